Source: an optimization exercise on an open RTL-to-GDS flow (aim: small area). Production flows keep margins and buffers that such runs may drop. RTL that was checked went through simulation tests only; none was proved equivalent to the original. Runs are listed by start time; runs that overlapped did not see each other's results, and the first one shown may already differ from the original design. The series may have gaps, and a smaller design here may also do less where the tests do not look. The RTL of runs 2 to 6 was laid out without a check of its function. In runs 5 to 8 and 10 to 15 the design's own scripts or RTL, not TritonCTS, make the clock network. No driver is modelled on the clock port, so clock power and skew are understated where the tree is cut down; a real chip needs a root buffer or a tree.

[design/flow/config.mk]
export PLATFORM = sky130hd
export DESIGN_NAME = top_digital_clock
export DESIGN_NICKNAME = top_digital_clock
export VERILOG_FILES = /design/flow/design.v
export SDC_FILE = /design/flow/constraint.sdc
export NUM_CORES = 4
export LEC_CHECK = 0
export CAP_MARGIN = 20
export CORE_MARGIN = 2
export CORE_UTILIZATION = 40
export SLEW_MARGIN = 20
[design/flow/constraint.sdc]
create_clock -name core_clock -period 10.0 [get_ports {clk_50mhz}]
set_input_delay 2.0000 -clock core_clock [delete_from_list [all_inputs] [get_ports {clk_50mhz}]]
set_output_delay 2.0000 -clock core_clock [all_outputs]
set_load 0.01 [all_outputs]
[design/flow/design.v]
module bcd_to_7seg (
    input  logic [3:0] bcd_in,
    output logic [6:0] seg_out  
);
    always_comb begin
        case (bcd_in)
            4'h0:    seg_out = 7'b1000000;  
            4'h1:    seg_out = 7'b1111001;  
            4'h2:    seg_out = 7'b0100100;  
            4'h3:    seg_out = 7'b0110000;  
            4'h4:    seg_out = 7'b0011001;  
            4'h5:    seg_out = 7'b0010010;  
            4'h6:    seg_out = 7'b0000010;  
            4'h7:    seg_out = 7'b1111000;  
            4'h8:    seg_out = 7'b0000000;  
            4'h9:    seg_out = 7'b0010000;  
            default: seg_out = 7'b1111111;  
        endcase
    end
endmodule
module clock_counter (
    input  logic clk,
    input  logic rst_n,
    input  logic clk_1hz_tick,  
    input  logic set_en,        
    input  logic set_load,      
    input  logic [7:0] set_hh,  
    input  logic [7:0] set_mm,
    input  logic [7:0] set_ss,
    output logic [7:0] hh,
    output logic [7:0] mm,
    output logic [7:0] ss
);
    logic [7:0] r_hh, r_mm, r_ss;
    assign hh = r_hh;
    assign mm = r_mm;
    assign ss = r_ss;
    always_ff @(posedge clk or negedge rst_n) begin
        if (!rst_n) begin
            r_hh <= 8'h12;
            r_mm <= 8'h00;
            r_ss <= 8'h00;
        end 
        else if (set_load) begin
            r_hh <= set_hh;
            r_mm <= set_mm;
            r_ss <= set_ss;
        end 
        else if (clk_1hz_tick && !set_en) begin
            if (r_ss == 8'h59) begin
                r_ss <= 8'h00;
                if (r_mm == 8'h59) begin
                    r_mm <= 8'h00;
                    if (r_hh == 8'h23) begin
                        r_hh <= 8'h00;
                    end else if (r_hh[3:0] == 9) begin
                        r_hh <= {r_hh[7:4] + 1, 4'h0};  
                    end else begin
                        r_hh <= r_hh + 1;  
                    end
                end else if (r_mm[3:0] == 9) begin
                    r_mm <= {r_mm[7:4] + 1, 4'h0};  
                end else begin
                    r_mm <= r_mm + 1;  
                end
            end else if (r_ss[3:0] == 9) begin
                r_ss <= {r_ss[7:4] + 1, 4'h0};  
            end else begin
                r_ss <= r_ss + 1;  
            end
        end
    end
endmodule
module clk_divider #(
    parameter CLK_FREQ = 50_000_000  
) (
    input  logic clk,
    input  logic rst_n,
    output logic clk_1hz_tick,  
    output logic blink_toggle   
);
    localparam CNT_1HZ_MAX = CLK_FREQ - 1;
    localparam CNT_2HZ_MAX = (CLK_FREQ / 2) - 1;
    logic [$clog2(CLK_FREQ):0] cnt_1hz;
    logic [$clog2(CLK_FREQ):0] cnt_2hz;
    logic r_blink_toggle;
    assign clk_1hz_tick = (cnt_1hz == CNT_1HZ_MAX);
    assign blink_toggle = r_blink_toggle;
    always_ff @(posedge clk or negedge rst_n) begin
        if (!rst_n) begin
            cnt_1hz <= 0;
            cnt_2hz <= 0;
            r_blink_toggle <= 1'b0;
        end else begin
            if (cnt_1hz == CNT_1HZ_MAX) begin
                cnt_1hz <= 0;
            end else begin
                cnt_1hz <= cnt_1hz + 1;
            end
            if (cnt_2hz == CNT_2HZ_MAX) begin
                cnt_2hz <= 0;
                r_blink_toggle <= ~r_blink_toggle;
            end else begin
                cnt_2hz <= cnt_2hz + 1;
            end
        end
    end
endmodule
module debouncer (
    input       clk,
    input       rst_n,
    input       btn_in,
    output reg  btn_out,
    output      btn_pulse
);
    parameter N = 10 ;            
    parameter FREQ = 32768;       
    parameter MAX_TIME = 20;      
    localparam TIMER_MAX_VAL =   MAX_TIME * FREQ / 1000;  
    wire button_diff;
    reg Q1, Q2;
    always @(posedge clk or negedge rst_n) begin
        if (!rst_n) begin
            Q1 <= 1'b1;
            Q2 <= 1'b1;
        end else begin
            Q1 <= btn_in;
            Q2 <= Q1;
        end
    end
    assign button_diff = Q1 ^ Q2;
    reg [N-1:0] cnt;
    always @(posedge clk or negedge rst_n) begin
        if (!rst_n) begin
            cnt <= 0;
        end else if (button_diff == 1) begin
            cnt <= 0;
        end else if (cnt == TIMER_MAX_VAL) begin
            cnt <= cnt;
        end else begin
            cnt <= cnt + 1;
        end
    end
    reg btn_out_temp1, btn_out_temp2;
    always @(posedge clk or negedge rst_n) begin
        if (!rst_n) begin
            btn_out <= 1'b1;
            btn_out_temp1 <= 1'b1;
            btn_out_temp2 <= 1'b1;
        end else if (cnt == TIMER_MAX_VAL) begin
            btn_out <= Q2;
            btn_out_temp1 <= Q2;
            btn_out_temp2 <= btn_out_temp1;
        end
    end
    assign btn_pulse = (btn_out_temp1 == 1'b1) && (btn_out_temp2 == 1'b0);
endmodule
module display_mux (
    input  logic clk,
    input  logic rst_n,
    input  logic [7:0] hh,         
    input  logic [7:0] mm,         
    input  logic [7:0] ss,         
    input  logic       blink_en,   
    input  logic [1:0] blink_sel,  
    output logic [7:0] seg_out,    
    output logic [7:0] an_out      
);
    logic [8:0]  mux_cnt;  
    logic [2:0]  sel;  
    always_ff @(posedge clk or negedge rst_n) begin
        if (!rst_n) mux_cnt <= '0;
        else        mux_cnt <= mux_cnt + 1;
    end
    assign sel = mux_cnt[8:6];  
    logic [3:0] digit_data;
    logic       dp;
    logic [6:0] seg_data;
    logic       digit_off;
    always_comb begin
        dp = 1'b1;  
        case (sel)
            3'h0:    begin 
                digit_data = ss[3:0];   
                an_out = 8'b00000001;
            end
            3'h1:    begin
                digit_data = ss[7:4];   
                an_out = 8'b00000010;
            end
            3'h2:    begin
                {dp, digit_data} = {1'b0, mm[3:0]};  
                an_out = 8'b00000100;
            end
            3'h3:    begin
                digit_data = mm[7:4];   
                an_out = 8'b00001000;
            end
            3'h4:    begin
                {dp, digit_data} = {1'b0, hh[3:0]};  
                an_out = 8'b00010000;
            end
            3'h5:    begin
                digit_data = hh[7:4];   
                an_out = 8'b00100000;
            end
            default: begin
                digit_data = 4'h0;      
                an_out = 8'b00000000;       
            end
        endcase
    end
    bcd_to_7seg u_decoder (
        .bcd_in (digit_data),
        .seg_out(seg_data)
    );
    always_comb begin
        digit_off = 1'b0;
        if (blink_en) begin  
            case (blink_sel)
                2'b00: if (sel == 3'h4 || sel == 3'h5) digit_off = 1'b1;  
                2'b01: if (sel == 3'h2 || sel == 3'h3) digit_off = 1'b1;  
                2'b10: if (sel == 3'h0 || sel == 3'h1) digit_off = 1'b1;  
                default: digit_off = 1'b0;
            endcase
        end
    end
    assign seg_out =  digit_off ? 8'b11111111 : {dp, seg_data};
endmodule
module time_setter (
    input  logic clk,
    input  logic rst_n,
    input  logic set_p,      
    input  logic sel_p,      
    input  logic inc_p,      
    input  logic [7:0] cur_hh,   
    input  logic [7:0] cur_mm,
    input  logic [7:0] cur_ss,
    output logic       set_en,      
    output logic       set_load,    
    output logic [7:0] set_hh,      
    output logic [7:0] set_mm,
    output logic [7:0] set_ss,
    output logic [1:0] blink_sel    
);
    typedef enum logic [1:0] {
        STATE_RUN,
        STATE_SET_HH,
        STATE_SET_MM,
        STATE_SET_SS
    } state_t;
    state_t state, next_state;
    logic [7:0] r_set_hh, r_set_mm, r_set_ss;
    function automatic [7:0] bcd_inc_59(input [7:0] val);
        if (val == 8'h59) bcd_inc_59 = 8'h00;
        else if (val[3:0] == 9) bcd_inc_59 = {val[7:4] + 1, 4'h0};
        else bcd_inc_59 = val + 1;
    endfunction
    function automatic [7:0] bcd_inc_23(input [7:0] val);
        if (val == 8'h23) bcd_inc_23 = 8'h00;
        else if (val[3:0] == 9) bcd_inc_23 = {val[7:4] + 1, 4'h0};
        else bcd_inc_23 = val + 1;
    endfunction
    always_ff @(posedge clk or negedge rst_n) begin
        if (!rst_n) begin
            state <= STATE_RUN;
        end else begin
            state <= next_state;
        end
    end
    always_comb begin
        next_state = state;
        set_load   = 1'b0;
        case (state)
            STATE_RUN:
                if (set_p) next_state = STATE_SET_HH;
            STATE_SET_HH:
                if (set_p)begin
                    next_state = STATE_RUN; 
                    set_load = 1'b1; 
                end 
                else if (sel_p) next_state = STATE_SET_MM;
            STATE_SET_MM:
                if (set_p) begin
                    next_state = STATE_RUN; 
                    set_load = 1'b1; 
                end
                else if (sel_p) next_state = STATE_SET_SS;
            STATE_SET_SS:
                if (set_p) begin
                    next_state = STATE_RUN; 
                    set_load = 1'b1; 
                end
                else if (sel_p) next_state = STATE_SET_HH;
            default:
                next_state = STATE_RUN;
        endcase
    end
    always_ff @(posedge clk or negedge rst_n) begin
        if (!rst_n) begin
            r_set_hh <= 8'h12;
            r_set_mm <= 8'h00;
            r_set_ss <= 8'h00;
        end else begin
            if (state == STATE_RUN && next_state == STATE_SET_HH) begin
                r_set_hh <= cur_hh;
                r_set_mm <= cur_mm;
                r_set_ss <= cur_ss;
            end 
            else if (state == STATE_SET_HH && inc_p) begin
                r_set_hh <= bcd_inc_23(r_set_hh);
            end
            else if (state == STATE_SET_MM && inc_p) begin
                r_set_mm <= bcd_inc_59(r_set_mm);
            end
            else if (state == STATE_SET_SS && inc_p) begin
                r_set_ss <= bcd_inc_59(r_set_ss);
            end
        end
    end
    assign set_hh = r_set_hh;
    assign set_mm = r_set_mm;
    assign set_ss = r_set_ss;
    assign set_en = (state != STATE_RUN);
    always_comb begin
        case(state)
            STATE_SET_HH: blink_sel = 2'b00;  
            STATE_SET_MM: blink_sel = 2'b01;  
            STATE_SET_SS: blink_sel = 2'b10;  
            default:      blink_sel = 2'b11;  
        endcase
    end
endmodule
module top_digital_clock (
    input  logic clk_50mhz,
    input  logic rst_n,
    input  logic btn_set_n,
    input  logic btn_sel_n,
    input  logic btn_inc_n,
    output logic [7:0] seg_out,  
    output logic [7:0] an_out    
);
    localparam CLK_FREQ = 32768;  
    logic clk_1hz_tick;
    logic blink_toggle;
    logic set_p, sel_p, inc_p;  
    logic [7:0] cur_hh, cur_mm, cur_ss;  
    logic [7:0] set_hh, set_mm, set_ss;  
    logic       set_en;      
    logic       set_load;    
    logic [1:0] blink_sel;   
    clk_divider #(
        .CLK_FREQ(CLK_FREQ)
    ) u_clk_div (
        .clk          (clk_50mhz),
        .rst_n        (rst_n),
        .clk_1hz_tick (clk_1hz_tick),
        .blink_toggle (blink_toggle)
    );
    debouncer u_db_set (
        .clk      (clk_50mhz),
        .rst_n    (rst_n),
        .btn_in   (~btn_set_n),  
        .btn_out  (),
        .btn_pulse(set_p)
    );
    debouncer u_db_sel (
        .clk      (clk_50mhz),
        .rst_n    (rst_n),
        .btn_in   (~btn_sel_n),
        .btn_out  (),
        .btn_pulse(sel_p)
    );
    debouncer u_db_inc (
        .clk      (clk_50mhz),
        .rst_n    (rst_n),
        .btn_in   (~btn_inc_n),
        .btn_out  (),
        .btn_pulse(inc_p)
    );
    clock_counter u_counter (
        .clk          (clk_50mhz),
        .rst_n        (rst_n),
        .clk_1hz_tick (clk_1hz_tick),
        .set_en       (set_en),
        .set_load     (set_load),
        .set_hh       (set_hh),
        .set_mm       (set_mm),
        .set_ss       (set_ss),
        .hh           (cur_hh),
        .mm           (cur_mm),
        .ss           (cur_ss)
    );
    time_setter u_setter (
        .clk      (clk_50mhz),
        .rst_n    (rst_n),
        .set_p    (set_p),
        .sel_p    (sel_p),
        .inc_p    (inc_p),
        .cur_hh   (cur_hh),
        .cur_mm   (cur_mm),
        .cur_ss   (cur_ss),
        .set_en   (set_en),
        .set_load (set_load),
        .set_hh   (set_hh),
        .set_mm   (set_mm),
        .set_ss   (set_ss),
        .blink_sel(blink_sel)
    );
    display_mux u_disp (
        .clk       (clk_50mhz),
        .rst_n     (rst_n),
        .hh        (set_en ? set_hh : cur_hh),
        .mm        (set_en ? set_mm : cur_mm),
        .ss        (set_en ? set_ss : cur_ss),
        .blink_en  (blink_toggle),
        .blink_sel (blink_sel),
        .seg_out   (seg_out),
        .an_out    (an_out)
    );
endmodule
[design/flow/run.sh]
#!/bin/bash
# synth_recipe.tcl (not shown) runs the flow's synth.tcl, then flattens the netlist and writes it again
# the make line also repeats each setting of config.mk as NAME=value (left out here)
make -C /OpenROAD-flow-scripts/flow DESIGN_CONFIG=/design/flow/config.mk WORK_HOME=/design/flow/orfs CLKGATE_MAP_FILE= SYNTH_SCRIPT=/design/flow/synth_recipe.tcl finish
==> run summary, run 1 <==
run status = finished clean
number of I/O pins = 21
n_diodes = 0
Post-DP HPWL = 11.9 mm
unique cell type count in the Yosys netlist = 75
CP required = 8.00 ns
WP buf/inv = 3
max incr delay on CP = 0.58 ns
Worst Setup SP = u_setter.state[1]
worst reg2reg path endpoint = u_setter.r_set_ss[6]
clk sinks = 134
Crit-path slowest cell = nor2_4
CTS H-tree lvls = 4
TNS Setup = 0 ns
FILL cells = 1918
Hold Path Depth = 0
hold_buf cts = 0
WP data arrival = 3.69 ns
unrepaired setup endpoints after global routing = no
share of cells above drive strength 1 = 9.69%
Fmax = 176 MHz
Seq/Total Area, Yosys = 42.8%
initial antenna violation count = 0
post-route ant nets = 0
clk root buf = clkbuf_16
Fin. Hold Viols = 0
gr usage total = 17.9%
Startpoint Class = register
drt drc = 0
gr ovfl total = 0
EDFF count, synth = 0
commonest register cell after synthesis = dfrtp_1
most used cell, CP = inv_1
period utilisation layout = 56.9%
DR vias/cell = 5.41
post-CTS setup buffers = 0
P&R area growth vs syn = 12.2%
Critical Path End Type = primary output
post-layout util = 45.5%
Crit path max-delay family = buffers and inverters
gpl congestion = 0.843
CP Cell Sequence = nor2_4 -> mux4_2 -> a211o_1 -> inv_1 -> ha_1 -> inv_1 -> o21ba_2 -> o21ai_0 -> clkdlybuf4s50_1
port bufs = 18
Post-Place Setup Slack = 4.74 ns
Final #Nets = 894
setup ws final = 4.31 ns
leading cell types in the layout, fill and taps excluded = dfrtp_1 (118), nor2_1 (89), nand2_1 (63)
commonest non-fill, non-tap cell in the layout = dfrtp_1
DR pass1 iterations = 5
Final Instance Area = 8830 sq um
die height = 144 microns
CTS Buf Count = 17
die area = 20800 sq um
Final Critical Period = 5.69 ns
Via Count = 6119
Die X = 144 microns
R2R setup slack = 7.28 ns
WHS Endpoint = u_db_set.Q2
vias in the first global route = 5813
first-pass GRT wire length = 29.6 mm
worst r2r path cells = 6
Cell Area, Placed = 8270 sq um
Avg WL per Cell = 15.2 microns
Initial Util = 40.6%
total of max-cap violations = 0
cell count after synthesis = 843
Mapped Area = 7870 sq um
reg2reg start = u_setter.state[1]
crit path max fanout = 19
Final setup viols = 0
Slew Limit Headroom = 34.3%
min-delay worst type = reg -> reg
CTS tree = built
Worst-path clk slew = 0.06 ns
Synth async-reset ratio = 100%
worst skew pair latency = 0.42 ns
max-slew violations = 0
Avg Inst Size Synth = 9.34 sq um
Seq cells post-synth = 134
Hold Crit Start = u_db_set.Q1
cell row count = 51
final wirelength = 17.3 mm
Core Area = 19400 sq um
Worst Tran Pin Value = 0.983 ns
largest net degree at the start of global routing = 76
worst setup path class = reg -> out
post-cts resize count = 0
Layout Skew = 0.00740 ns
Bufs on Longest Clock Path = 2
warnings from Yosys = 6
DR iter-0 viols = 478
==> worst max-delay path by stage <==
stage,slack [ns],endpoint,depth (start not counted)
finish,4.31,seg_out[2],9
global route,4.09,seg_out[1],9
CTS,4.28,seg_out[2],9
detailed placement,4.74,seg_out[2],9
global placement,4.79,seg_out[2],9
floorplan,5.64,seg_out[2],11
==> routing by layer <==
layer | part of all wire [%] | global-route usage, %
met1 | 49 | 25.4
met2 | 46 | 28.0
met3 | 4.2 | 4.14
met4 | 0.97 | 3.99
met5 | 0 | 0
==> sequential cells by signal, indices dropped and copies added (netlist names), 2 cells and up <==
signal and flops:
u_clk_div.cnt_2hz 16, u_db_inc.cnt 10, u_db_sel.cnt 10, u_clk_div.cnt_1hz 16, u_counter.r_mm 8, u_disp.mux_cnt 9, u_setter.r_set_hh 8, u_setter.state 2
u_setter.r_set_mm 8, u_setter.r_set_ss 8, u_db_set.cnt 10, u_counter.r_ss 8, u_counter.r_hh 8
==> logic make-up (layout without fill, tap and decap cells) <==
kind of cell / after synthesis / count (layout) / synth area share, %
simple gates: 332 / 332 / 21.9
fa+ha+maj: 35 / 35 / 5.56
xor+xnor: 59 / 59 / 6.56
other cells: 1 / 2 / 0.0476
mux: 45 / 45 / 6.28
buf+inv: 63 / 86 / 3.48
compound gates: 174 / 174 / 13.3
flops: 134 / 134 / 42.8
==> stage by stage <==
stage / instances / hold WS, ns
global route: 1132 / 0.368
global placement: 1100 / 0.363
detailed placement: 1100 / 0.366
CTS: 1132 / 0.364
finish: 1132 / 0.367
floorplan: 844 / 0.360
==> area by class of cell <==
| cell class | instances | area [sq um] | area share, % |
|---|---|---|---|
| clock buffers | 18 | 439 | 4.97 |
| clock inverters | 14 | 126 | 1.43 |
| repair buffers | 21 | 204 | 2.31 |
| flip-flops and latches | 134 | 3370 | 38.2 |
| multi-input cells | 647 | 4240 | 47.9 |
| inverters | 33 | 124 | 1.40 |
| well taps | 265 | 332 | 3.75 |
==> synth_stat cells, types with 5 or more instances <==
library cell	instances	area (sq um)
a21oi_1	49	245
a31oi_1	9	56.3
and3_1	20	125
and4_1	6	52.6
buf_2	6	30.0
clkbuf_1	16	60.1
dfrtp_1	118	2950
dfstp_2	16	420
ha_1	35	438
inv_1	33	124
mux2_2	11	124
mux2i_1	31	310
nand2_1	63	236
nand2b_1	7	43.8
nand3_1	50	250
nand3b_1	7	52.6
nand4_1	9	56.3
nor2_1	91	342
nor2b_1	15	93.8
nor3_1	19	95.1
nor3b_1	6	45.0
o21ai_0	54	270
o22ai_1	14	87.6
or2_2	5	31.3
or3_1	8	50.1
xnor2_1	21	184
xor2_1	38	333
==> worst reg2reg max path: stages, from the launching register on <==
cell and delay, ns:
dfrtp_1 0.50, nor2_4 0.58, nand2_1 0.71, o31ai_1 0.40, a21oi_1 0.07, o21ai_0 0.17, a31oi_1 0.12
Power of run 1 is not shown: the default activity estimate is doubtful for this run.
==> run 2: changes to the inputs <==
==> design/flow/design.v (replaced) <==
module bcd_to_7seg (
    input  logic [3:0] bcd_in,
    output logic [6:0] seg_out
);
    always_comb begin
        case (bcd_in)
            4'h0:    seg_out = 7'b1000000;
            4'h1:    seg_out = 7'b1111001;
            4'h2:    seg_out = 7'b0100100;
            4'h3:    seg_out = 7'b0110000;
            4'h4:    seg_out = 7'b0011001;
            4'h5:    seg_out = 7'b0010010;
            4'h6:    seg_out = 7'b0000010;
            4'h7:    seg_out = 7'b1111000;
            4'h8:    seg_out = 7'b0000000;
            4'h9:    seg_out = 7'b0010000;
            default: seg_out = 7'b1111111;
        endcase
    end
endmodule
module time_regs (
    input  logic clk,
    input  logic rst_n,
    input  logic adv,
    input  logic inc_en,
    input  logic [1:0] st,
    output logic [1:0] h1, output logic [3:0] h0,
    output logic [2:0] m1, output logic [3:0] m0,
    output logic [2:0] s1, output logic [3:0] s0
);
    wire s0_9 = (s0 == 4'd9);
    wire m0_9 = (m0 == 4'd9);
    wire h0_9 = (h0 == 4'd9);
    wire s59 = (s1 == 3'd5) && s0_9;
    wire m59 = (m1 == 3'd5) && m0_9;
    wire h23 = (h1 == 2'd2) && (h0 == 4'd3);
    wire inc_s = adv | (inc_en && st == 2'd3);
    wire inc_m = (adv & s59) | (inc_en && st == 2'd2);
    wire inc_h = (adv & s59 & m59) | (inc_en && st == 2'd1);
    always_ff @(posedge clk or negedge rst_n) begin
        if (!rst_n) begin
            h1 <= 2'd1; h0 <= 4'd2;
            m1 <= 3'd0; m0 <= 4'd0;
            s1 <= 3'd0; s0 <= 4'd0;
        end else begin
            if (inc_s) begin
                s0 <= s0_9 ? 4'd0 : s0 + 4'd1;
                if (s0_9) s1 <= (s1 == 3'd5) ? 3'd0 : s1 + 3'd1;
            end
            if (inc_m) begin
                m0 <= m0_9 ? 4'd0 : m0 + 4'd1;
                if (m0_9) m1 <= (m1 == 3'd5) ? 3'd0 : m1 + 3'd1;
            end
            if (inc_h) begin
                if (h23) begin
                    h1 <= 2'd0; h0 <= 4'd0;
                end else begin
                    h0 <= h0_9 ? 4'd0 : h0 + 4'd1;
                    if (h0_9) h1 <= h1 + 2'd1;
                end
            end
        end
    end
endmodule
module debouncer (
    input  logic clk,
    input  logic rst_n,
    input  logic btn_n,
    output logic pulse
);
    localparam logic [9:0] START = 10'h268;
    logic q1, q2, t1, t2;
    logic [9:0] x;
    wire [9:0] c = x ^ START;
    wire diff = q1 ^ q2;
    wire z9   = (c[8:0] == 9'd0);
    wire done = z9 & ~c[9];
    wire fb   = (c[9] ^ c[2]) & ~z9;
    wire [9:0] c_next = {c[8:0], fb};
    always_ff @(posedge clk or negedge rst_n) begin
        if (!rst_n) begin
            q1 <= 1'b0; q2 <= 1'b0; t1 <= 1'b0; t2 <= 1'b0;
            x <= '0;
        end else begin
            q1 <= btn_n;
            q2 <= q1;
            x  <= diff ? 10'd0 : (c_next ^ START);
            if (done) begin
                t1 <= q2;
                t2 <= t1;
            end
        end
    end
    assign pulse = ~t1 & t2;
endmodule
module display_mux (
    input  logic [2:0] sel,
    input  logic       blink,
    input  logic [1:0] st,
    input  logic [1:0] h1, input logic [3:0] h0,
    input  logic [2:0] m1, input logic [3:0] m0,
    input  logic [2:0] s1, input logic [3:0] s0,
    output logic [7:0] seg_out,
    output logic [7:0] an_out
);
    logic [3:0] d;
    always_comb begin
        case (sel)
            3'd0: d = s0;
            3'd1: d = {1'b0, s1};
            3'd2: d = m0;
            3'd3: d = {1'b0, m1};
            3'd4: d = h0;
            3'd5: d = {2'b00, h1};
            default: d = 4'd0;
        endcase
    end
    always_comb begin
        an_out = 8'd0;
        if (sel < 3'd6) an_out[sel] = 1'b1;
    end
    wire dp = ~(sel == 3'd2 || sel == 3'd4);
    wire blank = blink && (
        (st == 2'd1 && (sel == 3'd4 || sel == 3'd5)) ||
        (st == 2'd2 && (sel == 3'd2 || sel == 3'd3)) ||
        (st == 2'd3 && (sel == 3'd0 || sel == 3'd1)));
    logic [6:0] seg;
    bcd_to_7seg u_dec (.bcd_in(d), .seg_out(seg));
    assign seg_out = blank ? 8'hFF : {dp, seg};
endmodule
module top_digital_clock (
    input  logic clk_50mhz,
    input  logic rst_n,
    input  logic btn_set_n,
    input  logic btn_sel_n,
    input  logic btn_inc_n,
    output logic [7:0] seg_out,
    output logic [7:0] an_out
);
    logic [5:0] lo;
    logic [2:0] mid;
    logic [5:0] hi;
    wire z5 = (lo[4:0] == 5'd0);
    wire c6 = lo[5] & z5;
    wire c9 = c6 & (&mid);
    always_ff @(posedge clk_50mhz or negedge rst_n)
        if (!rst_n) begin
            lo <= '0; mid <= '0; hi <= '0;
        end else begin
            lo <= {lo[4:0], lo[5] ^ lo[4] ^ z5};
            if (c6) mid <= mid + 3'd1;
            if (c9) hi  <= hi + 6'd1;
        end
    wire tick  = c9 & (&hi);
    wire blink = hi[5];
    wire [2:0] sel = mid;
    wire set_p, sel_p, inc_p;
    debouncer u_db_set (.clk(clk_50mhz), .rst_n(rst_n), .btn_n(btn_set_n), .pulse(set_p));
    debouncer u_db_sel (.clk(clk_50mhz), .rst_n(rst_n), .btn_n(btn_sel_n), .pulse(sel_p));
    debouncer u_db_inc (.clk(clk_50mhz), .rst_n(rst_n), .btn_n(btn_inc_n), .pulse(inc_p));
    logic [1:0] st;
    wire run = (st == 2'd0);
    always_ff @(posedge clk_50mhz or negedge rst_n)
        if (!rst_n)       st <= 2'd0;
        else if (set_p)   st <= run ? 2'd1 : 2'd0;
        else if (sel_p && !run) st <= (st == 2'd3) ? 2'd1 : st + 2'd1;
    logic [1:0] h1; logic [3:0] h0;
    logic [2:0] m1; logic [3:0] m0;
    logic [2:0] s1; logic [3:0] s0;
    time_regs u_time (
        .clk(clk_50mhz), .rst_n(rst_n),
        .adv(run & tick & ~set_p),
        .inc_en(~run & inc_p & ~set_p),
        .st(st),
        .h1(h1), .h0(h0), .m1(m1), .m0(m0), .s1(s1), .s0(s0)
    );
    display_mux u_disp (
        .sel(sel), .blink(blink), .st(st),
        .h1(h1), .h0(h0), .m1(m1), .m0(m0), .s1(s1), .s0(s0),
        .seg_out(seg_out), .an_out(an_out)
    );
endmodule
--- a/design/flow/config.mk
+++ b/design/flow/config.mk
@@ -6,4 +6,5 @@
 export NUM_CORES = 4
 export LEC_CHECK = 0
+export ABC_AREA = 1
 export CAP_MARGIN = 20
 export CORE_MARGIN = 2
==> run summary, run 2 <==
run status = finished clean
post-cts resize count = 0
total of max-cap violations = 0
worst reg2reg path endpoint = u_time.h1[1]
unique cell type count in the Yosys netlist = 28
Bufs on Longest Clock Path = 2
Layout Skew = 0.00921 ns
TNS Setup = 0 ns
Crit path max-delay family = simple AND/OR/NAND/NOR gates
top cells by area, synth = dfrtp_1 (50%), nand2_1 (10%), inv_1 (6.2%)
post-CTS setup buffers = 0
CTS Buf Count = 9
Core Area = 9330 sq um
Final Instance Area = 4440 sq um
Avg Inst Size Synth = 8.67 sq um
FILL cells = 919
Slew Limit Headroom = 53.0%
Cell Area, Placed = 4200 sq um
Largest regs = u_db_inc.x (10), u_db_sel.x (10), u_db_set.x (10)
final wirelength = 7.03 mm
Mapped Area = 3870 sq um
initial antenna violation count = 0
reg2reg start = mid[1]
min-delay worst type = reg -> reg
drt drc = 0
WP buf/inv = 3
gr ovfl total = 0
commonest non-fill, non-tap cell in the layout = nand2_1
Cells after DPL = 593
Non-Filler Instances = 609
vias in the first global route = 2718
cell count after synthesis = 446
Worst Tran Pin Value = 0.705 ns
first-pass GRT wire length = 12.5 mm
synth cell count leaders = nand2_1 (108), dfrtp_1 (77), inv_1 (64)
DR vias/cell = 4.63
Synth async-reset ratio = 100%
area leader, netlist = dfrtp_1
R2R setup slack = 8.21 ns
Yosys top cell area share = 49.8%
most used cell, CP = nand2_1
Seq cells post-synth = 79
DR iter-0 viols = 115
Seq/Total Area, Yosys = 51.2%
worst r2r path cells = 9
Final Critical Period = 5.12 ns
register area = 1980 sq um
EDFF count, synth = 0
worst skew pair latency = 0.35 ns
DR pass1 iterations = 5
port bufs = 20
Fin. Hold Viols = 0
worst setup path class = reg -> out
commonest register cell after synthesis = dfrtp_1
Final setup viols = 0
max-slew violations = 0
Avg WL per Cell = 11.6 microns
Final #Nets = 498
Hold Crit Start = u_db_set.q1
CP Cell Sequence = inv_1 -> ha_1 -> ha_1 -> nand2_1 -> nand2_1 -> a21oi_1 -> nand2_1 -> nand2_1 -> inv_1 -> ha_1 -> or2_2 -> nand3_1 -> nand2_1 -> clkdlybuf4s50_1
WHS Endpoint = u_db_set.q2
most common cell in the netlist = nand2_1
clk sinks = 79
CP required = 8.00 ns
warnings from Yosys = 5
unrepaired setup endpoints after global routing = no
Die X = 102 microns
crit path max fanout = 6
clk root buf = clkbuf_8
die area = 10500 sq um
period utilisation layout = 51.2%
WP data arrival = 3.12 ns
share of cells above drive strength 1 = 7.50%
leading cell types in the layout, fill and taps excluded = nand2_1 (108), dfrtp_1 (77), inv_1 (64)
post-route ant nets = 0
cell row count = 35
Hold Path Depth = 0
n_diodes = 0
largest net degree at the start of global routing = 80
max incr delay on CP = 0.48 ns
Initial Util = 41.4%
CTS H-tree lvls = 3
gpl congestion = 0.890
hold_buf cts = 0
Post-DP HPWL = 5.17 mm
Worst-path clk slew = 0.09 ns
gr usage total = 15.5%
Fmax = 195 MHz
Startpoint Class = register
die height = 102 microns
Crit-path slowest cell = clkdlybuf4s50_1
P&R area growth vs syn = 14.8%
Worst path depth = 14
area of the multi-input gates = 1620 sq um
Critical Path End Type = primary output
number of I/O pins = 21
CTS tree = built
Via Count = 2817
==> run 2: cell types whose count changed after synthesis, sizes merged, moves of 22 or more <==
cell and delta:
dfrtp -41, a21oi -40, o21ai -32, nor2 -40
nand2 +51, xor2 -22, mux2i -31, inv +32
==> run 2: layout make-up <==
cell class,count,share of cell area (%)
Clock buffer,9,2.79
Clock inverter,7,2.45
Inverter,65,5.61
Multi-Input combinational cell,300,36.4
Sequential cell,79,44.6
Tap cell,129,3.64
Timing Repair Buffer,20,4.54
==> run 2: kinds of logic (layout without fill, tap and decap cells) <==
family          count (synthesis)  after routing  synth area share [%]
compound gates                 41             41                  5.92
xor+xnor                       19             19                  4.30
fa+ha+maj                      18             18                  5.83
buf+inv                        67            101                  7.02
flops                          79             79                  51.2
simple gates                  222            222                  25.7
==> run 2: worst max-delay path by stage <==
stage	from	end	slack, ns
CTS	mid[0]	seg_out[3]	4.84
global route	mid[0]	seg_out[3]	4.60
global placement	mid[0]	seg_out[3]	5.30
finish	mid[0]	seg_out[3]	4.88
floorplan	mid[0]	seg_out[3]	5.88
detailed placement	mid[0]	seg_out[3]	5.24
==> run 2: per-layer routing <==
metal  global-route usage, %  share of wire [%]  vias to the layer above
met5                       0                  0                        -
met4                    4.92               0.80                        0
met3                    3.90                2.9                        6
met2                    25.1                 47                       43
met1                    20.6                 49                     1299
li1                        -                  -                     1469
==> run 2: through the flow <==
stage / hold slack [ns] / util, % / setup WS, ns
after CTS: 0.391 / 47.6 / 4.84
after global placement: 0.366 / 45.1 / 5.30
after detailed placement: 0.370 / 45.1 / 5.24
final: 0.389 / 47.6 / 4.88
after floorplan: 0.354 / - / 5.88
after global routing: 0.408 / 47.6 / 4.60
Power of run 2 is not shown: the default activity estimate is doubtful for this run.
==> run 3: changes to the inputs <==
==> design/flow/flow/run.sh (new file) <==
#!/bin/bash
# Standard layout, with plain buf_1 port buffers and a small clock tree.
set -euo pipefail
export BUFFER_PORTS_ARGS="-buffer_cell sky130_fd_sc_hd__buf_1"
export CTS_ARGS="-sink_clustering_enable -sink_clustering_size 100 -sink_clustering_max_diameter 500 -buf_list sky130_fd_sc_hd__clkbuf_8 -dont_use_dummy_load -repair_clock_nets"
bash standard.sh > standard.log 2>&1
==> design/flow/standard.sh (new file) <==
#!/bin/bash
# synth_recipe.tcl (not shown) runs the flow's synth.tcl, then flattens the netlist and writes it again
# the make line also repeats each setting of config.mk as NAME=value (left out here)
make -C /OpenROAD-flow-scripts/flow DESIGN_CONFIG=/design/flow/config.mk WORK_HOME=/design/flow/orfs CLKGATE_MAP_FILE= SYNTH_SCRIPT=/design/flow/synth_recipe.tcl "${@:-finish}"
removed: design/flow/run.sh
==> run summary, run 3 <==
unrepaired setup endpoints after global routing = no
drt drc = 0
DR iter-0 viols = 152
total of max-cap violations = 0
gr ovfl total = 0
P&R area growth vs syn = 9.13%
unique cell type count in the Yosys netlist = 28
Worst Tran Pin Value = 0.710 ns
max-slew violations = 0
number of I/O pins = 21
Fin. Hold Viols = 0
Final #Nets = 499
clk root buf = clkbuf_8
die area = 10500 sq um
port bufs = 20
Seq cells post-synth = 79
Post-DP HPWL = 4.99 mm
Initial Util = 41.4%
Die X = 102 microns
worst skew pair latency = 0.34 ns
register area = 1980 sq um
Slew Limit Headroom = 52.7%
die height = 102 microns
Final Critical Period = 4.84 ns
WP data arrival = 2.84 ns
Startpoint Class = register
max incr delay on CP = 0.44 ns
area leader, netlist = dfrtp_1
first-pass GRT wire length = 12.4 mm
Yosys top cell area share = 49.8%
Mapped Area = 3870 sq um
most used cell, CP = nand2_1
CP Cell Sequence = inv_1 -> ha_1 -> ha_1 -> nand2_1 -> nand2_1 -> a21oi_1 -> nand2_1 -> nand2_1 -> inv_1 -> ha_1 -> or2_2 -> nand3_1 -> nand2_1 -> buf_1
clk sinks = 79
top cells by area, synth = dfrtp_1 (50%), nand2_1 (10%), inv_1 (6.2%)
cell count after synthesis = 446
run status = finished clean
FILL cells = 920
commonest register cell after synthesis = dfrtp_1
most common cell in the netlist = nand2_1
largest net degree at the start of global routing = 80
initial antenna violation count = 0
cell row count = 35
vias in the first global route = 2746
Critical Path End Type = primary output
Seq/Total Area, Yosys = 51.2%
Avg WL per Cell = 11.3 microns
n_diodes = 0
worst setup path class = reg -> out
hold_buf cts = 0
post-CTS setup buffers = 0
post-route ant nets = 0
Largest regs = u_db_inc.x (10), u_db_sel.x (10), u_db_set.x (10)
Worst-path clk slew = 0.07 ns
Avg Inst Size Synth = 8.67 sq um
warnings from Yosys = 5
CTS Buf Count = 9
area of the multi-input gates = 1620 sq um
Synth async-reset ratio = 100%
share of cells above drive strength 1 = 6.33%
DR vias/cell = 4.64
post-cts resize count = 0
CP required = 8.00 ns
synth cell count leaders = nand2_1 (108), dfrtp_1 (77), inv_1 (64)
Layout Skew = 0.0260 ns
Crit-path slowest cell = dfrtp_1
crit path max fanout = 6
Fmax = 207 MHz
commonest non-fill, non-tap cell in the layout = nand2_1
final wirelength = 6.80 mm
Core Area = 9330 sq um
Bufs on Longest Clock Path = 2
TNS Setup = 0 ns
CTS tree = built
min-delay worst type = reg -> reg
Via Count = 2799
DR pass1 iterations = 5
CTS H-tree lvls = 3
gpl congestion = 0.982
leading cell types in the layout, fill and taps excluded = nand2_1 (108), dfrtp_1 (77), inv_1 (64)
gr usage total = 15.0%
EDFF count, synth = 0
period utilisation layout = 48.4%
Final setup viols = 0
-- run 3: changes by cell type in the layout (fill, tap and decap cells not counted) --
| cell | previous run | this run |
|---|---|---|
| buf_1 | 0 | 19 |
| clkdlybuf4s50_1 | 19 | 0 |
| bufinv_16 | 2 | 0 |
| inv_6 | 3 | 1 |
| inv_8 | 2 | 0 |
| clkbuf_4 | 0 | 1 |
| clkinv_4 | 1 | 0 |
-- run 3: layout make-up --
| type | count | area share, % |
|---|---|---|
| clock buffer | 9 | 2.94 |
| inverter | 65 | 5.90 |
| multi-input combinational | 300 | 38.3 |
| sequential | 79 | 46.9 |
| tap | 129 | 3.83 |
| timing repair buffer | 21 | 2.14 |
-- run 3: worst max-delay path, delay by kind of cell (launching register included) --
family	cells	cell delay (ns)
fa+ha+maj	3	0.78
compound gates	1	0.12
simple gates	7	0.80
buf+inv	3	0.36
flops	1	0.44
-- run 3: cell families (layout without fill, tap and decap cells) --
logic type	after synthesis	after routing	synth area share [%]
adders and majority gates	18	18	5.83
DFF	79	79	51.2
xor gates and xnor gates	19	19	4.30
AOI/OAI and AO/OA	41	41	5.92
buffers and inverters	67	95	7.02
and+or+nand+nor	222	222	25.7
-- run 3: final timing paths --
path / from / slack (ns) / end / cells after the start
max in group asynchronous: rst_n / 7.68 / u_time.m0[2] / 2
max: mid[0] / 5.16 / seg_out[3] / 14
max reg2reg: mid[0] / 8.24 / u_time.h1[1] / 9
min in group asynchronous: rst_n / 1.80 / u_time.h0[2] / 2
min: u_db_set.q1 / 0.40 / u_db_set.q2 / 0
min reg2reg: u_db_set.q1 / 0.40 / u_db_set.q2 / 0
-- run 3: per-stage QoR --
stage	cells	setup WS (ns)	area, sq um	hold slack, ns	utilization, %
after global placement	594	5.66	4090	0.376	43.9
after floorplan	446	5.88	3870	0.354	-
final	603	5.16	4220	0.397	45.2
after global routing	603	4.92	4220	0.411	45.2
after CTS	603	5.17	4220	0.402	45.2
after detailed placement	594	5.55	4090	0.376	43.9
-- run 3: metal layers --
| layer | track usage, % | routed length, microns |
|---|---|---|
| met1 | 19.9 | 3400 |
| met2 | 24.5 | 3080 |
| met3 | 3.76 | 220 |
| met4 | 4.41 | 102 |
| met5 | 0 | 0 |
Power of run 3 is not shown: the default activity estimate is doubtful for this run.
==> run 4: changes to the inputs <==
==> design/flow/flow/run.sh (replaced) <==
#!/bin/bash
# Standard layout, with plain buf_1 port buffers and a small clock tree.
set -euo pipefail
export BUFFER_PORTS_ARGS="-buffer_cell sky130_fd_sc_hd__buf_1"
export CTS_ARGS="-sink_clustering_enable -sink_clustering_size 100 -sink_clustering_max_diameter 500 -buf_list sky130_fd_sc_hd__clkbuf_16 -dont_use_dummy_load -repair_clock_nets"
bash standard.sh > standard.log 2>&1
==> run summary, run 4 <==
Final Instance Area = 4320 sq um
Final setup viols = 0
cell count after synthesis = 446
drt drc = 0
DR iter-0 viols = 151
most common cell in the netlist = nand2_1
commonest non-fill, non-tap cell in the layout = nand2_1
Final Critical Period = 4.82 ns
Worst Tran Pin Value = 0.729 ns
gpl congestion = 0.982
largest net degree at the start of global routing = 80
gr ovfl total = 0
n_diodes = 0
Final #Nets = 499
DR pass1 iterations = 5
worst setup path class = reg -> out
EDFF count, synth = 0
die area = 10500 sq um
initial antenna violation count = 0
Yosys top cell area share = 49.8%
CTS tree = built
Avg WL per Cell = 11.5 microns
FILL cells = 904
post-cts resize count = 0
Seq cells post-synth = 79
busiest grt layer = met2
grt met2 use = 25.4%
crit path max fanout = 6
Initial Util = 41.4%
Core Area = 9330 sq um
leading cell types in the layout, fill and taps excluded = nand2_1 (108), dfrtp_1 (77), inv_1 (64)
first-pass GRT wire length = 12.5 mm
Startpoint Class = register
area leader, netlist = dfrtp_1
worst skew pair latency = 0.33 ns
vias in the first global route = 2798
Avg Inst Size Synth = 8.67 sq um
die height = 102 microns
TNS Setup = 0 ns
number of I/O pins = 21
met3 Use GR = 3.97%
period utilisation layout = 48.2%
P&R area growth vs syn = 11.7%
Largest regs = u_db_inc.x (10), u_db_sel.x (10), u_db_set.x (10)
CTS H-tree lvls = 3
GR Layer Usage met1 = 19.5%
Die X = 102 microns
CTS Buf Count = 9
Slew Limit Headroom = 51.4%
DR vias/cell = 4.65
cell row count = 35
WP data arrival = 2.82 ns
Synth async-reset ratio = 100%
run status = finished clean
Hold Slack = 0.394 ns
Via Count = 2806
Layout Skew = 0.0177 ns
max-slew violations = 0
Bufs on Longest Clock Path = 2
clk sinks = 79
post-route ant nets = 0
total of max-cap violations = 0
Fin. Hold Viols = 0
clk root buf = clkbuf_16
Cell Area, Placed = 4090 sq um
Post-DP HPWL = 4.99 mm
Worst-path clk slew = 0.06 ns
hold_buf cts = 0
warnings from Yosys = 5
Non-Filler Instances = 603
unrepaired setup endpoints after global routing = no
Seq/Total Area, Yosys = 51.2%
commonest register cell after synthesis = dfrtp_1
Mapped Area = 3870 sq um
post-CTS setup buffers = 0
top cells by area, synth = dfrtp_1 (50%), nand2_1 (10%), inv_1 (6.2%)
port bufs = 20
Cells after DPL = 594
synth cell count leaders = nand2_1 (108), dfrtp_1 (77), inv_1 (64)
min-delay worst type = reg -> reg
gr usage total = 15.2%
unique cell type count in the Yosys netlist = 28
share of cells above drive strength 1 = 6.33%
final wirelength = 6.95 mm
CP required = 8.00 ns
Fmax = 207 MHz
Critical Path End Type = primary output
-- run 4: cells by family after synthesis --
| logic type | after synthesis | synth area share [%] |
|---|---|---|
| AOI/OAI and AO/OA | 41 | 5.92 |
| DFF | 79 | 51.2 |
| adders and majority gates | 18 | 5.83 |
| and+or+nand+nor | 222 | 25.7 |
| buffers and inverters | 67 | 7.02 |
| xor gates and xnor gates | 19 | 4.30 |
-- run 4: area by class of cell --
cell class                 instances  area (sq um)  share of cell area [%]
tap                              129           161                    3.74
timing repair buffer              21          90.1                    2.09
clock buffer                       9           225                    5.21
multi-input combinational        300          1620                    37.4
inverter                          65           249                    5.76
sequential                        79          1980                    45.8
-- run 4: per-layer routing --
metal | wire [microns] | share of wire [%]
met1 | 3420 | 49
met2 | 3220 | 46
met3 | 209 | 3.0
met4 | 101 | 1.5
met5 | 0 | 0
-- run 4: worst max-delay path, cell delays in order (launching register included) --
cell	delay (ns)
dfrtp_1	0.43
inv_1	0.13
ha_1	0.25
ha_1	0.23
nand2_1	0.08
nand2_1	0.06
a21oi_1	0.12
nand2_1	0.07
nand2_1	0.17
inv_1	0.10
ha_1	0.30
or2_2	0.30
nand3_1	0.07
nand2_1	0.05
buf_1	0.13
-- run 4: final timing paths --
kind / start / slack [ns] / cells past startpoint / end
max: mid[0] / 5.18 / 14 / seg_out[3]
min: u_db_set.q1 / 0.39 / 0 / u_db_set.q2
max reg2reg: mid[0] / 8.24 / 9 / u_time.h1[1]
min reg2reg: u_db_set.q1 / 0.39 / 0 / u_db_set.q2
max in group asynchronous: rst_n / 7.68 / 2 / u_time.s0[2]
min in group asynchronous: rst_n / 1.79 / 2 / u_time.h0[2]
-- run 4: stage by stage --
stage / util [%] / setup slack (ns)
after floorplan: - / 5.88
after global placement: 43.9 / 5.66
after detailed placement: 43.9 / 5.55
after CTS: 46.3 / 5.19
after global routing: 46.3 / 4.94
final: 46.3 / 5.18
Power of run 4 is not shown: the default activity estimate is doubtful for this run.
==> run 5: changes to the inputs <==
==> design/flow/flow/run.sh (replaced) <==
#!/bin/bash
# The standard layout (standard.sh), with two changes:
#  - ports are buffered with buf_1 cells;
#  - the clock tree is a few hand-placed clock buffers (flow/clock_buffers.tcl,
#    run as the CTS step's PRE hook) in place of CTS's H-tree and dummy loads.
set -euo pipefail
W=$(pwd)
export BUFFER_PORTS_ARGS="-buffer_cell sky130_fd_sc_hd__buf_1"
export PRE_CTS_TCL=$W/flow/clock_buffers.tcl
export CLK_NBUF=${CLK_NBUF:-4}
export CLK_BUF_CELL=${CLK_BUF_CELL:-sky130_fd_sc_hd__clkbuf_16}
bash standard.sh > standard.log 2>&1
==> design/flow/flow/clock_buffers.tcl (new file) <==
# Replaces CTS's tree: the flip-flops' clock pins are grouped by position
# (k-means, CLK_NBUF groups) and each group is driven by one clock buffer
# placed at its centre. The clock port then drives only those buffers.
set nbuf [expr {[info exists ::env(CLK_NBUF)] ? $::env(CLK_NBUF) : 2}]
set bufcell [expr {[info exists ::env(CLK_BUF_CELL)] ? $::env(CLK_BUF_CELL) : "sky130_fd_sc_hd__clkbuf_8"}]
set block [ord::get_db_block]
set master [[ord::get_db] findMaster $bufcell]
set clknet [$block findNet clk_50mhz]
set items {}
foreach it [$clknet getITerms] {
  set loc [[$it getInst] getLocation]
  lappend items [list [lindex $loc 0] [lindex $loc 1] $it]
}
set n [llength $items]
puts "clock_buffers: $n clock pins, $nbuf x $bufcell"
# k-means, seeded with points spread along the sorted x order
set items [lsort -integer -index 0 $items]
set cent {}
for {set b 0} {$b < $nbuf} {incr b} {
  set e [lindex $items [expr {(2 * $b + 1) * $n / (2 * $nbuf)}]]
  lappend cent [list [lindex $e 0] [lindex $e 1]]
}
for {set iter 0} {$iter < 50} {incr iter} {
  for {set b 0} {$b < $nbuf} {incr b} { set grp($b) {} }
  foreach e $items {
    set best 0; set bd -1
    for {set b 0} {$b < $nbuf} {incr b} {
      set c [lindex $cent $b]
      set d [expr {abs([lindex $e 0] - [lindex $c 0]) + abs([lindex $e 1] - [lindex $c 1])}]
      if {$bd < 0 || $d < $bd} { set bd $d; set best $b }
    }
    lappend grp($best) $e
  }
  set newc {}
  for {set b 0} {$b < $nbuf} {incr b} {
    set sx 0; set sy 0; set k [llength $grp($b)]
    if {$k == 0} { lappend newc [lindex $cent $b]; continue }
    foreach e $grp($b) { incr sx [lindex $e 0]; incr sy [lindex $e 1] }
    lappend newc [list [expr {$sx / $k}] [expr {$sy / $k}]]
  }
  if {$newc eq $cent} break
  set cent $newc
}
for {set b 0} {$b < $nbuf} {incr b} {
  if {[llength $grp($b)] == 0} continue
  set c [lindex $cent $b]
  set inst [odb::dbInst_create $block $master "clkbuf_hand_$b"]
  set net [odb::dbNet_create $block "clknet_hand_$b"]
  $net setSigType CLOCK
  foreach e $grp($b) {
    set it [lindex $e 2]
    $it disconnect
    $it connect $net
  }
  [$inst findITerm A] connect $clknet
  [$inst findITerm X] connect $net
  $inst setLocation [lindex $c 0] [lindex $c 1]
  $inst setPlacementStatus PLACED
  puts "clock_buffers: clkbuf_hand_$b drives [llength $grp($b)] pins at $c"
}
proc clock_tree_synthesis { args } {
  puts "clock_tree_synthesis skipped: clock buffers placed by clock_buffers.tcl"
}
==> run summary, run 5 <==
run status = finished clean
commonest register cell after synthesis = dfrtp_1
Initial Util = 41.4%
n_diodes = 0
WP data arrival = 2.63 ns
crit path max fanout = 6
Fmax = 216 MHz
WP buf/inv = 3
max incr delay on CP = 0.43 ns
unique cell type count in the Yosys netlist = 28
Worst-path clk slew = 0.08 ns
Post-DP HPWL = 4.99 mm
Largest regs = u_db_inc.x (10), u_db_sel.x (10), u_db_set.x (10)
total of max-cap violations = 0
Final #Nets = 494
synth cell count leaders = nand2_1 (108), dfrtp_1 (77), inv_1 (64)
drt drc = 0
Final Instance Area = 4200 sq um
Avg Inst Size Synth = 8.67 sq um
Non-Filler Instances = 598
gr usage total = 13.9%
unrepaired setup endpoints after global routing = no
worst skew pair latency = 0.15 ns
most used cell, CP = nand2_1
cell count after synthesis = 446
final wirelength = 6.72 mm
Synth async-reset ratio = 100%
die height = 102 microns
initial antenna violation count = 0
FILL cells = 926
gr ovfl total = 0
Final Critical Period = 4.63 ns
DR iter-0 viols = 198
Seq cells post-synth = 79
Mapped Area = 3870 sq um
EDFF count, synth = 0
post-CTS setup buffers = 0
gpl congestion = 0.982
cell row count = 35
Via Count = 2760
largest net degree at the start of global routing = 80
area leader, netlist = dfrtp_1
post-route ant nets = 0
share of cells above drive strength 1 = 5.33%
P&R area growth vs syn = 8.51%
vias in the first global route = 2712
commonest non-fill, non-tap cell in the layout = nand2_1
DR pass1 iterations = 4
min-delay worst type = reg -> reg
CP required = 8.00 ns
post-cts resize count = 0
Worst Tran Pin Value = 0.725 ns
first-pass GRT wire length = 12.2 mm
DR vias/cell = 4.62
Avg WL per Cell = 11.2 microns
Final setup viols = 0
Slew Limit Headroom = 51.7%
top cells by area, synth = dfrtp_1 (50%), nand2_1 (10%), inv_1 (6.2%)
Seq/Total Area, Yosys = 51.2%
period utilisation layout = 46.3%
leading cell types in the layout, fill and taps excluded = nand2_1 (108), dfrtp_1 (77), inv_1 (64)
number of I/O pins = 21
hold_buf cts = 0
Critical Path End Type = primary output
worst setup path class = reg -> out
Crit-path slowest cell = dfrtp_1
Cell Area, Placed = 4090 sq um
Yosys top cell area share = 49.8%
Crit path max-delay family = simple AND/OR/NAND/NOR gates
warnings from Yosys = 5
Die X = 102 microns
most common cell in the netlist = nand2_1
Startpoint Class = register
port bufs = 20
Fin. Hold Viols = 0
TNS Setup = 0 ns
Layout Skew = 0.0245 ns
max-slew violations = 0
die area = 10500 sq um
CP Cell Sequence = inv_1 -> ha_1 -> ha_1 -> nand2_1 -> nand2_1 -> a21oi_1 -> nand2_1 -> nand2_1 -> inv_1 -> ha_1 -> or2_2 -> nand3_1 -> nand2_1 -> buf_1
Cells after DPL = 594
Core Area = 9330 sq um
==> run 5: cell families after synthesis <==
family / after synthesis / synth area share (%)
AND/OR/NAND/NOR: 222 / 25.7
XOR/XNOR: 19 / 4.30
AO/OA/AOI/OAI: 41 / 5.92
adder cells (fa/ha/maj): 18 / 5.83
flip-flops: 79 / 51.2
buffers and inverters: 67 / 7.02
==> run 5: worst paths after layout <==
kind / slack, ns / endpoint / start / depth (start not counted)
min in group asynchronous: 1.97 / u_time.h0[2] / rst_n / 2
max in group asynchronous: 7.51 / u_time.h0[3] / rst_n / 2
worst max register to register: 8.25 / u_time.h1[1] / mid[1] / 9
worst max-delay path: 5.37 / seg_out[3] / mid[0] / 14
worst min register to register: 0.40 / u_db_set.q2 / u_db_set.q1 / 0
worst min-delay path: 0.40 / u_db_set.q2 / u_db_set.q1 / 0
==> run 5: per-stage QoR <==
stage          hold slack (ns)  util (%)  setup WS (ns)
2_1_floorplan            0.354         -           5.88
3_3_place_gp             0.376      43.9           5.66
3_5_place_dp             0.376      43.9           5.55
4_1_cts                  0.382      44.9           5.55
5_1_grt                  0.414      45.0           5.14
6_report                 0.397      45.0           5.37
==> run 5: routing by layer <==
layer,track usage (%),routed length (microns),up-vias
met2,24.7,3050,42
met4,1.44,78,0
met1,19.4,3360,1263
li1,-,-,1450
met3,0.821,227,5
met5,0,0,-
==> run 5: area by class of cell <==
class	count	area, sq um	area share (%)
Timing Repair Buffer	21	90.1	2.15
Buffer	4	100	2.39
Tap cell	129	161	3.85
Sequential cell	79	1980	47.2
Inverter	65	249	5.93
Multi-Input combinational cell	300	1620	38.5
Power of run 5 is not shown: the default activity estimate is doubtful for this run.
==> run 6: changes to the inputs <==
--- a/design/flow/design.v
+++ b/design/flow/design.v
@@ -70,5 +70,5 @@
 );
     localparam logic [9:0] START = 10'h268;
-    logic q1, q2, t1, t2;
+    logic q1, q2, t1, p;
     logic [9:0] x;
     wire [9:0] c = x ^ START;
@@ -80,5 +80,5 @@
     always_ff @(posedge clk or negedge rst_n) begin
         if (!rst_n) begin
-            q1 <= 1'b0; q2 <= 1'b0; t1 <= 1'b0; t2 <= 1'b0;
+            q1 <= 1'b0; q2 <= 1'b0; t1 <= 1'b0; p <= 1'b0;
             x <= '0;
         end else begin
@@ -88,9 +88,9 @@
             if (done) begin
                 t1 <= q2;
-                t2 <= t1;
+                p  <= t1 & ~q2;
             end
         end
     end
-    assign pulse = ~t1 & t2;
+    assign pulse = p;
 endmodule
 module display_mux (
==> design/flow/flow/run.sh (replaced) <==
#!/bin/bash
# Own layout flow: the standard layout (standard.sh) with three changes.
#  1. After the standard synthesis, the combinational logic is re-mapped by
#     ABC for area (flow/resynth.sh); every flip-flop stays as synthesised.
#  2. Ports are buffered with buf_1 cells.
#  3. The clock tree is a few hand-placed clock buffers (flow/clock_buffers.tcl,
#     run as the CTS step's PRE hook) in place of CTS's H-tree.
# Each tool's output goes to a log file of its own in this folder.
set -euo pipefail
W=$(pwd)
R=$W/orfs/results/sky130hd/top_digital_clock/base
export BUFFER_PORTS_ARGS="-buffer_cell sky130_fd_sc_hd__buf_1"
export PRE_CTS_TCL=$W/flow/clock_buffers.tcl
export CLK_NBUF=${CLK_NBUF:-3}
export CLK_BUF_CELL=${CLK_BUF_CELL:-sky130_fd_sc_hd__clkbuf_16}
bash standard.sh synth > synth.log 2>&1
cp $R/1_2_yosys.v $W/standard_synth.v
bash flow/resynth.sh $W/standard_synth.v $W/resynth.v $W > resynth.log 2>&1
cp $W/resynth.v $R/1_2_yosys.v
touch $R/1_2_yosys.v
bash standard.sh > layout.log 2>&1
==> design/flow/flow/abc/a1.abc (new file) <==
strash
dc2
dc2
dch -f
amap
==> design/flow/flow/abc/a2.abc (new file) <==
strash
dch -f
amap
==> design/flow/flow/abc/a3.abc (new file) <==
strash
&get -n
&deepsyn -T 30
&put
dch -f
amap
==> design/flow/flow/abc/a4.abc (new file) <==
strash
ifraig
dc2
dch -f
amap
--- a/design/flow/flow/clock_buffers.tcl
+++ b/design/flow/flow/clock_buffers.tcl
@@ -22,13 +22,23 @@
 }
 for {set iter 0} {$iter < 50} {incr iter} {
-  for {set b 0} {$b < $nbuf} {incr b} { set grp($b) {} }
+  # balanced assignment: nearest centre first, at most cap pins per buffer
+  set cap [expr {($n + $nbuf - 1) / $nbuf}]
+  set pairs {}
+  set i 0
   foreach e $items {
-    set best 0; set bd -1
     for {set b 0} {$b < $nbuf} {incr b} {
       set c [lindex $cent $b]
-      set d [expr {abs([lindex $e 0] - [lindex $c 0]) + abs([lindex $e 1] - [lindex $c 1])}]
-      if {$bd < 0 || $d < $bd} { set bd $d; set best $b }
+      lappend pairs [list [expr {abs([lindex $e 0] - [lindex $c 0]) + abs([lindex $e 1] - [lindex $c 1])}] $i $b]
     }
-    lappend grp($best) $e
+    incr i
+  }
+  for {set b 0} {$b < $nbuf} {incr b} { set grp($b) {}; set cnt($b) 0 }
+  array unset done
+  foreach pr [lsort -integer -index 0 $pairs] {
+    lassign $pr d i b
+    if {[info exists done($i)] || $cnt($b) >= $cap} continue
+    set done($i) 1
+    incr cnt($b)
+    lappend grp($b) [lindex $items $i]
   }
   set newc {}
==> design/flow/flow/gen_map.py (new file) <==
#!/usr/bin/env python3
"""Writes a Yosys techmap file that turns each combinational cell of a
Liberty library into plain logic (from its pins' function attributes).
usage: gen_map.py LIB > comb_map.v"""
import re, sys

text = open(sys.argv[1]).read()

def cells(t):
    for m in re.finditer(r'\n\s*cell\s*\(\s*"?([\w]+)"?\s*\)\s*\{', t):
        name, start = m.group(1), m.end()
        depth, i = 1, start
        while depth:
            c = t[i]
            if c == '{': depth += 1
            elif c == '}': depth -= 1
            i += 1
        yield name, t[start:i - 1]

def pins(body):
    for m in re.finditer(r'\n\s*pin\s*\(\s*"?([\w]+)"?\s*\)\s*\{', body):
        name, start = m.group(1), m.end()
        depth, i = 1, start
        while depth:
            c = body[i]
            if c == '{': depth += 1
            elif c == '}': depth -= 1
            i += 1
        yield name, body[start:i - 1]

def expr(f):
    f = f.replace('!', '~').replace('*', '&').replace('+', '|')
    return f

out = []
for name, body in cells(text):
    if re.search(r'\b(ff|latch|statetable)\s*\(', body) or 'lpflow' in name or 'probe' in name:
        continue
    ins, outs = [], []
    for p, pb in pins(body):
        d = re.search(r'direction\s*:\s*"?(\w+)"?', pb)
        if not d:
            continue
        if d.group(1) == 'input':
            ins.append(p)
        elif d.group(1) == 'output':
            f = re.search(r'function\s*:\s*"([^"]*)"', pb)
            if not f:
                outs = None
                break
            outs.append((p, f.group(1)))
    if not outs:
        continue
    if any(re.search(r'VPWR|VGND|KAPWR|SLEEP', f) for _, f in outs):
        continue
    ports = ins + [p for p, _ in outs]
    out.append(f'module {name} ({", ".join(ports)});')
    for p in ins:
        out.append(f'  input {p};')
    for p, f in outs:
        out.append(f'  output {p};')
        out.append(f'  assign {p} = {expr(f)};')
    out.append('endmodule')
print('\n'.join(out))
==> design/flow/flow/resynth.sh (new file) <==
#!/bin/bash
# usage: resynth.sh IN.v OUT.v LOGDIR
# Re-maps the combinational logic of the standard synthesis netlist with ABC,
# area-oriented, keeping every flip-flop instance (name, cell type and
# connections) as it is. Tries the ABC scripts in flow/abc/*.abc and keeps
# the smallest result.
set -euo pipefail
IN=$1; OUT=$2; LOGDIR=$3
HERE=$(cd "$(dirname "$0")" && pwd)
YOSYS=$(command -v yosys || echo $FLOW_HOME/../tools/install/yosys/bin/yosys)
LIB=$FLOW_HOME/platforms/sky130hd/lib/sky130_fd_sc_hd__tt_025C_1v80.lib
TMP=$LOGDIR/resynth_tmp
mkdir -p $TMP
python3 $HERE/gen_map.py $LIB > $TMP/comb_map.v
DU=""
for c in $(sed -n '/DONT_USE_CELLS +=/,/^$/p' $FLOW_HOME/platforms/sky130hd/config.mk | tr -d '\\' | grep -o 'sky130_fd_sc_hd__[a-z0-9_]*'); do DU="$DU -dont_use $c"; done
best=""; besta=""
for s in $HERE/abc/*.abc; do
  n=$(basename $s .abc)
  $YOSYS -p "
read_liberty -lib $LIB
read_verilog $IN
hierarchy -top top_digital_clock
techmap -map $TMP/comb_map.v
techmap
opt -purge
abc -liberty $LIB $DU -script $s
opt_clean -purge
hilomap -singleton -hicell sky130_fd_sc_hd__conb_1 HI -locell sky130_fd_sc_hd__conb_1 LO
insbuf -buf sky130_fd_sc_hd__buf_4 A X
splitnets
opt_clean -purge
tee -o $TMP/$n.stat stat -liberty $LIB
write_verilog -noattr -noexpr -nohex -nodec $TMP/$n.v
" > $LOGDIR/resynth_$n.log 2>&1 || { echo "resynth: $n failed"; continue; }
  a=$(grep "Chip area" $TMP/$n.stat | awk '{print $NF}')
  echo "resynth: $n area $a"
  if [[ -z "$besta" ]] || python3 -c "import sys; sys.exit(0 if $a < $besta else 1)"; then best=$n; besta=$a; fi
done
[[ -n "$best" ]] || { echo "resynth: no result"; exit 1; }
echo "resynth: using $best ($besta)"
cp $TMP/$best.v $OUT
==> run summary, run 6 <==
DR iter-0 viols = 132
port bufs = 18
worst setup path class = reg -> out
WP buf/inv = 4
run status = finished clean
TNS Setup = 0 ns
Worst-path clk slew = 0.10 ns
commonest non-fill, non-tap cell in the layout = dfrtp_1
leading cell types in the layout, fill and taps excluded = dfrtp_1 (77), nor2_1 (61), clkinv_1 (38)
FILL cells = 754
DR pass1 iterations = 6
register area = 1980 sq um
WP data arrival = 2.99 ns
Avg WL per Cell = 12.1 microns
Mapped Area = 3180 sq um
Final #Nets = 345
drt drc = 0
vias in the first global route = 2149
largest net degree at the start of global routing = 80
hold_buf cts = 0
gpl congestion = 0.775
cell count after synthesis = 317
Hold Path Depth = 0
gr ovfl total = 0
period utilisation layout = 49.9%
Die X = 93.1 microns
Avg Inst Size Synth = 10.0 sq um
crit path max fanout = 7
Slew Limit Headroom = 35.4%
Largest regs = u_db_inc.x (10), u_db_sel.x (10), u_db_set.x (10)
warnings from Yosys = 5
initial antenna violation count = 0
Fmax = 201 MHz
min-delay worst type = reg -> reg
post-route ant nets = 0
area of the multi-input gates = 1040 sq um
Critical Path End Type = primary output
most used cell, CP = clkinv_1
cell row count = 32
post-CTS setup buffers = 0
P&R area growth vs syn = 8.51%
first-pass GRT wire length = 9.74 mm
Layout Skew = 0.0116 ns
Core Area = 7730 sq um
DR vias/cell = 4.94
total of max-cap violations = 0
CP required = 8.00 ns
worst r2r path cells = 23
Startpoint Class = register
Final setup viols = 0
final wirelength = 5.34 mm
Crit-path slowest cell = dfrtp_1
Worst Tran Pin Value = 0.970 ns
CP Cell Sequence = clkinv_1 -> nor3_1 -> a222oi_1 -> nand3_1 -> nor2b_1 -> clkinv_1 -> nor2_1 -> a21oi_1 -> clkinv_1 -> o31ai_1 -> nor3_1 -> nor2_1 -> or3_1 -> buf_1
share of cells above drive strength 1 = 2.07%
n_diodes = 0
R2R setup slack = 5.19 ns
Initial Util = 41.1%
Final Critical Period = 4.99 ns
worst reg2reg path endpoint = u_time.h1[1]
Fin. Hold Viols = 0
worst skew pair latency = 0.16 ns
reg2reg start = lo[3]
Crit path max-delay family = simple AND/OR/NAND/NOR gates
Post-DP HPWL = 3.88 mm
unrepaired setup endpoints after global routing = no
max incr delay on CP = 0.46 ns
number of I/O pins = 21
post-cts resize count = 0
WHS Endpoint = lo[4]
die area = 8670 sq um
die height = 93.1 microns
gr usage total = 13.2%
max-slew violations = 0
Hold Crit Start = lo[3]
Via Count = 2174
[run 6: worst max-delay path by stage]
| stage | startpoint | end | slack (ns) | cells past startpoint |
|---|---|---|---|---|
| global placement | mid[2] | seg_out[3] | 5.25 | 14 |
| detailed placement | lo[3] | u_time.h1[1] | 5.20 | 23 |
| finish | mid[2] | seg_out[3] | 5.01 | 14 |
| global route | lo[3] | u_time.h1[1] | 4.51 | 23 |
| CTS | lo[3] | u_time.h1[1] | 5.19 | 23 |
| floorplan | mid[2] | seg_out[3] | 5.57 | 13 |
[run 6: layout make-up]
class / instances / area share, %
plain buffers: 3 / 2.18
flip-flops and latches: 79 / 57.4
inverters: 38 / 4.14
repair buffers: 19 / 2.29
well taps: 102 / 3.70
multi-input cells: 199 / 30.3
[run 6: metal layers]
layer	vias up	track usage, %	share of wire, %
li1	1119	-	-
met1	1015	19.3	50
met2	33	22.0	45
met3	7	1.05	3.7
met4	0	2.21	1.5
met5	-	0	0
[run 6: through the flow]
| stage | utilization (%) | cells | area [sq um] | hold WS, ns | worst slack [ns] |
|---|---|---|---|---|---|
| final | 44.6 | 440 | 3450 | 0.384 | 5.01 |
| after global routing | 44.6 | 440 | 3450 | 0.412 | 4.51 |
| after CTS | 44.6 | 440 | 3450 | 0.364 | 5.19 |
| after detailed placement | 43.6 | 437 | 3370 | 0.364 | 5.20 |
| after global placement | 43.6 | 437 | 3370 | 0.358 | 5.25 |
| after floorplan | - | 318 | 3180 | 0.354 | 5.57 |
Power of run 6 is not shown: the default activity estimate is doubtful for this run.
==> run 7: changes to the inputs <==
--- a/design/flow/design.v
+++ b/design/flow/design.v
@@ -1,22 +1,2 @@
-module bcd_to_7seg (
-    input  logic [3:0] bcd_in,
-    output logic [6:0] seg_out
-);
-    always_comb begin
-        case (bcd_in)
-            4'h0:    seg_out = 7'b1000000;
-            4'h1:    seg_out = 7'b1111001;
-            4'h2:    seg_out = 7'b0100100;
-            4'h3:    seg_out = 7'b0110000;
-            4'h4:    seg_out = 7'b0011001;
-            4'h5:    seg_out = 7'b0010010;
-            4'h6:    seg_out = 7'b0000010;
-            4'h7:    seg_out = 7'b1111000;
-            4'h8:    seg_out = 7'b0000000;
-            4'h9:    seg_out = 7'b0010000;
-            default: seg_out = 7'b1111111;
-        endcase
-    end
-endmodule
 module time_regs (
     input  logic clk,
@@ -29,34 +9,36 @@
     output logic [2:0] s1, output logic [3:0] s0
 );
-    wire s0_9 = (s0 == 4'd9);
-    wire m0_9 = (m0 == 4'd9);
-    wire h0_9 = (h0 == 4'd9);
-    wire s59 = (s1 == 3'd5) && s0_9;
-    wire m59 = (m1 == 3'd5) && m0_9;
-    wire h23 = (h1 == 2'd2) && (h0 == 4'd3);
-    wire inc_s = adv | (inc_en && st == 2'd3);
-    wire inc_m = (adv & s59) | (inc_en && st == 2'd2);
-    wire inc_h = (adv & s59 & m59) | (inc_en && st == 2'd1);
+    function automatic [3:0] t10(input [3:0] d, input e);
+        t10 = {e & d[0] & (d[3] | (d[1] & d[2])), e & d[0] & d[1], e & d[0] & ~d[3], e};
+    endfunction
+    function automatic [2:0] t6(input [2:0] d, input e);
+        t6 = {e & d[0] & (d[1] | d[2]), e & d[0] & ~d[2], e};
+    endfunction
+    wire s0_9 = s0[0] & s0[3];
+    wire m0_9 = m0[0] & m0[3];
+    wire s59 = s0_9 & s1[0] & s1[2];
+    wire m59 = m0_9 & m1[0] & m1[2];
+    wire h23 = h1[1] & h0[0] & h0[1];
+    wire e_s = adv | (inc_en & st == 2'd3);
+    wire e_m = (adv & s59) | (inc_en & st == 2'd2);
+    wire e_h = (adv & s59 & m59) | (inc_en & st == 2'd1);
+    logic [1:0] h1x; logic [3:0] h0x;
+    assign h1 = h1x ^ 2'd1;
+    assign h0 = h0x ^ 4'd2;
     always_ff @(posedge clk or negedge rst_n) begin
         if (!rst_n) begin
-            h1 <= 2'd1; h0 <= 4'd2;
+            h1x <= 2'd0; h0x <= 4'd0;
             m1 <= 3'd0; m0 <= 4'd0;
             s1 <= 3'd0; s0 <= 4'd0;
         end else begin
-            if (inc_s) begin
-                s0 <= s0_9 ? 4'd0 : s0 + 4'd1;
-                if (s0_9) s1 <= (s1 == 3'd5) ? 3'd0 : s1 + 3'd1;
-            end
-            if (inc_m) begin
-                m0 <= m0_9 ? 4'd0 : m0 + 4'd1;
-                if (m0_9) m1 <= (m1 == 3'd5) ? 3'd0 : m1 + 3'd1;
-            end
-            if (inc_h) begin
-                if (h23) begin
-                    h1 <= 2'd0; h0 <= 4'd0;
-                end else begin
-                    h0 <= h0_9 ? 4'd0 : h0 + 4'd1;
-                    if (h0_9) h1 <= h1 + 2'd1;
-                end
+            s0 <= s0 ^ t10(s0, e_s);
+            s1 <= s1 ^ t6(s1, e_s & s0_9);
+            m0 <= m0 ^ t10(m0, e_m);
+            m1 <= m1 ^ t6(m1, e_m & m0_9);
+            if (e_h & h23) begin
+                h1x <= 2'd1; h0x <= 4'd2;
+            end else begin
+                h0x <= h0x ^ t10(h0, e_h);
+                h1x <= h1x ^ {e_h & h0[0] & h0[3] & h1[0], e_h & h0[0] & h0[3]};
             end
         end
@@ -104,28 +86,24 @@
     output logic [7:0] an_out
 );
-    logic [3:0] d;
-    always_comb begin
-        case (sel)
-            3'd0: d = s0;
-            3'd1: d = {1'b0, s1};
-            3'd2: d = m0;
-            3'd3: d = {1'b0, m1};
-            3'd4: d = h0;
-            3'd5: d = {2'b00, h1};
-            default: d = 4'd0;
-        endcase
-    end
-    always_comb begin
-        an_out = 8'd0;
-        if (sel < 3'd6) an_out[sel] = 1'b1;
-    end
-    wire dp = ~(sel == 3'd2 || sel == 3'd4);
-    wire blank = blink && (
-        (st == 2'd1 && (sel == 3'd4 || sel == 3'd5)) ||
-        (st == 2'd2 && (sel == 3'd2 || sel == 3'd3)) ||
-        (st == 2'd3 && (sel == 3'd0 || sel == 3'd1)));
-    logic [6:0] seg;
-    bcd_to_7seg u_dec (.bcd_in(d), .seg_out(seg));
-    assign seg_out = blank ? 8'hFF : {dp, seg};
+    logic [5:0] a;
+    always_comb for (int i = 0; i < 6; i++) a[i] = (sel == i);
+    assign an_out = {2'b00, a};
+    wire [3:0] d = ({4{a[0]}} & s0) | ({4{a[1]}} & {1'b0, s1}) |
+                   ({4{a[2]}} & m0) | ({4{a[3]}} & {1'b0, m1}) |
+                   ({4{a[4]}} & h0) | ({4{a[5]}} & {2'b00, h1});
+    wire dp = ~(a[2] | a[4]);
+    wire blank = blink & ((st == 2'd1 & (a[4] | a[5])) |
+                          (st == 2'd2 & (a[2] | a[3])) |
+                          (st == 2'd3 & (a[0] | a[1])));
+    wire A = d[3], B = d[2], C = d[1], D = d[0];
+    wire [6:0] on;
+    assign on[0] = A | C | (B & D) | (~B & ~D);
+    assign on[1] = ~B | (~C & ~D) | (C & D);
+    assign on[2] = B | ~C | D;
+    assign on[3] = A | (~B & ~D) | (~B & C) | (C & ~D) | (B & ~C & D);
+    assign on[4] = (~B & ~D) | (C & ~D);
+    assign on[5] = A | (~C & ~D) | (B & ~C) | (B & ~D);
+    assign on[6] = A | (~B & C) | (B & ~C) | (C & ~D);
+    assign seg_out = {dp | blank, ~on | {7{blank}}};
 endmodule
 module top_digital_clock (
==> run summary, run 7 <==
Final setup viols = 0
initial antenna violation count = 0
Fin. Hold Viols = 0
vias in the first global route = 2042
cell count after synthesis = 317
number of I/O pins = 21
P&R area growth vs syn = 8.41%
reg2reg start = lo[4]
Worst-path clk slew = 0.10 ns
TNS Setup = 0 ns
Cells after DPL = 436
gpl congestion = 0.885
commonest non-fill, non-tap cell in the layout = dfrtp_1
cell row count = 32
Mapped Area = 3130 sq um
Largest regs = u_db_inc.x (10), u_db_sel.x (10), u_db_set.x (10)
Avg WL per Cell = 12.4 microns
Hold Crit Start = lo[3]
share of cells above drive strength 1 = 1.19%
area of the multi-input gates = 1000 sq um
WP buf/inv = 3
Worst Tran Pin Value = 0.973 ns
WP data arrival = 2.41 ns
worst setup path class = reg -> out
drt drc = 0
Via Count = 2168
Hold Slack = 0.385 ns
total of max-cap violations = 0
post-route ant nets = 0
Critical Path End Type = primary output
gr usage total = 13.1%
CP Cell Sequence = clkinv_1 -> nor3_1 -> a22oi_1 -> nand2_1 -> clkinv_1 -> nor2_1 -> nor2_1 -> o41ai_1 -> buf_1
DR iter-0 viols = 160
Final #Nets = 344
max incr delay on CP = 0.51 ns
register area = 1980 sq um
largest net degree at the start of global routing = 80
run status = finished clean
DR pass1 iterations = 5
post-cts resize count = 0
n_diodes = 0
first-pass GRT wire length = 9.47 mm
leading cell types in the layout, fill and taps excluded = dfrtp_1 (79), nor2_1 (75), clkinv_1 (36)
DR vias/cell = 4.94
Slew Limit Headroom = 35.1%
CP required = 8.00 ns
min-delay worst type = reg -> reg
Crit path max-delay family = simple AND/OR/NAND/NOR gates
Layout Skew = 0.00805 ns
post-CTS setup buffers = 0
Crit-path slowest cell = nor3_1
Non-Filler Instances = 439
Worst Setup SP = mid[2]
Avg Inst Size Synth = 9.86 sq um
Fmax = 227 MHz
port bufs = 18
worst skew pair latency = 0.16 ns
die height = 92.4 microns
period utilisation layout = 44.1%
max-slew violations = 0
Core Area = 7650 sq um
final wirelength = 5.43 mm
FILL cells = 759
crit path max fanout = 7
Post-DP HPWL = 3.87 mm
gr ovfl total = 0
die area = 8540 sq um
Final Critical Period = 4.41 ns
unrepaired setup endpoints after global routing = no
Die X = 92.4 microns
warnings from Yosys = 4
Startpoint Class = register
post-layout util = 44.3%
hold_buf cts = 0
Initial Util = 40.9%
## run 7: worst paths after layout
path	endpoint	slack (ns)	depth (start not counted)
max in group asynchronous	hi[3]	7.39	1
min in group asynchronous	u_db_sel.x[4]	1.98	1
hold reg to reg	lo[4]	0.38	0
hold / removal	lo[4]	0.38	0
setup reg to reg	u_time.h0x[3]	6.66	16
setup / recovery	seg_out[3]	5.59	9
## run 7: stage by stage
stage / area, sq um / setup slack, ns
detailed placement: 3310 / 5.84
global route: 3390 / 5.34
CTS: 3390 / 5.81
global placement: 3310 / 5.99
finish: 3390 / 5.59
floorplan: 3130 / 5.95
## run 7: final cells by class
type	instances	share of cell area, %
Multi-Input combinational cell	201	29.6
Buffer	3	2.22
Timing Repair Buffer	18	2.10
Tap cell	102	3.77
Sequential cell	79	58.3
Inverter	36	3.99
## run 7: layer usage
layer  GRT usage (%)  share of wire, %
met1            19.4                48
met2            21.8                46
met3           0.814               4.2
met4            1.99               1.6
met5               0                 0
Power of run 7 is not shown: the default activity estimate is doubtful for this run.
==> run 8: changes to the inputs <==
--- a/design/flow/flow/run.sh
+++ b/design/flow/flow/run.sh
@@ -12,6 +12,6 @@
 export BUFFER_PORTS_ARGS="-buffer_cell sky130_fd_sc_hd__buf_1"
 export PRE_CTS_TCL=$W/flow/clock_buffers.tcl
-export CLK_NBUF=${CLK_NBUF:-3}
-export CLK_BUF_CELL=${CLK_BUF_CELL:-sky130_fd_sc_hd__clkbuf_16}
+export CLK_NBUF=${CLK_NBUF:-4}
+export CLK_BUF_CELL=${CLK_BUF_CELL:-sky130_fd_sc_hd__clkbuf_8}
 bash standard.sh synth > synth.log 2>&1
 cp $R/1_2_yosys.v $W/standard_synth.v
--- a/design/flow/config.mk
+++ b/design/flow/config.mk
@@ -9,4 +9,4 @@
 export CAP_MARGIN = 20
 export CORE_MARGIN = 2
-export CORE_UTILIZATION = 40
+export CORE_UTILIZATION = 70
 export SLEW_MARGIN = 20
==> run summary, run 8 <==
run status = finished clean
warnings from Yosys = 4
leading cell types in the layout, fill and taps excluded = dfrtp_1 (79), nor2_1 (75), clkinv_1 (36)
register area = 1980 sq um
share of cells above drive strength 1 = 1.48%
TNS Setup = 0 ns
die area = 5020 sq um
n_diodes = 0
final wirelength = 5.28 mm
Crit-path slowest cell = nor3_1
FILL cells = 294
cell row count = 24
Critical Path End Type = primary output
worst skew pair latency = 0.17 ns
vias in the first global route = 2123
max-slew violations = 0
post-CTS setup buffers = 0
post-cts resize count = 0
R2R setup slack = 6.55 ns
unrepaired setup endpoints after global routing = no
Startpoint Class = register
gpl congestion = 0.849
first-pass GRT wire length = 9.43 mm
Post-DP HPWL = 3.98 mm
DR pass1 iterations = 4
number of I/O pins = 21
max incr delay on CP = 0.48 ns
Core Area = 4320 sq um
Fmax = 226 MHz
Slew Limit Headroom = 38.9%
Initial Util = 72.3%
initial antenna violation count = 0
worst r2r path cells = 16
period utilisation layout = 44.3%
post-layout util = 76.4%
area of the multi-input gates = 1000 sq um
worst reg2reg path endpoint = u_time.h0x[3]
post-route ant nets = 0
Via Count = 2237
Fin. Hold Viols = 0
gr usage total = 22.7%
CP Cell Sequence = clkinv_1 -> nor3_1 -> a22oi_1 -> nand2_1 -> clkinv_1 -> nor2_1 -> nor2_1 -> o41ai_1 -> buf_1
Worst Setup SP = mid[2]
Worst Tran Pin Value = 0.917 ns
drt drc = 0
Worst-path clk slew = 0.11 ns
total of max-cap violations = 0
Avg Inst Size Synth = 9.86 sq um
min-delay worst type = reg -> reg
crit path max fanout = 7
Layout Skew = 0.0117 ns
DR iter-0 viols = 175
die height = 70.8 microns
cell count after synthesis = 317
CP required = 8.00 ns
Worst setup endpoint = seg_out[3]
largest net degree at the start of global routing = 80
P&R area growth vs syn = 5.76%
Die X = 70.8 microns
worst setup path class = reg -> out
DR vias/cell = 5.74
Mapped Area = 3130 sq um
hold_buf cts = 0
gr ovfl total = 0
Final setup viols = 0
reg2reg start = lo[4]
WP data arrival = 2.43 ns
Avg WL per Cell = 13.5 microns
Final #Nets = 345
Largest regs = u_db_inc.x (10), u_db_sel.x (10), u_db_set.x (10)
port bufs = 18
commonest non-fill, non-tap cell in the layout = dfrtp_1
Final Critical Period = 4.43 ns
-- run 8: metal layers --
metal	global-route usage (%)	share of wire, %
met3	1.99	4.0
met1	32.9	46
met4	4.40	2.5
met2	38.8	47
met5	0	0
-- run 8: stage by stage --
| step | setup WS (ns) | area, sq um | cells | hold WS [ns] |
|---|---|---|---|---|
| 2_1_floorplan | 5.95 | 3130 | 318 | 0.354 |
| 3_3_place_gp | 6.02 | 3250 | 386 | 0.358 |
| 3_5_place_dp | 5.84 | 3250 | 386 | 0.367 |
| 4_1_cts | 5.86 | 3310 | 390 | 0.367 |
| 5_1_grt | 5.31 | 3310 | 390 | 0.405 |
| 6_report | 5.57 | 3310 | 390 | 0.385 |
-- run 8: worst max-delay path, delay by kind of cell (launching register included) --
family,cells,cell delay [ns]
buffers and inverters,3,0.49
flip-flops,1,0.47
AO/OA/AOI/OAI,2,0.42
AND/OR/NAND/NOR,4,0.88
-- run 8: worst min path at each step --
stage,startpoint,to,slack (ns),cells after the start
final,lo[2],lo[3],0.38,0
after global routing,lo[2],lo[3],0.40,0
after CTS,lo[1],lo[2],0.37,0
after detailed placement,lo[1],lo[2],0.37,0
after global placement,lo[2],lo[3],0.36,0
after floorplan,lo[2],lo[3],0.35,0
-- run 8: layout make-up --
class	count	share of cell area [%]
Sequential cell	79	59.8
Tap cell	52	1.97
Timing Repair Buffer	18	2.16
Buffer	4	1.67
Multi-Input combinational cell	201	30.3
Inverter	36	4.09
Power of run 8 is not shown: the default activity estimate is doubtful for this run.
==> run 9: changes to the inputs <==
==> design/flow/flow/abc/a2.abc (replaced) <==
strash
dc2
dc2
dch -f
amap
strash
dc2
dch -f
amap
==> design/flow/flow/abc/d1.abc (new file) <==
strash
&get -n
&deepsyn -T 20 -S 1
&put
dc2
dch -f
amap
==> design/flow/flow/abc/d13.abc (new file) <==
strash
&get -n
&deepsyn -T 20 -S 13
&put
dc2
dch -f
amap
==> design/flow/flow/abc/d29.abc (new file) <==
strash
&get -n
&deepsyn -T 20 -S 29
&put
dc2
dch -f
amap
==> design/flow/flow/abc/d42.abc (new file) <==
strash
&get -n
&deepsyn -T 20 -S 42
&put
dc2
dch -f
amap
==> design/flow/flow/abc/d7.abc (new file) <==
strash
&get -n
&deepsyn -T 20 -S 7
&put
dc2
dch -f
amap
==> design/flow/flow/abc/d77.abc (new file) <==
strash
&get -n
&deepsyn -T 20 -S 77
&put
dc2
dch -f
amap
--- a/design/flow/flow/resynth.sh
+++ b/design/flow/flow/resynth.sh
@@ -15,6 +15,6 @@
 DU=""
 for c in $(sed -n '/DONT_USE_CELLS +=/,/^$/p' $FLOW_HOME/platforms/sky130hd/config.mk | tr -d '\\' | grep -o 'sky130_fd_sc_hd__[a-z0-9_]*'); do DU="$DU -dont_use $c"; done
-best=""; besta=""
-for s in $HERE/abc/*.abc; do
+run_one() {
+  local s=$1 n
   n=$(basename $s .abc)
   $YOSYS -p "
@@ -33,5 +33,16 @@
 tee -o $TMP/$n.stat stat -liberty $LIB
 write_verilog -noattr -noexpr -nohex -nodec $TMP/$n.v
-" > $LOGDIR/resynth_$n.log 2>&1 || { echo "resynth: $n failed"; continue; }
+" > $LOGDIR/resynth_$n.log 2>&1 || echo "resynth: $n failed"
+}
+jobs_max=${NUM_CORES:-4}
+for s in $HERE/abc/*.abc; do
+  while (( $(jobs -rp | wc -l) >= jobs_max )); do sleep 1; done
+  run_one $s &
+done
+wait
+best=""; besta=""
+for s in $HERE/abc/*.abc; do
+  n=$(basename $s .abc)
+  [[ -f $TMP/$n.stat && -f $TMP/$n.v ]] || continue
   a=$(grep "Chip area" $TMP/$n.stat | awk '{print $NF}')
   echo "resynth: $n area $a"
--- a/design/flow/config.mk
+++ b/design/flow/config.mk
@@ -9,4 +9,4 @@
 export CAP_MARGIN = 20
 export CORE_MARGIN = 2
-export CORE_UTILIZATION = 70
+export CORE_UTILIZATION = 85
 export SLEW_MARGIN = 20
removed: design/flow/flow/abc/a3.abc
removed: design/flow/flow/abc/a4.abc
==> run summary, run 9 <==
run status = aborted with a tool error
Fail Step = global placement (3_3_place_gp)
warnings from Yosys = 4
number of I/O pins = 21
die height = 64.4 microns
Initial Util = 90.8%
cell count after synthesis = 309
Die X = 64.4 microns
Mapped Area = 3100 sq um
Avg Inst Size Synth = 10.0 sq um
port bufs = 18
cell row count = 21
tool error = [ERROR GPL-0301] Utilization 100.762 % exceeds 100%.
==> run 10: changes to the inputs <==
--- a/design/flow/flow/run.sh
+++ b/design/flow/flow/run.sh
@@ -12,6 +12,6 @@
 export BUFFER_PORTS_ARGS="-buffer_cell sky130_fd_sc_hd__buf_1"
 export PRE_CTS_TCL=$W/flow/clock_buffers.tcl
-export CLK_NBUF=${CLK_NBUF:-4}
-export CLK_BUF_CELL=${CLK_BUF_CELL:-sky130_fd_sc_hd__clkbuf_8}
+export CLK_NBUF=${CLK_NBUF:-3}
+export CLK_BUF_CELL=${CLK_BUF_CELL:-sky130_fd_sc_hd__clkbuf_16}
 bash standard.sh synth > synth.log 2>&1
 cp $R/1_2_yosys.v $W/standard_synth.v
--- a/design/flow/config.mk
+++ b/design/flow/config.mk
@@ -9,4 +9,4 @@
 export CAP_MARGIN = 20
 export CORE_MARGIN = 2
-export CORE_UTILIZATION = 85
+export CORE_UTILIZATION = 70
 export SLEW_MARGIN = 20
==> run summary, run 10 <==
run status = finished clean
n_diodes = 0
Via Count = 2121
WL met3 = 206 microns
WP buf/inv = 3
Startpoint Class = register
gr usage total = 21.5%
Final Critical Period = 4.52 ns
worst setup path class = reg -> out
leading cell types in the layout, fill and taps excluded = dfrtp_1 (79), nor2_1 (70), clkinv_1 (36)
gpl congestion = 0.781
max-slew violations = 0
P&R area growth vs syn = 6.46%
period utilisation layout = 45.2%
vias in the first global route = 2064
Cells after DPL = 378
cell count after synthesis = 309
Initial Util = 71.7%
number of I/O pins = 21
Core Area = 4320 sq um
post-CTS setup buffers = 0
DR pass1 iterations = 4
hold_buf cts = 0
area of the multi-input gates = 977 sq um
post-layout util = 76.3%
Post-DP HPWL = 3.70 mm
Layout Skew = 0.00941 ns
Non-Filler Instances = 381
Avg Inst Size Synth = 10.0 sq um
largest net degree at the start of global routing = 80
commonest non-fill, non-tap cell in the layout = dfrtp_1
max incr delay on CP = 0.43 ns
warnings from Yosys = 4
wire length on met2 = 2.41 mm
M1 WL = 2.31 mm
DR vias/cell = 5.57
Fmax = 221 MHz
Die X = 70.6 microns
Largest regs = u_db_inc.x (10), u_db_sel.x (10), u_db_set.x (10)
initial antenna violation count = 0
cell row count = 24
Fin. Hold Viols = 0
Worst Tran Pin Value = 0.929 ns
drt drc = 0
Final setup viols = 0
Avg WL per Cell = 13.2 microns
total of max-cap violations = 0
share of cells above drive strength 1 = 1.22%
Final #Nets = 336
TNS Setup = 0 ns
register area = 1980 sq um
Crit-path slowest cell = a221oi_1
Post-Place Setup Slack = 5.67 ns
Slew Limit Headroom = 38.0%
setup ws final = 5.48 ns
post-route ant nets = 0
die height = 70.6 microns
crit path max fanout = 6
WP data arrival = 2.52 ns
CP required = 8.00 ns
port bufs = 18
worst skew pair latency = 0.16 ns
final wirelength = 5.03 mm
min-delay worst type = reg -> reg
CP Cell Sequence = clkinv_1 -> nand2_1 -> nor2_1 -> a222oi_1 -> clkinv_1 -> a221oi_1 -> nor2_1 -> a21oi_1 -> nor2_1 -> o31ai_1 -> buf_1
gr ovfl total = 0
Mapped Area = 3100 sq um
Crit path max-delay family = compound AO/OA/AOI/OAI gates
most used cell, CP = nor2_1
Critical Path End Type = primary output
die area = 4980 sq um
unrepaired setup endpoints after global routing = no
Worst-path clk slew = 0.09 ns
DR iter-0 viols = 106
post-cts resize count = 0
FILL cells = 302
Highest Signal Layer = met4
first-pass GRT wire length = 8.97 mm
[run 10: layer usage]
layer | vias up | GRT usage [%]
met1 | 981 | 29.9
met4 | 0 | 4.61
met3 | 9 | 1.99
met2 | 48 | 37.9
li1 | 1083 | -
met5 | - | 0
[run 10: cell type report]
class / instances / area share, %
Timing Repair Buffer: 18 / 2.16
Inverter: 36 / 4.09
Sequential cell: 79 / 59.9
Buffer: 3 / 2.27
Multi-Input combinational cell: 193 / 29.6
Tap cell: 52 / 1.97
[run 10: worst paths after layout]
check                           slack, ns  cells past startpoint   start            end
worst max-delay path                 5.48                     11  mid[2]     seg_out[6]
worst min-delay path                 0.39                      0   lo[3]          lo[4]
worst max register to register       6.13                     18   lo[4]  u_time.h0x[3]
worst min register to register       0.39                      0   lo[3]          lo[4]
max in group asynchronous            7.43                      1   rst_n  u_db_sel.x[0]
min in group asynchronous            1.98                      1   rst_n  u_time.h1x[0]
[run 10: worst reg2reg max path: stages, from the launching register on]
cell and delay, ns:
dfrtp_1 0.41, nor3_1 0.23, and3_1 0.23, nand2_1 0.09
nor2_1 0.17, and3_1 0.22, and3_1 0.22, and3_1 0.22
nand2_1 0.09, nor4_1 0.29, nand3_1 0.14, or4_1 0.47
o21ai_0 0.15, nand2_1 0.17, nor2_1 0.23, clkinv_1 0.13
nor2_1 0.14, nand2_1 0.07, a21oi_1 0.13
[run 10: per-stage QoR]
stage	instance area [sq um]	hold WS (ns)
3_5_place_dp	3230	0.368
4_1_cts	3300	0.374
3_3_place_gp	3230	0.363
5_1_grt	3300	0.408
6_report	3300	0.393
2_1_floorplan	3100	0.354
Power of run 10 is not shown: the default activity estimate is doubtful for this run.
==> run 11: changes to the inputs <==
--- a/design/flow/flow/run.sh
+++ b/design/flow/flow/run.sh
@@ -12,6 +12,6 @@
 export BUFFER_PORTS_ARGS="-buffer_cell sky130_fd_sc_hd__buf_1"
 export PRE_CTS_TCL=$W/flow/clock_buffers.tcl
-export CLK_NBUF=${CLK_NBUF:-3}
-export CLK_BUF_CELL=${CLK_BUF_CELL:-sky130_fd_sc_hd__clkbuf_16}
+export CLK_NBUF=${CLK_NBUF:-4}
+export CLK_BUF_CELL=${CLK_BUF_CELL:-sky130_fd_sc_hd__clkbuf_8}
 bash standard.sh synth > synth.log 2>&1
 cp $R/1_2_yosys.v $W/standard_synth.v
--- a/design/flow/config.mk
+++ b/design/flow/config.mk
@@ -10,3 +10,4 @@
 export CORE_MARGIN = 2
 export CORE_UTILIZATION = 70
+export PLACE_DENSITY = 0.9
 export SLEW_MARGIN = 20
==> run summary, run 11 <==
Hold Crit Start = lo[2]
DR pass1 iterations = 5
commonest non-fill, non-tap cell in the layout = dfrtp_1
Crit-path slowest cell = a221oi_1
Final Critical Period = 4.59 ns
FILL cells = 286
final wirelength = 5.50 mm
largest net degree at the start of global routing = 80
post-cts resize count = 0
WP data arrival = 2.59 ns
cell row count = 24
DR vias/cell = 5.80
vias in the first global route = 2152
Die X = 70.6 microns
leading cell types in the layout, fill and taps excluded = dfrtp_1 (79), nor2_1 (70), clkinv_1 (36)
Post-DP HPWL = 4.02 mm
reg2reg start = lo[4]
Largest regs = u_db_inc.x (10), u_db_sel.x (10), u_db_set.x (10)
post-route ant nets = 0
first-pass GRT wire length = 9.77 mm
Worst Tran Pin Value = 0.932 ns
port bufs = 18
number of I/O pins = 21
Core Area = 4320 sq um
TNS Setup = 0 ns
worst skew pair latency = 0.17 ns
Startpoint Class = register
n_diodes = 0
max-slew violations = 0
min-delay worst type = reg -> reg
post-CTS setup buffers = 0
Worst-path clk slew = 0.12 ns
total of max-cap violations = 0
drt drc = 0
max incr delay on CP = 0.46 ns
Final #Nets = 337
Critical Path End Type = primary output
Initial Util = 71.7%
hold_buf cts = 0
Final setup viols = 0
Mapped Area = 3100 sq um
share of cells above drive strength 1 = 1.52%
initial antenna violation count = 0
gpl congestion = 0.865
crit path max fanout = 6
unrepaired setup endpoints after global routing = no
Worst Setup SP = mid[2]
Fin. Hold Viols = 0
Avg Inst Size Synth = 10.0 sq um
CP required = 8.00 ns
gr usage total = 24.0%
CP Cell Sequence = clkinv_1 -> nand2_1 -> nor2_1 -> a222oi_1 -> clkinv_1 -> a221oi_1 -> nor2_1 -> a21oi_1 -> nand2_1 -> o21ai_0 -> buf_1
Avg WL per Cell = 14.4 microns
Layout Skew = 0.0172 ns
warnings from Yosys = 4
die height = 70.6 microns
period utilisation layout = 45.9%
Slew Limit Headroom = 37.9%
cell count after synthesis = 309
worst setup path class = reg -> out
Via Count = 2217
P&R area growth vs syn = 5.81%
Fmax = 218 MHz
run status = finished clean
die area = 4980 sq um
DR iter-0 viols = 202
gr ovfl total = 0
-- run 11: worst paths after layout --
check / endpoint / slack (ns) / depth (start not counted)
max: seg_out[0] / 5.41 / 11
min: lo[3] / 0.39 / 0
max reg2reg: u_time.h0x[3] / 6.04 / 18
min reg2reg: lo[3] / 0.39 / 0
max in group asynchronous: u_db_sel.x[8] / 7.43 / 1
min in group asynchronous: u_time.h0x[2] / 1.94 / 1
-- run 11: routing by layer --
| metal | part of all wire [%] | GRT usage, % |
|---|---|---|
| met1 | 43 | 35.1 |
| met2 | 51 | 40.4 |
| met3 | 4.1 | 1.71 |
| met4 | 2.3 | 6.50 |
| met5 | 0 | 0 |
-- run 11: cell type report --
| type | count | area (sq um) | share of cell area [%] |
|---|---|---|---|
| Sequential cell | 79 | 1980 | 60.3 |
| Multi-Input combinational cell | 193 | 977 | 29.8 |
| Inverter | 36 | 135 | 4.12 |
| Timing Repair Buffer | 18 | 71.3 | 2.17 |
| Tap cell | 52 | 65.1 | 1.98 |
| Buffer | 4 | 55.1 | 1.68 |
-- run 11: critical path, delay by kind of cell, from the launching register on --
kind / cells / cell delay, ns
AND/OR/NAND/NOR: 4 / 0.43
buffers and inverters: 3 / 0.40
AO/OA/AOI/OAI: 4 / 1.18
flip-flops: 1 / 0.42
-- run 11: metrics by stage --
step | cell area [sq um] | hold WS [ns] | instances | setup WS, ns | util [%]
floorplan | 3100 | 0.354 | 310 | 5.92 | -
global placement | 3230 | 0.359 | 378 | 5.80 | 74.6
detailed placement | 3230 | 0.361 | 378 | 5.70 | 74.6
CTS | 3280 | 0.361 | 382 | 5.68 | 75.9
global route | 3280 | 0.406 | 382 | 4.94 | 75.9
finish | 3280 | 0.385 | 382 | 5.41 | 75.9
Power of run 11 is not shown: the default activity estimate is doubtful for this run.
==> run 12: changes to the inputs <==
--- a/design/flow/design.v
+++ b/design/flow/design.v
@@ -4,5 +4,5 @@
     input  logic adv,
     input  logic inc_en,
-    input  logic [1:0] st,
+    input  logic mh, input logic mm, input logic ms,
     output logic [1:0] h1, output logic [3:0] h0,
     output logic [2:0] m1, output logic [3:0] m0,
@@ -20,7 +20,7 @@
     wire m59 = m0_9 & m1[0] & m1[2];
     wire h23 = h1[1] & h0[0] & h0[1];
-    wire e_s = adv | (inc_en & st == 2'd3);
-    wire e_m = (adv & s59) | (inc_en & st == 2'd2);
-    wire e_h = (adv & s59 & m59) | (inc_en & st == 2'd1);
+    wire e_s = adv | (inc_en & ms);
+    wire e_m = (adv & s59) | (inc_en & mm);
+    wire e_h = (adv & s59 & m59) | (inc_en & mh);
     logic [1:0] h1x; logic [3:0] h0x;
     assign h1 = h1x ^ 2'd1;
@@ -51,12 +51,11 @@
     output logic pulse
 );
-    localparam logic [9:0] START = 10'h268;
+    localparam logic [9:0] START = 10'h114;
     logic q1, q2, t1, p;
     logic [9:0] x;
     wire [9:0] c = x ^ START;
     wire diff = q1 ^ q2;
-    wire z9   = (c[8:0] == 9'd0);
-    wire done = z9 & ~c[9];
-    wire fb   = (c[9] ^ c[2]) & ~z9;
+    wire done = (c[6:0] == 7'd0);
+    wire fb   = (c[9] ^ c[0]) & ~done;
     wire [9:0] c_next = {c[8:0], fb};
     always_ff @(posedge clk or negedge rst_n) begin
@@ -79,5 +78,5 @@
     input  logic [2:0] sel,
     input  logic       blink,
-    input  logic [1:0] st,
+    input  logic mh, input logic mm, input logic ms,
     input  logic [1:0] h1, input logic [3:0] h0,
     input  logic [2:0] m1, input logic [3:0] m0,
@@ -93,7 +92,7 @@
                    ({4{a[4]}} & h0) | ({4{a[5]}} & {2'b00, h1});
     wire dp = ~(a[2] | a[4]);
-    wire blank = blink & ((st == 2'd1 & (a[4] | a[5])) |
-                          (st == 2'd2 & (a[2] | a[3])) |
-                          (st == 2'd3 & (a[0] | a[1])));
+    wire blank = blink & ((mh & (a[4] | a[5])) |
+                          (mm & (a[2] | a[3])) |
+                          (ms & (a[0] | a[1])));
     wire A = d[3], B = d[2], C = d[1], D = d[0];
     wire [6:0] on;
@@ -137,10 +136,12 @@
     debouncer u_db_sel (.clk(clk_50mhz), .rst_n(rst_n), .btn_n(btn_sel_n), .pulse(sel_p));
     debouncer u_db_inc (.clk(clk_50mhz), .rst_n(rst_n), .btn_n(btn_inc_n), .pulse(inc_p));
+    localparam logic [1:0] SH = 2'd1, SM = 2'd2, SS = 2'd3;
     logic [1:0] st;
     wire run = (st == 2'd0);
+    wire mh = (st == SH), mm = (st == SM), ms = (st == SS);
     always_ff @(posedge clk_50mhz or negedge rst_n)
         if (!rst_n)       st <= 2'd0;
-        else if (set_p)   st <= run ? 2'd1 : 2'd0;
-        else if (sel_p && !run) st <= (st == 2'd3) ? 2'd1 : st + 2'd1;
+        else if (set_p)   st <= run ? SH : 2'd0;
+        else if (sel_p && !run) st <= mh ? SM : mm ? SS : SH;
     logic [1:0] h1; logic [3:0] h0;
     logic [2:0] m1; logic [3:0] m0;
@@ -150,9 +151,9 @@
         .adv(run & tick & ~set_p),
         .inc_en(~run & inc_p & ~set_p),
-        .st(st),
+        .mh(mh), .mm(mm), .ms(ms),
         .h1(h1), .h0(h0), .m1(m1), .m0(m0), .s1(s1), .s0(s0)
     );
     display_mux u_disp (
-        .sel(sel), .blink(blink), .st(st),
+        .sel(sel), .blink(blink), .mh(mh), .mm(mm), .ms(ms),
         .h1(h1), .h0(h0), .m1(m1), .m0(m0), .s1(s1), .s0(s0),
         .seg_out(seg_out), .an_out(an_out)
--- a/design/flow/flow/run.sh
+++ b/design/flow/flow/run.sh
@@ -12,6 +12,6 @@
 export BUFFER_PORTS_ARGS="-buffer_cell sky130_fd_sc_hd__buf_1"
 export PRE_CTS_TCL=$W/flow/clock_buffers.tcl
-export CLK_NBUF=${CLK_NBUF:-4}
-export CLK_BUF_CELL=${CLK_BUF_CELL:-sky130_fd_sc_hd__clkbuf_8}
+export CLK_NBUF=${CLK_NBUF:-3}
+export CLK_BUF_CELL=${CLK_BUF_CELL:-sky130_fd_sc_hd__clkbuf_16}
 bash standard.sh synth > synth.log 2>&1
 cp $R/1_2_yosys.v $W/standard_synth.v
--- a/design/flow/config.mk
+++ b/design/flow/config.mk
@@ -10,4 +10,3 @@
 export CORE_MARGIN = 2
 export CORE_UTILIZATION = 70
-export PLACE_DENSITY = 0.9
 export SLEW_MARGIN = 20
==> run summary, run 12 <==
run status = finished clean
max-slew violations = 0
worst setup path class = reg -> out
setup ws final = 5.75 ns
warnings from Yosys = 4
Layout Skew = 0.0135 ns
n_diodes = 0
total of max-cap violations = 0
share of cells above drive strength 1 = 1.27%
unrepaired setup endpoints after global routing = no
post-cts resize count = 0
Critical Path End Type = primary output
Slew Limit Headroom = 37.3%
Fmax = 235 MHz
port bufs = 18
CP Cell Sequence = clkinv_1 -> nand2_1 -> nor2_1 -> a222oi_1 -> a21oi_1 -> nor2_1 -> o221ai_1 -> o21ai_0 -> buf_1
largest net degree at the start of global routing = 80
DR pass1 iterations = 5
DR iter-0 viols = 176
Worst-path clk slew = 0.10 ns
hold_buf cts = 0
max incr delay on CP = 0.47 ns
period utilisation layout = 42.5%
Core Area = 4260 sq um
Final #Nets = 323
die height = 70.1 microns
post-CTS setup buffers = 0
Mapped Area = 3050 sq um
die area = 4910 sq um
crit path max fanout = 4
final wirelength = 5.08 mm
DR vias/cell = 5.67
Via Count = 2086
Avg Inst Size Synth = 10.3 sq um
Post-Place Setup Slack = 5.96 ns
Avg WL per Cell = 13.8 microns
gr usage total = 22.2%
gpl congestion = 0.865
Initial Util = 71.6%
WP buf/inv = 2
drt drc = 0
Crit path max-delay family = compound AO/OA/AOI/OAI gates
number of I/O pins = 21
Fin. Hold Viols = 0
Die X = 70.1 microns
Post-DP HPWL = 3.64 mm
Worst Tran Pin Value = 0.940 ns
Largest regs = u_db_inc.x (10), u_db_sel.x (10), u_db_set.x (10)
Final Critical Period = 4.25 ns
cell row count = 24
commonest non-fill, non-tap cell in the layout = dfrtp_1
P&R area growth vs syn = 6.55%
CP required = 8.00 ns
leading cell types in the layout, fill and taps excluded = dfrtp_1 (79), nor2_1 (68), clkinv_1 (27)
vias in the first global route = 1994
Crit-path slowest cell = a222oi_1
post-route ant nets = 0
most used cell, CP = nor2_1
min-delay worst type = reg -> reg
gr ovfl total = 0
Startpoint Class = register
cell count after synthesis = 296
WP data arrival = 2.25 ns
first-pass GRT wire length = 8.97 mm
TNS Setup = 0 ns
initial antenna violation count = 0
Final setup viols = 0
worst skew pair latency = 0.16 ns
-- run 12: changes by cell type in the layout (fill, tap and decap cells not counted), sizes merged, moves of 2 or more --
cell	change
nand2	-4
nand2b	+2
a21oi	-3
o22ai	+3
o21ai	-2
nor2	-2
nor3	+3
clkinv	-9
o21a	+2
a22o	-3
-- run 12: final timing paths --
check,slack (ns),start,endpoint,cells past startpoint
min,0.37,lo[2],lo[3],0
max,5.75,mid[1],seg_out[0],9
max in group asynchronous,7.42,rst_n,u_db_inc.x[9],1
max reg2reg,6.23,lo[4],u_time.m1[1],18
min reg2reg,0.37,lo[2],lo[3],0
min in group asynchronous,1.97,rst_n,u_time.s0[1],1
-- run 12: layout make-up --
cell class / count / area, sq um
repair buffers: 18 / 71.3
well taps: 52 / 65.1
plain buffers: 3 / 75.1
flip-flops and latches: 79 / 1980
multi-input cells: 189 / 965
inverters: 27 / 101
fillers: 293 / 1010
-- run 12: worst reg2reg max path: stages (launching register included) --
cell and delay (ns):
dfrtp_1 0.42, nor3_1 0.25, and3_1 0.24, nand2_1 0.11
nor2_1 0.18, and3_1 0.23, and3_1 0.21, and3_1 0.21
nand2_1 0.08, or4_1 0.44, nor3_1 0.26, o21bai_1 0.20
nand2_1 0.15, nor2_1 0.16, clkinv_1 0.10, nor2_1 0.16
nand2_1 0.11, nor2_1 0.10, a21oi_1 0.05
-- run 12: metrics by stage --
stage	utilization (%)	hold WS, ns	instances	area (sq um)
3_3_place_gp	74.6	0.360	365	3180
6_report	76.3	0.368	368	3250
3_5_place_dp	74.6	0.359	365	3180
4_1_cts	76.3	0.361	368	3250
2_1_floorplan	-	0.354	297	3060
5_1_grt	76.3	0.381	368	3250
-- run 12: metal layers --
metal,vias to the layer above,GRT usage (%),share of wire (%)
met2,43,39.5,49
li1,1056,-,-
met4,0,2.35,0.89
met1,983,32.1,46
met5,-,0,0
met3,4,1.01,3.5
Power of run 12 is not shown: the default activity estimate is doubtful for this run.
==> run 13: changes to the inputs <==
--- a/design/flow/flow/run.sh
+++ b/design/flow/flow/run.sh
@@ -5,5 +5,6 @@
 #  2. Ports are buffered with buf_1 cells.
 #  3. The clock tree is a few hand-placed clock buffers (flow/clock_buffers.tcl,
-#     run as the CTS step's PRE hook) in place of CTS's H-tree.
+#     inserted before global placement; CTS is skipped by flow/cts_skip.tcl)
+#     in place of CTS's H-tree.
 # Each tool's output goes to a log file of its own in this folder.
 set -euo pipefail
@@ -11,7 +12,8 @@
 R=$W/orfs/results/sky130hd/top_digital_clock/base
 export BUFFER_PORTS_ARGS="-buffer_cell sky130_fd_sc_hd__buf_1"
-export PRE_CTS_TCL=$W/flow/clock_buffers.tcl
-export CLK_NBUF=${CLK_NBUF:-3}
-export CLK_BUF_CELL=${CLK_BUF_CELL:-sky130_fd_sc_hd__clkbuf_16}
+export PRE_GLOBAL_PLACE_TCL=$W/flow/clock_buffers.tcl
+export PRE_CTS_TCL=$W/flow/cts_skip.tcl
+export CLK_NBUF=${CLK_NBUF:-4}
+export CLK_BUF_CELL=${CLK_BUF_CELL:-sky130_fd_sc_hd__clkbuf_8}
 bash standard.sh synth > synth.log 2>&1
 cp $R/1_2_yosys.v $W/standard_synth.v
--- a/design/flow/flow/clock_buffers.tcl
+++ b/design/flow/flow/clock_buffers.tcl
@@ -1,5 +1,8 @@
 # Replaces CTS's tree: the flip-flops' clock pins are grouped by position
-# (k-means, CLK_NBUF groups) and each group is driven by one clock buffer
-# placed at its centre. The clock port then drives only those buffers.
+# (balanced k-means, CLK_NBUF groups) and each group is driven by one clock
+# buffer placed at its centre. The clock port then drives only those buffers.
+# Run before global placement (PRE_GLOBAL_PLACE_TCL), so that placement pulls
+# each group together around its buffer; flow/cts_skip.tcl then stands in
+# for CTS.
 set nbuf [expr {[info exists ::env(CLK_NBUF)] ? $::env(CLK_NBUF) : 2}]
 set bufcell [expr {[info exists ::env(CLK_BUF_CELL)] ? $::env(CLK_BUF_CELL) : "sky130_fd_sc_hd__clkbuf_8"}]
@@ -67,7 +70,6 @@
   $inst setLocation [lindex $c 0] [lindex $c 1]
   $inst setPlacementStatus PLACED
+  set_dont_touch [get_cells clkbuf_hand_$b]
+  set_dont_touch [get_nets clknet_hand_$b]
   puts "clock_buffers: clkbuf_hand_$b drives [llength $grp($b)] pins at $c"
 }
-proc clock_tree_synthesis { args } {
-  puts "clock_tree_synthesis skipped: clock buffers placed by clock_buffers.tcl"
-}
==> design/flow/flow/cts_skip.tcl (new file) <==
# CTS step hook: the clock buffers were placed before global placement
# (flow/clock_buffers.tcl), so CTS itself does nothing.
proc clock_tree_synthesis { args } {
  puts "clock_tree_synthesis skipped: clock buffers placed by clock_buffers.tcl"
}
==> run summary, run 13 <==
Final #Nets = 324
Worst Tran Pin Value = 0.934 ns
cell row count = 24
unrepaired setup endpoints after global routing = no
Cells after DPL = 369
Via Count = 2076
Final Critical Period = 4.38 ns
vias in the first global route = 2007
run status = finished clean
n_diodes = 0
Critical Path End Type = primary output
hold_buf cts = 0
worst r2r path cells = 16
Slew Limit Headroom = 37.7%
total of max-cap violations = 0
drt drc = 0
post-CTS setup buffers = 0
Post-DP HPWL = 3.93 mm
Hold Path Depth = 1
Final Instance Area = 3230 sq um
die area = 4910 sq um
cell count after synthesis = 296
commonest non-fill, non-tap cell in the layout = dfrtp_1
Avg Inst Size Synth = 10.3 sq um
Startpoint Class = register
DR iter-0 viols = 193
share of cells above drive strength 1 = 1.58%
worst skew pair latency = 0.18 ns
Final setup viols = 0
worst setup path class = reg -> out
area of the multi-input gates = 965 sq um
Initial Util = 71.6%
warnings from Yosys = 4
post-cts resize count = 0
period utilisation layout = 43.8%
gpl congestion = 0.848
register area = 1980 sq um
Cell Area, Placed = 3230 sq um
Fmax = 229 MHz
Die X = 70.1 microns
min-delay worst type = reg -> reg
largest net degree at the start of global routing = 80
Worst-path clk slew = 0.12 ns
die height = 70.1 microns
port bufs = 18
number of I/O pins = 21
final wirelength = 5.03 mm
FILL cells = 306
initial antenna violation count = 0
post-route ant nets = 0
DR pass1 iterations = 5
WP data arrival = 2.38 ns
Post-Place Setup Slack = 5.91 ns
DR vias/cell = 5.63
TNS Setup = 0 ns
gr ovfl total = 0
max-slew violations = 0
P&R area growth vs syn = 5.90%
Core Area = 4260 sq um
leading cell types in the layout, fill and taps excluded = dfrtp_1 (79), nor2_1 (68), clkinv_1 (27)
Non-Filler Instances = 369
gr usage total = 21.6%
crit path max fanout = 4
Mapped Area = 3050 sq um
Fin. Hold Viols = 0
Layout Skew = 0.0180 ns
Avg WL per Cell = 13.6 microns
first-pass GRT wire length = 8.78 mm
CP required = 8.00 ns
setup ws final = 5.62 ns
Largest regs = u_db_inc.x (10), u_db_sel.x (10), u_db_set.x (10)
==> run 13: worst max-delay path: stages (launching register included) <==
cell	delay (ns)
dfrtp_1	0.39
clkinv_1	0.12
nand2_1	0.12
nor2_1	0.09
a222oi_1	0.52
a21oi_1	0.19
nor2_1	0.21
o221ai_1	0.16
o21ai_0	0.22
buf_1	0.17
==> run 13: path summary, 6_finish.rpt <==
check / from / endpoint / slack, ns
worst max register to register: lo[4] / u_time.h1x[1] / 6.35
worst min register to register: u_db_sel.x[7] / u_db_sel.x[8] / 0.40
min in group asynchronous: rst_n / hi[2] / 1.95
worst min-delay path: u_db_sel.x[7] / u_db_sel.x[8] / 0.40
max in group asynchronous: rst_n / u_db_inc.q1 / 7.44
worst max-delay path: mid[2] / seg_out[3] / 5.62
==> run 13: area by class of cell <==
class | count | area share, %
flip-flops and latches | 79 | 61.1
multi-input cells | 189 | 29.8
inverters | 27 | 3.13
repair buffers | 18 | 2.21
well taps | 52 | 2.01
plain buffers | 4 | 1.70
==> run 13: layer usage <==
| metal | track usage (%) | routed length, microns |
|---|---|---|
| met1 | 32.5 | 2420 |
| met2 | 37.9 | 2440 |
| met3 | 0.433 | 149 |
| met4 | 1.71 | 15 |
| met5 | 0 | 0 |
==> run 13: through the flow <==
step | hold WS, ns | utilization [%]
2_1_floorplan | 0.354 | -
3_3_place_gp | 0.359 | 75.9
3_5_place_dp | 0.373 | 75.9
4_1_cts | 0.380 | 75.9
5_1_grt | 0.406 | 75.9
6_report | 0.395 | 75.9
Power of run 13 is not shown: the default activity estimate is doubtful for this run.
==> run 14: changes to the inputs <==
--- a/design/flow/flow/run.sh
+++ b/design/flow/flow/run.sh
@@ -5,6 +5,5 @@
 #  2. Ports are buffered with buf_1 cells.
 #  3. The clock tree is a few hand-placed clock buffers (flow/clock_buffers.tcl,
-#     inserted before global placement; CTS is skipped by flow/cts_skip.tcl)
-#     in place of CTS's H-tree.
+#     run as the CTS step's PRE hook) in place of CTS's H-tree.
 # Each tool's output goes to a log file of its own in this folder.
 set -euo pipefail
@@ -12,8 +11,6 @@
 R=$W/orfs/results/sky130hd/top_digital_clock/base
 export BUFFER_PORTS_ARGS="-buffer_cell sky130_fd_sc_hd__buf_1"
-export PRE_GLOBAL_PLACE_TCL=$W/flow/clock_buffers.tcl
-export PRE_CTS_TCL=$W/flow/cts_skip.tcl
-export CLK_NBUF=${CLK_NBUF:-4}
-export CLK_BUF_CELL=${CLK_BUF_CELL:-sky130_fd_sc_hd__clkbuf_8}
+export PRE_CTS_TCL=$W/flow/clock_buffers.tcl
+export CLK_BUF_CELLS=${CLK_BUF_CELLS:-"sky130_fd_sc_hd__clkbuf_16 sky130_fd_sc_hd__clkbuf_16 sky130_fd_sc_hd__clkbuf_16"}
 bash standard.sh synth > synth.log 2>&1
 cp $R/1_2_yosys.v $W/standard_synth.v
==> design/flow/flow/abc/d11.abc (new file) <==
strash
&get -n
&deepsyn -T 20 -S 11
&put
dc2
dch -f
amap
==> design/flow/flow/abc/d19.abc (new file) <==
strash
&get -n
&deepsyn -T 20 -S 19
&put
dc2
dch -f
amap
==> design/flow/flow/abc/d3.abc (new file) <==
strash
&get -n
&deepsyn -T 20 -S 3
&put
dc2
dch -f
amap
==> design/flow/flow/abc/d31.abc (new file) <==
strash
&get -n
&deepsyn -T 20 -S 31
&put
dc2
dch -f
amap
==> design/flow/flow/abc/d53.abc (new file) <==
strash
&get -n
&deepsyn -T 20 -S 53
&put
dc2
dch -f
amap
==> design/flow/flow/abc/d61.abc (new file) <==
strash
&get -n
&deepsyn -T 20 -S 61
&put
dc2
dch -f
amap
==> design/flow/flow/abc/d89.abc (new file) <==
strash
&get -n
&deepsyn -T 20 -S 89
&put
dc2
dch -f
amap
==> design/flow/flow/abc/d97.abc (new file) <==
strash
&get -n
&deepsyn -T 20 -S 97
&put
dc2
dch -f
amap
--- a/design/flow/flow/clock_buffers.tcl
+++ b/design/flow/flow/clock_buffers.tcl
@@ -1,12 +1,12 @@
 # Replaces CTS's tree: the flip-flops' clock pins are grouped by position
-# (balanced k-means, CLK_NBUF groups) and each group is driven by one clock
-# buffer placed at its centre. The clock port then drives only those buffers.
-# Run before global placement (PRE_GLOBAL_PLACE_TCL), so that placement pulls
-# each group together around its buffer; flow/cts_skip.tcl then stands in
-# for CTS.
-set nbuf [expr {[info exists ::env(CLK_NBUF)] ? $::env(CLK_NBUF) : 2}]
-set bufcell [expr {[info exists ::env(CLK_BUF_CELL)] ? $::env(CLK_BUF_CELL) : "sky130_fd_sc_hd__clkbuf_8"}]
+# (balanced k-means) and each group is driven by one clock buffer
+# placed at its centre. The clock port then drives only those buffers.
+# CLK_BUF_CELLS lists one clock buffer cell per group; each group's share of
+# the pins follows the buffer's drive (the number ending its name).
+set cells $::env(CLK_BUF_CELLS)
+set nbuf [llength $cells]
 set block [ord::get_db_block]
-set master [[ord::get_db] findMaster $bufcell]
+set wsum 0
+foreach c $cells { incr wsum [lindex [split $c _] end] }
 set clknet [$block findNet clk_50mhz]
 set items {}
@@ -16,5 +16,5 @@
 }
 set n [llength $items]
-puts "clock_buffers: $n clock pins, $nbuf x $bufcell"
+puts "clock_buffers: $n clock pins, buffers $cells"
 # k-means, seeded with points spread along the sorted x order
 set items [lsort -integer -index 0 $items]
@@ -26,5 +26,8 @@
 for {set iter 0} {$iter < 50} {incr iter} {
   # balanced assignment: nearest centre first, at most cap pins per buffer
-  set cap [expr {($n + $nbuf - 1) / $nbuf}]
+  for {set b 0} {$b < $nbuf} {incr b} {
+    set w [lindex [split [lindex $cells $b] _] end]
+    set cap($b) [expr {int(ceil(double($n) * $w / $wsum))}]
+  }
   set pairs {}
   set i 0
@@ -40,5 +43,5 @@
   foreach pr [lsort -integer -index 0 $pairs] {
     lassign $pr d i b
-    if {[info exists done($i)] || $cnt($b) >= $cap} continue
+    if {[info exists done($i)] || $cnt($b) >= $cap($b)} continue
     set done($i) 1
     incr cnt($b)
@@ -58,4 +61,5 @@
   if {[llength $grp($b)] == 0} continue
   set c [lindex $cent $b]
+  set master [[ord::get_db] findMaster [lindex $cells $b]]
   set inst [odb::dbInst_create $block $master "clkbuf_hand_$b"]
   set net [odb::dbNet_create $block "clknet_hand_$b"]
@@ -70,6 +74,7 @@
   $inst setLocation [lindex $c 0] [lindex $c 1]
   $inst setPlacementStatus PLACED
-  set_dont_touch [get_cells clkbuf_hand_$b]
-  set_dont_touch [get_nets clknet_hand_$b]
   puts "clock_buffers: clkbuf_hand_$b drives [llength $grp($b)] pins at $c"
 }
+proc clock_tree_synthesis { args } {
+  puts "clock_tree_synthesis skipped: clock buffers placed by clock_buffers.tcl"
+}
removed: design/flow/flow/cts_skip.tcl
==> run summary, run 14 <==
Final #Nets = 323
Avg WL per Cell = 13.8 microns
Worst Tran Pin Value = 0.940 ns
Slew Limit Headroom = 37.3%
leading cell types in the layout, fill and taps excluded = dfrtp_1 (79), nor2_1 (68), clkinv_1 (27)
Mapped Area = 3050 sq um
Cells after DPL = 365
worst setup path class = reg -> out
Via Count = 2086
TNS Setup = 0 ns
gr ovfl total = 0
Post-DP HPWL = 3.64 mm
Fin. Hold Viols = 0
setup ws final = 5.75 ns
min-delay worst type = reg -> reg
Critical Path End Type = primary output
share of cells above drive strength 1 = 1.27%
area of the multi-input gates = 965 sq um
period utilisation layout = 42.5%
n_diodes = 0
vias in the first global route = 1994
drt drc = 0
WP data arrival = 2.25 ns
die area = 4910 sq um
unrepaired setup endpoints after global routing = no
Core Area = 4260 sq um
max-slew violations = 0
DR pass1 iterations = 5
FILL cells = 293
Post-Place Setup Slack = 5.96 ns
final wirelength = 5.08 mm
gpl congestion = 0.865
Final setup viols = 0
cell row count = 24
gr usage total = 22.2%
worst skew pair latency = 0.16 ns
port bufs = 18
worst r2r path cells = 18
commonest non-fill, non-tap cell in the layout = dfrtp_1
largest net degree at the start of global routing = 80
Layout Skew = 0.0135 ns
crit path max fanout = 4
Largest regs = u_db_inc.x (10), u_db_sel.x (10), u_db_set.x (10)
P&R area growth vs syn = 6.55%
Non-Filler Instances = 368
die height = 70.1 microns
Worst-path clk slew = 0.10 ns
CP required = 8.00 ns
DR iter-0 viols = 176
Fmax = 235 MHz
cell count after synthesis = 296
initial antenna violation count = 0
warnings from Yosys = 4
Hold Path Depth = 0
total of max-cap violations = 0
post-CTS setup buffers = 0
post-route ant nets = 0
hold_buf cts = 0
Initial Util = 71.6%
number of I/O pins = 21
Final Critical Period = 4.25 ns
Avg Inst Size Synth = 10.3 sq um
run status = finished clean
register area = 1980 sq um
first-pass GRT wire length = 8.97 mm
DR vias/cell = 5.67
Startpoint Class = register
Die X = 70.1 microns
post-cts resize count = 0
[run 14: path summary, 6_finish.rpt]
check	startpoint	end	slack (ns)
max	mid[1]	seg_out[0]	5.75
min	lo[2]	lo[3]	0.37
max reg2reg	lo[4]	u_time.m1[1]	6.23
min reg2reg	lo[2]	lo[3]	0.37
max in group asynchronous	rst_n	u_db_inc.x[9]	7.42
min in group asynchronous	rst_n	u_time.s0[1]	1.97
[run 14: through the flow]
stage | cell area [sq um] | utilization, % | hold slack [ns]
floorplan | 3060 | - | 0.354
global placement | 3180 | 74.6 | 0.360
detailed placement | 3180 | 74.6 | 0.359
CTS | 3250 | 76.3 | 0.361
global route | 3250 | 76.3 | 0.381
finish | 3250 | 76.3 | 0.368
[run 14: cell type report]
| type | instances | share of cell area [%] |
|---|---|---|
| plain buffers | 3 | 2.31 |
| inverters | 27 | 3.11 |
| multi-input cells | 189 | 29.6 |
| flip-flops and latches | 79 | 60.7 |
| well taps | 52 | 2.00 |
| repair buffers | 18 | 2.19 |
[run 14: critical path, cell delays in order, from the launching register on]
cell and delay, ns:
dfrtp_1 0.38, clkinv_1 0.11, nand2_1 0.13, nor2_1 0.09, a222oi_1 0.47, a21oi_1 0.19, nor2_1 0.22, o221ai_1 0.15
o21ai_0 0.18, buf_1 0.17
[run 14: metal layers]
layer / routed length, microns / share of wire, % / track usage [%]
met1: 2350 / 46 / 32.1
met2: 2510 / 49 / 39.5
met4: 45 / 0.89 / 2.35
met5: 0 / 0 / 0
met3: 176 / 3.5 / 1.01
Power of run 14 is not shown: the default activity estimate is doubtful for this run.
==> run 15: changes to the inputs <==
--- a/design/flow/flow/run.sh
+++ b/design/flow/flow/run.sh
@@ -12,5 +12,5 @@
 export BUFFER_PORTS_ARGS="-buffer_cell sky130_fd_sc_hd__buf_1"
 export PRE_CTS_TCL=$W/flow/clock_buffers.tcl
-export CLK_BUF_CELLS=${CLK_BUF_CELLS:-"sky130_fd_sc_hd__clkbuf_16 sky130_fd_sc_hd__clkbuf_16 sky130_fd_sc_hd__clkbuf_16"}
+export CLK_BUF_CELLS=${CLK_BUF_CELLS:-"sky130_fd_sc_hd__clkbuf_16 sky130_fd_sc_hd__clkbuf_16 sky130_fd_sc_hd__clkbuf_8"}
 bash standard.sh synth > synth.log 2>&1
 cp $R/1_2_yosys.v $W/standard_synth.v
==> run summary, run 15 <==
WHS Endpoint = lo[3]
worst reg2reg path endpoint = u_time.m1[1]
Avg Inst Size Synth = 10.3 sq um
Final setup viols = 0
number of I/O pins = 21
FILL cells = 303
DR iter-0 viols = 168
gpl congestion = 0.865
Final Critical Period = 4.28 ns
post-route ant nets = 0
share of cells above drive strength 1 = 1.27%
Cell Area, Placed = 3180 sq um
Initial Util = 71.6%
Post-DP HPWL = 3.64 mm
unrepaired setup endpoints after global routing = no
WP buf/inv = 2
first-pass GRT wire length = 8.73 mm
setup ws final = 5.72 ns
Avg WL per Cell = 13.5 microns
post-cts resize count = 0
Critical Path End Type = primary output
WP data arrival = 2.28 ns
Fin. Hold Viols = 0
n_diodes = 0
Hold Crit Start = lo[2]
max incr delay on CP = 0.48 ns
CP required = 8.00 ns
Largest regs = u_db_inc.x (10), u_db_sel.x (10), u_db_set.x (10)
largest net degree at the start of global routing = 80
Slew Limit Headroom = 38.0%
Layout Skew = 0.0221 ns
port bufs = 18
worst skew pair latency = 0.17 ns
DR pass1 iterations = 5
die area = 4910 sq um
min-delay worst type = reg -> reg
Crit path max-delay family = compound AO/OA/AOI/OAI gates
CP Cell Sequence = clkinv_1 -> nand2_1 -> nor2_1 -> a222oi_1 -> a21oi_1 -> nor2_1 -> o221ai_1 -> o21ai_0 -> buf_1
most used cell, CP = nor2_1
Worst Tran Pin Value = 0.929 ns
Mapped Area = 3050 sq um
Crit-path slowest cell = a222oi_1
P&R area growth vs syn = 6.19%
R2R setup slack = 6.25 ns
Fmax = 233 MHz
Core Area = 4260 sq um
max-slew violations = 0
run status = finished clean
initial antenna violation count = 0
gr ovfl total = 0
Die X = 70.1 microns
Worst-path clk slew = 0.11 ns
area of the multi-input gates = 965 sq um
die height = 70.1 microns
cell row count = 24
DR vias/cell = 5.74
Via Count = 2111
Hold Path Depth = 0
total of max-cap violations = 0
reg2reg start = lo[4]
cell count after synthesis = 296
Startpoint Class = register
worst setup path class = reg -> out
commonest non-fill, non-tap cell in the layout = dfrtp_1
warnings from Yosys = 4
crit path max fanout = 4
TNS Setup = 0 ns
drt drc = 0
leading cell types in the layout, fill and taps excluded = dfrtp_1 (79), nor2_1 (68), clkinv_1 (27)
post-CTS setup buffers = 0
period utilisation layout = 42.8%
hold_buf cts = 0
Post-Place Setup Slack = 5.96 ns
gr usage total = 21.6%
worst r2r path cells = 18
Final Instance Area = 3240 sq um
register area = 1980 sq um
Final #Nets = 323
vias in the first global route = 1961
final wirelength = 4.96 mm
-- run 15: layer usage --
| layer | wire [microns] | global-route usage [%] | part of all wire [%] |
|---|---|---|---|
| met1 | 2210 | 31.1 | 45 |
| met2 | 2480 | 38.4 | 50 |
| met3 | 218 | 1.01 | 4.4 |
| met4 | 45 | 2.35 | 0.91 |
| met5 | 0 | 0 | 0 |
-- run 15: area by class of cell --
type | count | area share [%]
flip-flops and latches | 79 | 61.0
well taps | 52 | 2.01
plain buffers | 3 | 1.97
repair buffers | 18 | 2.20
multi-input cells | 189 | 29.7
inverters | 27 | 3.12
-- run 15: stage by stage --
| step | cells | hold WS [ns] | util (%) |
|---|---|---|---|
| global placement | 365 | 0.360 | 74.6 |
| detailed placement | 365 | 0.359 | 74.6 |
| CTS | 368 | 0.361 | 76.1 |
| global route | 368 | 0.379 | 76.1 |
| floorplan | 297 | 0.354 | - |
| finish | 368 | 0.366 | 76.1 |
-- run 15: worst max-delay path by stage --
stage	from	to	slack, ns	cells after the start
6_report	mid[1]	seg_out[0]	5.72	9
5_1_grt	mid[2]	seg_out[0]	5.53	10
4_1_cts	mid[1]	seg_out[3]	5.96	9
3_5_place_dp	mid[1]	seg_out[3]	5.96	9
3_3_place_gp	mid[2]	seg_out[3]	6.07	9
2_1_floorplan	mid[2]	seg_out[3]	6.16	8
Power of run 15 is not shown: the default activity estimate is doubtful for this run.

[static timing again, ports no longer ideal]
The results above use ideal ports. As a check the final layouts listed here were re-extracted and re-timed, cells and wires unchanged.
Step 1: set_driving_cell puts a clkbuf_16 on clk_50mhz and a buf_2 on each other input, an assumption about the parent block.
Step 2, shift: input delay + t, output delay - t, t = (earliest + latest rising clock arrival at the registers) / 2. This alone moves slack from input paths to output paths.
Three values: no drivers, after step 1, after step 2; two values: the first two.
run | t, ns | setup WS [ns] | worst register clock-pin slew, ns
run 1 | 0.466 | 4.307 / 4.262 / 4.728 | 0.06 / 0.06
run 2 | 0.372 | 4.877 / 4.847 / 5.219 | 0.09 / 0.09
run 3 | 0.364 | 5.158 / 5.124 / 5.488 | 0.09 / 0.09
run 4 | 0.361 | 5.181 / 5.141 / 5.502 | 0.06 / 0.06
run 5 | 0.217 | 5.370 / 5.295 / 5.513 | 0.09 / 0.09
run 6 | 0.217 | 5.015 / 4.953 / 5.170 | 0.10 / 0.10
run 7 | 0.216 | 5.591 / 5.531 / 5.747 | 0.10 / 0.10
run 8 | 0.215 | 5.568 / 5.515 / 5.730 | 0.11 / 0.11
run 10 | 0.213 | 5.476 / 5.417 / 5.630 | 0.10 / 0.10
run 11 | 0.222 | 5.411 / 5.352 / 5.574 | 0.12 / 0.12
run 12 | 0.213 | 5.750 / 5.693 / 5.906 | 0.10 / 0.10
run 13 | 0.201 | 5.624 / 5.590 / 5.791 | 0.12 / 0.12
run 14 | 0.213 | 5.750 / 5.693 / 5.906 | 0.10 / 0.10
run 15 | 0.215 | 5.716 / 5.662 / 5.877 | 0.11 / 0.11
After both steps every run listed still meets setup and hold.
